Context: an optimization exercise on an open-source flow, tuned for small area, a short achievable clock period and few clock cycles. The choices shown serve that exercise and are no tape-out recipe.
Where RTL was checked, it was by simulation tests only, not by an equivalence proof against the original.
Runs are listed by start time; runs that overlapped did not see each other's results, and the first one shown may already differ from the original design.
Not every run is shown, and edits may drop behaviour that the tests do not exercise.
Only the layout flow was run in runs 5 and 6; the RTL was not checked for function there.
No activity file was given, so power comes from the tool's default toggle rates.

## design/flow/config.mk

```make
export PLATFORM = sky130hd
export DESIGN_NAME = SingleCycleProcessor
export DESIGN_NICKNAME = SingleCycleProcessor
export VERILOG_FILES = /design/flow/design.v
export SDC_FILE = /design/flow/constraint.sdc
export NUM_CORES = 4
export LEC_CHECK = 0
export CAP_MARGIN = 20
export CORE_MARGIN = 2
export CORE_UTILIZATION = 40
export SLEW_MARGIN = 20
```

## design/flow/design.v

```verilog
`timescale 1ns / 1ps
module SingleCycleProcessor(
    input         clk,
    input         rst,
    output [31:0] imem_addr,
    input  [31:0] imem_rdata,
    output [31:0] dmem_addr,
    output [31:0] dmem_wdata,
    output        dmem_we,
    input  [31:0] dmem_rdata
    );
    wire [31:0] PC, PCNext;
    wire [31:0] PCPlus4;
    wire [31:0] PCTarget;
    wire [31:0] Instr;
    wire [31:0] WriteData;
    wire [31:0] ImmExt;
    wire [31:0] SrcA, SrcB;
    wire [31:0] ALUResult;
    wire [31:0] ReadData;
    wire [31:0] Result;
    wire [6:0] op;
    wire [2:0] func3;
    wire        funct7;
    wire        Zero;
    wire        PCSrc;
    wire [1:0]  ResultSrc;
    wire        MemWrite;
    wire [2:0]  ALUControl;
    wire        ALUSrc;
    wire [1:0]  ImmSrc;
    wire        RegWrite;
    assign op = Instr[6:0];
    assign func3 = Instr[14:12];
    assign funct7 = Instr[30];
    ControlUnit u_ControlUnit (
        .op(op),
        .func3(func3),
        .funct7(funct7),
        .Zero(Zero),
        .PCSrc(PCSrc),
        .ResultSrc(ResultSrc),
        .MemWrite(MemWrite),
        .ALUControl(ALUControl),
        .ALUSrc(ALUSrc),
        .ImmSrc(ImmSrc),
        .RegWrite(RegWrite)
    );
    assign PCPlus4 = PC + 4;
    assign PCTarget = PC + ImmExt;
    assign PCNext = (PCSrc == 1) ? PCTarget : PCPlus4;
    assign ImmExt = (ImmSrc == 2'b00 ) ? {{20{Instr[31]}},Instr[31:20]}:
    (ImmSrc == 2'b01 ) ? {{20{Instr[31]}},Instr[31:25],Instr[11:7]}:
    (ImmSrc == 2'b10)?{{20{Instr[31]}},Instr[7],Instr[31:25],Instr[11:8],1'b0}:
    {{12{Instr[31]}}, Instr[19:12], Instr[20], Instr[30:21],1'b0};
    ProgramCounter pc(
    .clk(clk),
    .rst(rst),
    .PCNext(PCNext),
    .PC(PC)
    );
    assign imem_addr = PC;
    assign Instr = imem_rdata;
    RegisterFile rf(
    .clk(clk),
    .WE3(RegWrite),
    .A1(Instr[19:15]),  
    .A2(Instr[24:20]),  
    .A3(Instr[11:7]),   
    .WD3(Result),
    .RD1(SrcA),
    .RD2(WriteData)
    );
    assign dmem_addr = ALUResult;
    assign dmem_wdata = WriteData;
    assign dmem_we = MemWrite;
    assign ReadData = dmem_rdata;
    assign SrcB = (ALUSrc == 0)? WriteData : ImmExt;
    ALU alu(
    .SrcA(SrcA),
    .SrcB(SrcB),
    .ALUControl(ALUControl),
    .ALUResult(ALUResult),
    .Zero(Zero)
    );
    assign Result = (ResultSrc == 2'b00)?ALUResult:
    (ResultSrc == 2'b01)?ReadData:
    (ResultSrc == 2'b10)?PCPlus4: 32'd0;
endmodule
module ProgramCounter(
    input clk,
    input rst,
    input [31:0] PCNext,
    output reg [31:0] PC
    );
    always @(posedge clk, posedge rst) begin
        if(rst == 1'b1) begin
            PC <= 32'h1000;
        end
        else begin
            PC <= PCNext;
        end
    end
endmodule
module RegisterFile(
    input clk,
    input WE3,  
    input [4:0] A1,  
    input [4:0] A2,  
    input [4:0] A3,  
    input [31:0] WD3,
    output  [31:0] RD1,
    output  [31:0] RD2
    );
    reg [31:0] x [1:31];
    assign RD1 = (A1 == 5'd0) ? 32'd0 : x[A1];
    assign RD2 = (A2 == 5'd0) ? 32'd0 : x[A2];
    always @(posedge clk) begin
        if(WE3  && A3 != 5'b00000) begin
            x[A3] <= WD3;
        end
    end
endmodule
module ALU(
    input [31:0] SrcA,
    input [31:0] SrcB,
    input [2:0] ALUControl,
    output reg[31:0] ALUResult,
    output Zero
    );
    always @(*) begin
        case(ALUControl)
            3'b000: ALUResult = SrcA + SrcB;
            3'b001: ALUResult = SrcA - SrcB;
            3'b010: ALUResult = SrcA & SrcB;
            3'b011: ALUResult = SrcA | SrcB;
            3'b100: ALUResult = SrcA ^ SrcB;
            3'b101: ALUResult = SrcA << SrcB;
            3'b110: ALUResult = SrcA >> SrcB;
            default: ALUResult = 32'd0;
        endcase
    end
    assign Zero = (ALUResult == 32'b0);
endmodule
module ControlUnit(
    input [6:0]op,
    input [2:0] func3,
    input funct7,
    input Zero,
    output PCSrc,
    output [1:0] ResultSrc,
    output MemWrite,
    output[2:0]ALUControl,
    output ALUSrc,
    output [1:0]ImmSrc,
    output RegWrite
    );
    wire Jump;
    wire Branch;
    wire [1:0]ALUOp ;
    MainDecoder m_D(op,Branch,Jump,ResultSrc,MemWrite,ALUSrc,ImmSrc,RegWrite,ALUOp);
    ALUDecoder alu_D(ALUOp,op[5],func3,funct7,ALUControl);
    assign PCSrc=(Zero&Branch) | Jump;
endmodule
module MainDecoder(
    input [6:0] op,
    output Branch,
    output Jump,
    output [1:0] ResultSrc,
    output MemWrite,
    output ALUSrc,
    output [1:0] ImmSrc,
    output RegWrite,
    output [1:0] ALUOp
    );
    assign RegWrite = (op == 7'b000_0011) || (op == 7'b011_0011) || (op == 7'b001_0011) || (op == 7'b110_1111);
    assign ImmSrc = (op == 7'b000_0011 || op == 7'b001_0011) ? 2'b00 :
                    (op == 7'b010_0011) ? 2'b01 :
                    (op == 7'b110_0011) ? 2'b10 :
                    (op == 7'b110_1111) ? 2'b11 : 2'b00;
    assign ALUSrc = (op==7'b000_0011 )|| (op == 7'b010_0011) || (op == 7'b001_0011);
    assign MemWrite = (op == 7'b010_0011);
    assign ResultSrc = (op == 7'b011_0011 || op == 7'b001_0011) ? 2'b00 :
                       (op == 7'b000_0011) ? 2'b01 :
                       (op == 7'b110_1111) ? 2'b10 : 2'b00;  
    assign Branch = (op == 7'b110_0011);
    assign ALUOp = ((op == 7'b000_0011) || (op == 7'b010_0011)) ? 2'b00 :
                   (op == 7'b011_0011 || op == 7'b001_0011) ? 2'b10 :
                   (op == 7'b110_0011) ? 2'b01 :
                   (op == 7'b110_1111) ? 2'b00 : 2'b00;  
    assign Jump = (op == 7'b110_1111);
endmodule
module ALUDecoder(
    input [1:0] ALUOp,
    input op5,
    input [2:0] funct3,
    input funct7,
    output [2:0] ALUControl
    );
    assign ALUControl = (ALUOp == 2'b00)? 3'b000:
    (ALUOp == 2'b01)? 3'b001:
    ((ALUOp == 2'b10) && (funct3 == 3'b000) && ({op5,funct7} !=2'b11))? 3'b000:
    ((ALUOp == 2'b10) && (funct3 == 3'b000) && ({op5,funct7} ==2'b11))? 3'b001:
    ((ALUOp == 2'b10) && (funct3 == 3'b010))? 3'b101:
    ((ALUOp == 2'b10) && (funct3 == 3'b110))? 3'b011:
    ((ALUOp == 2'b10) && (funct3 == 3'b111))? 3'b010: 3'b000;
endmodule
```

## design/flow/run.sh

```bash
#!/bin/bash
# synth_recipe.tcl (not shown) runs the flow's synth.tcl, then flattens the netlist and writes it again
# the make line also repeats each setting of config.mk as NAME=value (left out here)
make -C /OpenROAD-flow-scripts/flow DESIGN_CONFIG=/design/flow/config.mk WORK_HOME=/design/flow/orfs CLKGATE_MAP_FILE= SYNTH_SCRIPT=/design/flow/synth_recipe.tcl finish
```

## design/flow/constraint.sdc

```tcl
create_clock -name core_clock -period 10.0 [get_ports {clk}]
set_input_delay 2.0000 -clock core_clock [delete_from_list [all_inputs] [get_ports {clk}]]
set_output_delay 2.0000 -clock core_clock [all_outputs]
set_load 0.01 [all_outputs]
```

==> impl_metrics.csv, run 1 <==
group,metric,value,unit
critical_path,path_delay_family,"compound AO/OA/AOI/OAI gates",
status,run_status,"complete, no violations",
critical_path,crit_arrival,7690,ps
global_route,grt_max_degree,88,
pwr,power_density,199,nW/um^2
final_layout,utilization,0.476,
synthesis,yosysTopAreaCell,"edfxtp_1",
final_layout,final_area,67500,um^2
placement,postPlaceCellArea,63900,um^2
synthesis,syn-num-nets,4239,
critical_path,crit_fanout,5,
global_route,grt_overflow,0,
floorplan,fp.dieW,382,um
final_layout,final-seq-area,30600,um^2
synthesis,synth.distinct_cells,109,
cts,clockRootBuffer,"clkbuf_16",
final_layout,multi_input_area,25100,um^2
placement,globalplace.congestion,0.974,
cts,cts_max_level,3,
pwr,ir_drop,0.228,mV
sta,rsz0062_at_grt,"no",
critical_path,cp_common_cell,"buf_4",
floorplan,row_count,138,
sta,post-route-period-util,0.969,
critical_path,crit_required,8000,ps
worst_hold_path,min_path_cells,1,
critical_path,startpoint_type,"primary input",
drt,drc,0,
final_layout,final_common_cell,"edfxtp_1",
final_layout,layout-drive-gt1-share,0.263,
global_route,globalRouteTotalUtil,0.300,
sta,report.final.slew_viol_count,0,
drt,wire_per_inst,34.7,um
global_route,grt_pass1_vias,41100,
drt,wl,225,mm
placement,dp_hpwl,151,mm
cts,clkSinkCount,1024,
synthesis,synth-seq-cells,1024,
critical_path,critPathMaxStageDelay,470,ps
floorplan,ios,163,
global_route,grt_pass1_wl,311,mm
pwr,p_total,13.4,mW
floorplan,die_h,382,um
synthesis,yosys_warnings,3,
critical_path,crit_cells,25,
cts,cts_tree,"done",
sta,min_period,9690,ps
floorplan,coreArea,142000,um^2
synthesis,syn-mean-instance-area,14.1,um^2
sta,worstMarginPinSlew,1150,ps
cts,clk_pin_slew,60,ps
sta,finalHoldViolCount,0,
global_route,antenna_found_initial,7,
final_layout,layout.nets,4722,
drt,detailroute.via_count,42300,
final_layout,final_cell_mix,"edfxtp_1, buf_4, mux4_2",
synthesis,yosysSeqAreaShare,0.535,
cts,clk_latency,730,ps
sta,finalSetupViolCount,0,
pwr,p_leak,23.8,nW
sta,tns,0,ps
critical_path,crit_type,"in -> out",
cts,cts_buffer_depth,3,
sta,fmax,103,MHz
synthesis,synth_edf_count,992,
run,maxCapViolations,0,
worst_hold_path,hold_class,"reg -> reg",
synthesis,synthArstFlopShare,0.0313,
sta,relSlewSlack,0.231,
synthesis,synth-main-ff-cell,"edfxtp_1",
critical_path,rr_worst_depth,31,
drt,dr.first_iter.drc_count,5570,
floorplan,initial_core_util,0.403,
sta,skew,29.2,ps
sta,whs,594,ps
final_layout,syn2layout_area_growth,18.0,%
synthesis,synth.top_cell.area_share,0.521,
critical_path,cp_slowest_cell,"clkdlybuf4s50_1",
drt,vias_per_cell,6.50,
drt,first_pass_iters,6,
critical_path,path_buf_inv,7,
drt,ant_nets,0,
cts,cts-buffers-inserted,104,
synthesis,synth_area,57200,um^2
final_layout,nFillCells,12300,
synthesis,syn_inst,4043,
synthesis,synth.area.top_cells,"edfxtp_1, mux4_2, mux2i_1",
critical_path,cp-end-kind,"output pin",
cts,postCtsHoldBufs,0,
placement,io_buffers,162,
floorplan,die-area,146000,um^2
==> power by group <==
part           switching, mW  internal, mW
Clock                   1.71          2.11
Combinational           2.51          1.51
Sequential             0.111          5.47
Total                   4.33          9.08
==> worst paths after layout <==
path | slack (ps) | endpoint | startpoint
worst max-delay path | 310 | dmem_addr[28] | imem_rdata[4]
worst min-delay path | 590 | pc.PC[0] | pc.PC[0]
worst max register to register | 3050 | pc.PC[6] | rf.x[4][4]
worst min register to register | 590 | pc.PC[0] | pc.PC[0]
max in group asynchronous | 7950 | pc.PC[12] | rst
min in group asynchronous | 1700 | pc.PC[22] | rst
==> sequential cells by signal, indices dropped and copies added (netlist names) <==
| signal | flops |
|---|---|
| rf.x | 992 |
| pc.PC | 32 |
==> cell usage after synthesis, drive strengths merged, types with 23 or more instances <==
| master | count |
|---|---|
| a21o | 33 |
| a211oi | 66 |
| a22o | 23 |
| xor2 | 38 |
| nand3 | 79 |
| o22ai | 71 |
| mux2i | 320 |
| a31oi | 36 |
| o221ai | 37 |
| and3 | 28 |
| nand2 | 208 |
| buf | 176 |
| xnor2 | 64 |
| o21ai | 99 |
| nor2b | 29 |
| dfrtp | 31 |
| mux2 | 72 |
| edfxtp | 992 |
| mux4 | 361 |
| inv | 112 |
| nand2b | 26 |
| a221o | 25 |
| ha | 128 |
| and2 | 38 |
| nor2 | 227 |
| nor3 | 49 |
| clkbuf | 101 |
| a22oi | 90 |
| a21oi | 145 |
==> cell families (layout without fill, tap and decap cells) <==
kind of cell / count (synthesis) / in the layout / synth area share
flip-flops: 1024 / 1024 / 0.535
adder cells (fa/ha/maj): 130 / 130 / 0.0287
other: 0 / 2 / 0
AO/OA/AOI/OAI: 839 / 839 / 0.105
multiplexers: 753 / 753 / 0.212
XOR/XNOR: 102 / 102 / 0.0156
buffers and inverters: 390 / 958 / 0.0341
AND/OR/NAND/NOR: 805 / 805 / 0.0692
==> cell type report <==
cell class | instances | share of cell area
antenna | 2 | 0.0000742
clock buffer | 121 | 0.0398
clock inverter | 70 | 0.00875
inverter | 113 | 0.00628
multi-input combinational | 2629 | 0.372
sequential | 1024 | 0.453
tap | 1890 | 0.0350
timing repair buffer | 654 | 0.0853
==> routing by layer <==
metal | wire length [um] | part of all wire | GRT usage
met1 | 83800 | 0.37 | 0.384
met2 | 106000 | 0.47 | 0.486
met5 | 25 | 0.00011 | 0
met4 | 12900 | 0.057 | 0.149
met3 | 22800 | 0.10 | 0.0625
==> timing repair <==
item | CTS | global route
buffers inserted | 0 | 2
pin swaps | 0 | 3
gates resized for setup | 2 | 35
cloned | 0 | 4
setup endpoints to repair | 3 | 9
==> through the flow <==
| stage | cells | worst slack (ps) |
|---|---|---|
| after floorplan | 4043 | 528 |
| after global placement | 6302 | -198 |
| after detailed placement | 6304 | -169 |
| after CTS | 6495 | 62.2 |
| after global routing | 6501 | 4.99 |
| final | 6503 | 313 |
Testbench counts, summed over its fixed seeds: cycles 54,235.
==> run 2: changes to the inputs <==
==> design/flow/design.v (replaced) <==
`timescale 1ns / 1ps
module SingleCycleProcessor(
    input         clk,
    input         rst,
    output [31:0] imem_addr,
    input  [31:0] imem_rdata,
    output [31:0] dmem_addr,
    output [31:0] dmem_wdata,
    output        dmem_we,
    input  [31:0] dmem_rdata
    );
    localparam [6:0] OP_LW  = 7'b0000011;
    localparam [6:0] OP_SW  = 7'b0100011;
    localparam [6:0] OP_R   = 7'b0110011;
    localparam [6:0] OP_I   = 7'b0010011;
    localparam [6:0] OP_BEQ = 7'b1100011;
    localparam [6:0] OP_JAL = 7'b1101111;
    localparam ALU_ADD = 0, ALU_SUB = 1, ALU_SHL = 2, ALU_OR = 3, ALU_AND = 4;
    reg  [31:0] pc;
    reg         id_ir0;        
    reg  [31:1] id_irh;
    wire [31:0] id_ir = {id_irh, id_ir0};
    reg  [31:0] id_pc;
    reg  [31:0] ex_a, ex_b, ex_c;
    reg         ex_fa, ex_fb, ex_fc;
    reg  [4:0]  ex_alu;
    reg         ex_wr, ex_ld, ex_st, ex_br;
    reg  [4:0]  ex_rd;
    reg  [31:0] mem_res, mem_wd;
    reg         mem_we, mem_wr, mem_ld;
    reg  [4:0]  mem_rd;
    reg  [31:0] rf [1:31];
    assign imem_addr = pc;
    assign dmem_addr  = mem_res;
    assign dmem_wdata = mem_wd;
    assign dmem_we    = mem_we;
    wire [31:0] wb_data = mem_ld ? dmem_rdata : mem_res;
    always @(posedge clk) begin
        if (mem_wr)
            rf[mem_rd] <= wb_data;
    end
    wire [6:0] op  = id_ir[6:0];
    wire [4:0] rs1 = id_ir[19:15];
    wire [4:0] rs2 = id_ir[24:20];
    wire [4:0] rd  = id_ir[11:7];
    wire [2:0] f3  = id_ir[14:12];
    wire d_ld  = (op == OP_LW);
    wire d_st  = (op == OP_SW);
    wire d_r   = (op == OP_R);
    wire d_i   = (op == OP_I);
    wire d_br  = (op == OP_BEQ);
    wire d_jal = (op == OP_JAL);
    wire d_wr  = (d_ld | d_r | d_i | d_jal) & (rd != 5'd0);
    wire use1  = d_ld | d_st | d_r | d_i | d_br;
    wire use2  = d_st | d_r | d_br;
    wire [31:0] imm_i = {{20{id_ir[31]}}, id_ir[31:20]};
    wire [31:0] imm_s = {{20{id_ir[31]}}, id_ir[31:25], id_ir[11:7]};
    wire [31:0] imm_b = {{19{id_ir[31]}}, id_ir[7], id_ir[31], id_ir[30:25], id_ir[11:8], 1'b0};
    wire [31:0] imm_j = {{12{id_ir[31]}}, id_ir[19:12], id_ir[20], id_ir[30:21], 1'b0};
    wire [31:0] target = id_pc + (d_jal ? imm_j : imm_b);
    wire [31:0] link   = id_pc + 32'd4;
    wire [31:0] rv1 = (rs1 == 5'd0) ? 32'd0 :
                      (mem_wr && mem_rd == rs1) ? wb_data : rf[rs1];
    wire [31:0] rv2 = (rs2 == 5'd0) ? 32'd0 :
                      (mem_wr && mem_rd == rs2) ? wb_data : rf[rs2];
    wire hit1 = ex_wr && (ex_rd == rs1) && use1;
    wire hit2 = ex_wr && (ex_rd == rs2) && use2;
    wire stall = ex_ld && (hit1 || hit2);
    reg [4:0] d_alu;
    always @(*) begin
        d_alu = 5'b00001;
        if (d_r || d_i) begin
            case (f3)
                3'b000: d_alu = (d_r && id_ir[30]) ? 5'b00010 : 5'b00001;
                3'b010: d_alu = 5'b00100;
                3'b110: d_alu = 5'b01000;
                3'b111: d_alu = 5'b10000;
                default: d_alu = 5'b00001;
            endcase
        end
    end
    wire [31:0] a = ex_fa ? mem_res : ex_a;
    wire [31:0] b = ex_fb ? mem_res : ex_b;
    wire [31:0] c = ex_fc ? mem_res : ex_c;
    wire [31:0] sum  = a + (ex_alu[ALU_SUB] ? ~b : b) + {31'd0, ex_alu[ALU_SUB]};
    wire [31:0] shl  = (|b[31:5]) ? 32'd0 : (a << b[4:0]);
    wire [31:0] alu  = ex_alu[ALU_SHL] ? shl :
                       ex_alu[ALU_OR]  ? (a | b) :
                       ex_alu[ALU_AND] ? (a & b) : sum;
    wire taken = ex_br && (a == b);
    always @(posedge clk or posedge rst) begin
        if (rst) begin
            pc       <= 32'h1000;
            id_ir0 <= 1'b0;
            ex_wr    <= 1'b0;
            ex_ld    <= 1'b0;
            ex_st    <= 1'b0;
            ex_br    <= 1'b0;
            mem_we   <= 1'b0;
            mem_wr   <= 1'b0;
        end else begin
            mem_we <= ex_st;
            mem_wr <= ex_wr;
            if (taken || stall) begin
                ex_wr <= 1'b0;
                ex_ld <= 1'b0;
                ex_st <= 1'b0;
                ex_br <= 1'b0;
            end else begin
                ex_wr <= d_wr;
                ex_ld <= d_ld;
                ex_st <= d_st;
                ex_br <= d_br;
            end
            if (taken) begin
                pc       <= c;
                id_ir0 <= 1'b0;
            end else if (stall) begin
                pc       <= pc;
            end else if (d_jal) begin
                pc       <= target;
                id_ir0 <= 1'b0;
            end else begin
                pc       <= pc + 32'd4;
                id_ir0 <= imem_rdata[0];
            end
        end
    end
    always @(posedge clk) begin
        mem_res <= alu;
        mem_wd  <= c;
        mem_ld  <= ex_ld;
        mem_rd  <= ex_rd;
        if (!stall) begin
            id_irh <= imem_rdata[31:1];
            id_pc       <= pc;
        end
        ex_a   <= d_jal ? link : rv1;
        ex_b   <= (d_i || d_ld) ? imm_i : d_st ? imm_s : d_jal ? 32'd0 : rv2;
        ex_c   <= d_st ? rv2 : target;
        ex_fa  <= hit1;
        ex_fb  <= hit2 && !d_st;
        ex_fc  <= hit2 && d_st;
        ex_alu <= d_alu;
        ex_rd  <= rd;
    end
endmodule
==> run 2 against run 1 <==
Still clean. Design area increased by 9.5%. First-iteration DRC count decreased by 4.1%. Register-to-register slack improved by 2100 ps. Global-route usage decreased by 3.8 points. Die area increased by 14%. Routed wire length decreased by 3.0%. Combinational power decreased by 12%. Cell count increased by 4.6%. Core utilization decreased by 1.7 points.
==> impl_metrics.csv, run 2 <==
group,metric,value,unit
status,run_status,"complete, no violations",
synthesis,yosysSeqAreaShare,0.560,
critical_path,cp-end-kind,"flop",
sta,finalHoldViolCount,0,
critical_path,critPathMaxStageDelay,540,ps
final_layout,layout.nets,4713,
drt,detailroute.via_count,42500,
drt,ant_nets,0,
floorplan,initial_core_util,0.404,
sta,worstMarginPinSlew,1180,ps
drt,wire_per_inst,32.1,um
cts,clk_latency,780,ps
cts,cts_tree,"done",
global_route,grt_max_degree,130,
final_layout,largest_reg_flops,992,
final_layout,nFillCells,14000,
sta,min_period,4880,ps
floorplan,coreArea,161000,um^2
synthesis,synthArstFlopShare,0.0304,
synthesis,yosysTopAreaCell,"edfxtp_1",
floorplan,ios,163,
drt,wl,219,mm
drt,dr.first_iter.drc_count,5340,
final_layout,layout-drive-gt1-share,0.222,
synthesis,synth.top_cell.area_share,0.487,
floorplan,die-area,166000,um^2
synthesis,synth.area.top_cells,"edfxtp_1, mux4_2, dfxtp_1",
cts,cts_resized,0,
critical_path,crit_fanout,47,
global_route,grt_pass1_vias,41700,
cts,clockRootBuffer,"clkbuf_16",
synthesis,syn-mean-instance-area,14.7,um^2
synthesis,syn-num-nets,4626,
critical_path,path_buf_inv,1,
floorplan,row_count,147,
global_route,grt_overflow,0,
sta,post-route-period-util,0.488,
sta,skew,30.8,ps
synthesis,synth_area,65000,um^2
critical_path,path_delay_family,"compound AO/OA/AOI/OAI gates",
critical_path,startpoint_type,"flop",
run,maxCapViolations,0,
drt,drc,0,
synthesis,synth-seq-cells,1282,
critical_path,crit_arrival,5520,ps
synthesis,yosys_warnings,1,
placement,io_buffers,162,
cts,clk_pin_slew,60,ps
cts,cts_setup_buffers,0,
cts,clkSinkCount,1282,
final_layout,final_common_cell,"edfxtp_1",
cts,cts-buffers-inserted,139,
synthesis,syn_inst,4428,
pwr,p_leak,24.9,nW
global_route,grt_pass1_wl,309,mm
global_route,globalRouteTotalUtil,0.262,
cts,postCtsHoldBufs,0,
synthesis,synth_edf_count,1055,
synthesis,synth.distinct_cells,94,
critical_path,crit_required,10640,ps
pwr,p_total,16.2,mW
final_layout,final_area,73900,um^2
placement,dp_cells,6534,
placement,dp_hpwl,141,mm
sta,tns,0,ps
synthesis,synth-main-ff-cell,"edfxtp_1",
cts,cts_max_level,4,
worst_hold_path,hold_class,"reg -> reg",
floorplan,die_h,407,um
final_layout,top_register,"rf",
drt,vias_per_cell,6.24,
synthesis,synth_common_cells,"edfxtp_1, mux4_2, nand2_1",
drt,first_pass_iters,6,
sta,report.final.slew_viol_count,0,
global_route,antenna_found_initial,11,
placement,postPlaceCellArea,69100,um^2
synthesis,yosysMostFrequentCell,"edfxtp_1",
final_layout,syn2layout_area_growth,13.7,%
pwr,power_density,219,nW/um^2
critical_path,cp_common_cell,"nand2_1",
final_layout,final_cell_mix,"edfxtp_1, mux4_2, nand2_1",
sta,fmax,205,MHz
critical_path,worstPathCellList,"nor2b_1, nand3_4, buf_4, nand2_1, nand2_1, ha_1, and4_1, nand2_1, o31ai_1, a32oi_1, o21ai_0, xor2_1, a2111oi_0, nor2_1",
floorplan,fp.dieW,407,um
sta,fin_ws,5120,ps
pwr,ir_drop,0.173,mV
critical_path,crit_type,"reg -> reg",
placement,place_ws,5320,ps
sta,relSlewSlack,0.216,
cts,cts_buffer_depth,3,
critical_path,cp_slowest_cell,"o31ai_1",
sta,finalSetupViolCount,0,
placement,globalplace.congestion,0.957,
sta,rsz0062_at_grt,"no",
final_layout,fin_cells,6801,
[run 2: cell families after synthesis]
| logic type | count (synthesis) | synth area share |
|---|---|---|
| flops | 1282 | 0.560 |
| mux | 832 | 0.236 |
| compound gates | 812 | 0.0772 |
| xor+xnor | 128 | 0.0173 |
| fa+ha+maj | 132 | 0.0256 |
| buf+inv | 408 | 0.0260 |
| simple gates | 834 | 0.0570 |
[run 2: path summary, 6_finish.rpt]
check | from | endpoint | slack [ps] | depth (start not counted)
setup reg to reg | id_irh[5] | pc[26] | 5120 | 14
hold reg to reg | ex_st | mem_we | 360 | 0
setup / recovery | id_irh[5] | pc[26] | 5120 | 14
max in group asynchronous | rst | mem_wr | 7860 | 3
min in group asynchronous | rst | mem_we | 1670 | 3
hold / removal | ex_st | mem_we | 360 | 0
[run 2: worst reg2reg max path: stages (launching register included)]
cell and delay [ps]:
edfxtp_1 410, nor2b_1 470, nand3_4 500, buf_4 480
nand2_1 150, nand2_1 70, ha_1 370, and4_1 240
nand2_1 70, o31ai_1 540, a32oi_1 290, o21ai_0 390
xor2_1 200, a2111oi_0 460, nor2_1 100
[run 2: final cells by class]
type	count	area, um^2	area share
clock inverter	83	980	0.0133
inverter	94	354	0.00479
tap	2160	2700	0.0366
multi-input combinational	2738	27200	0.368
clock buffer	173	3750	0.0508
timing repair buffer	260	2440	0.0330
sequential	1282	36500	0.493
antenna	11	27.5	0.000372
[run 2: per-stage QoR]
step,hold slack [ps],util
2_1_floorplan,331,-
6_report,358,0.459
3_3_place_gp,342,0.429
5_1_grt,377,0.459
3_5_place_dp,347,0.430
4_1_cts,360,0.459
[run 2: where the power goes]
part	switching [mW]	total [mW]	internal (mW)
clock	2.21	5.36	3.15
sequential	0.592	7.29	6.70
combinational	2.27	3.54	1.27
[run 2: metal layers]
| layer | part of all wire | vias up | global-route usage |
|---|---|---|---|
| met5 | 0.000096 | - | 0 |
| met3 | 0.086 | 438 | 0.0388 |
| li1 | - | 17800 | - |
| met1 | 0.40 | 22000 | 0.362 |
| met2 | 0.48 | 2233 | 0.421 |
| met4 | 0.041 | 4 | 0.0987 |
Testbench counts for the RTL of run 2, summed over its fixed seeds: cycles 65,421.
==> run 3: changes to the inputs <==
--- a/design/flow/design.v
+++ b/design/flow/design.v
@@ -17,4 +17,4 @@
     localparam [6:0] OP_JAL = 7'b1101111;
-    localparam ALU_ADD = 0, ALU_SUB = 1, ALU_SHL = 2, ALU_OR = 3, ALU_AND = 4;
-    reg  [31:0] pc;
+    localparam ALU_SUB = 0, ALU_SHL = 1, ALU_OR = 2, ALU_AND = 3;
+    reg  [31:1] pc;
     reg         id_ir0;        
@@ -22,6 +22,6 @@
     wire [31:0] id_ir = {id_irh, id_ir0};
-    reg  [31:0] id_pc;
+    reg  [31:1] id_x;          
     reg  [31:0] ex_a, ex_b, ex_c;
     reg         ex_fa, ex_fb, ex_fc;
-    reg  [4:0]  ex_alu;
+    reg  [3:0]  ex_alu;
     reg         ex_wr, ex_ld, ex_st, ex_br;
@@ -32,3 +32,10 @@
     reg  [31:0] rf [1:31];
-    assign imem_addr = pc;
+    assign imem_addr = {pc, 1'b0};
+    wire [31:0] fi = imem_rdata;
+    wire f_jal   = (fi[6:0] == OP_JAL);
+    wire f_bsame = (fi[6:0] == OP_BEQ) && (fi[19:15] == fi[24:20]);
+    wire [31:1] f_imm = f_jal ? {{12{fi[31]}}, fi[19:12], fi[20], fi[30:21]}
+                              : {{19{fi[31]}}, fi[7], fi[31], fi[30:25], fi[11:8]};
+    wire [31:1] f_target = pc + f_imm;
+    wire [31:1] f_next   = pc + 31'd2;
     assign dmem_addr  = mem_res;
@@ -50,3 +57,3 @@
     wire d_i   = (op == OP_I);
-    wire d_br  = (op == OP_BEQ);
+    wire d_br  = (op == OP_BEQ) && (rs1 != rs2);
     wire d_jal = (op == OP_JAL);
@@ -57,6 +64,2 @@
     wire [31:0] imm_s = {{20{id_ir[31]}}, id_ir[31:25], id_ir[11:7]};
-    wire [31:0] imm_b = {{19{id_ir[31]}}, id_ir[7], id_ir[31], id_ir[30:25], id_ir[11:8], 1'b0};
-    wire [31:0] imm_j = {{12{id_ir[31]}}, id_ir[19:12], id_ir[20], id_ir[30:21], 1'b0};
-    wire [31:0] target = id_pc + (d_jal ? imm_j : imm_b);
-    wire [31:0] link   = id_pc + 32'd4;
     wire [31:0] rv1 = (rs1 == 5'd0) ? 32'd0 :
@@ -65,15 +68,15 @@
                       (mem_wr && mem_rd == rs2) ? wb_data : rf[rs2];
-    wire hit1 = ex_wr && (ex_rd == rs1) && use1;
-    wire hit2 = ex_wr && (ex_rd == rs2) && use2;
+    wire hit1  = ex_wr && (ex_rd == rs1) && use1;
+    wire hit2  = ex_wr && (ex_rd == rs2) && use2;
     wire stall = ex_ld && (hit1 || hit2);
-    reg [4:0] d_alu;
+    reg [3:0] d_alu;
     always @(*) begin
-        d_alu = 5'b00001;
+        d_alu = 4'b0000;
         if (d_r || d_i) begin
             case (f3)
-                3'b000: d_alu = (d_r && id_ir[30]) ? 5'b00010 : 5'b00001;
-                3'b010: d_alu = 5'b00100;
-                3'b110: d_alu = 5'b01000;
-                3'b111: d_alu = 5'b10000;
-                default: d_alu = 5'b00001;
+                3'b000: d_alu = {3'b000, d_r & id_ir[30]};
+                3'b010: d_alu = 4'b0010;
+                3'b110: d_alu = 4'b0100;
+                3'b111: d_alu = 4'b1000;
+                default: d_alu = 4'b0000;
             endcase
@@ -84,7 +87,7 @@
     wire [31:0] c = ex_fc ? mem_res : ex_c;
-    wire [31:0] sum  = a + (ex_alu[ALU_SUB] ? ~b : b) + {31'd0, ex_alu[ALU_SUB]};
-    wire [31:0] shl  = (|b[31:5]) ? 32'd0 : (a << b[4:0]);
-    wire [31:0] alu  = ex_alu[ALU_SHL] ? shl :
-                       ex_alu[ALU_OR]  ? (a | b) :
-                       ex_alu[ALU_AND] ? (a & b) : sum;
+    wire [31:0] sum = a + (ex_alu[ALU_SUB] ? ~b : b) + {31'd0, ex_alu[ALU_SUB]};
+    wire [31:0] shl = (|b[31:5]) ? 32'd0 : (a << b[4:0]);
+    wire [31:0] alu = ex_alu[ALU_SHL] ? shl :
+                      ex_alu[ALU_OR]  ? (a | b) :
+                      ex_alu[ALU_AND] ? (a & b) : sum;
     wire taken = ex_br && (a == b);
@@ -92,10 +95,10 @@
         if (rst) begin
-            pc       <= 32'h1000;
+            pc     <= 31'h800;        
             id_ir0 <= 1'b0;
-            ex_wr    <= 1'b0;
-            ex_ld    <= 1'b0;
-            ex_st    <= 1'b0;
-            ex_br    <= 1'b0;
-            mem_we   <= 1'b0;
-            mem_wr   <= 1'b0;
+            ex_wr  <= 1'b0;
+            ex_ld  <= 1'b0;
+            ex_st  <= 1'b0;
+            ex_br  <= 1'b0;
+            mem_we <= 1'b0;
+            mem_wr <= 1'b0;
         end else begin
@@ -115,11 +118,6 @@
             if (taken) begin
-                pc       <= c;
+                pc     <= c[31:1];
                 id_ir0 <= 1'b0;
-            end else if (stall) begin
-                pc       <= pc;
-            end else if (d_jal) begin
-                pc       <= target;
-                id_ir0 <= 1'b0;
-            end else begin
-                pc       <= pc + 32'd4;
+            end else if (!stall) begin
+                pc     <= (f_jal || f_bsame) ? f_target : f_next;
                 id_ir0 <= imem_rdata[0];
@@ -135,7 +133,7 @@
             id_irh <= imem_rdata[31:1];
-            id_pc       <= pc;
+            id_x   <= f_jal ? f_next : f_target;
         end
-        ex_a   <= d_jal ? link : rv1;
+        ex_a   <= d_jal ? {id_x, 1'b0} : rv1;
         ex_b   <= (d_i || d_ld) ? imm_i : d_st ? imm_s : d_jal ? 32'd0 : rv2;
-        ex_c   <= d_st ? rv2 : target;
+        ex_c   <= d_st ? rv2 : {id_x, 1'b0};
         ex_fa  <= hit1;
--- a/design/flow/config.mk
+++ b/design/flow/config.mk
@@ -7,2 +7,3 @@
 export LEC_CHECK = 0
+export ABC_CLOCK_PERIOD_IN_PS = 3000
 export CAP_MARGIN = 20
@@ -10,2 +11,4 @@
 export CORE_UTILIZATION = 40
+export SETUP_SLACK_MARGIN = 5
 export SLEW_MARGIN = 20
+export TNS_END_PERCENT = 100
==> run 3 against run 2 <==
Design area increased by 0.29%. Routed wire length up 3.4%. Combinational power rose by 5.9%. Power grew 0.53%. Setup slack better by 56 ps. Non-clock buffer count increased by 2. Worst hold slack worse by 5.5 ps. Sequential share of layout area shrank 0.22 points. Area after synthesis grew 0.62%. Critical path type unchanged. Highest routed layer is now met4.
==> impl_metrics.csv, run 3 <==
group,metric,value,unit
pwr,power_density,220,nW/um^2
synthesis,synth.top_cell.area_share,0.484,
placement,postPlaceCellArea,69400,um^2
run,maxCapViolations,0,
sta,finalSetupViolCount,0,
synthesis,synth.area.top_cells,"edfxtp_1, mux4_2, dfxtp_1",
worst_hold_path,min_path_cells,0,
sta,rsz0062_at_grt,"no",
synthesis,synth-seq-cells,1280,
floorplan,fp.dieW,408,um
synthesis,yosysTopAreaCell,"edfxtp_1",
drt,wire_per_inst,33.3,um
final_layout,syn2layout_area_growth,13.3,%
synthesis,synth_area,65400,um^2
sta,report.final.slew_viol_count,0,
final_layout,largest_reg_flops,992,
sta,worstMarginPinSlew,1130,ps
final_layout,utilization,0.456,
drt,dr.first_iter.drc_count,5570,
cts,cts_tree,"done",
cts,cts-buffers-inserted,142,
critical_path,cp_common_cell,"buf_4",
sta,finalHoldViolCount,0,
synthesis,synth-main-ff-cell,"edfxtp_1",
final_layout,final_area,74100,um^2
cts,cts_max_level,4,
synthesis,synth.distinct_cells,107,
final_layout,final_common_cell,"edfxtp_1",
placement,dp_cells,6530,
floorplan,initial_core_util,0.402,
final_layout,fin_cells,6800,
status,run_status,"complete, no violations",
drt,ant_nets,0,
critical_path,cp-end-kind,"flop",
final_layout,layout.nets,4714,
cts,clockRootBuffer,"clkbuf_16",
sta,post-route-period-util,0.482,
placement,io_buffers,161,
cts,postCtsHoldBufs,0,
cts,cts_buffer_depth,3,
floorplan,coreArea,163000,um^2
critical_path,rrSetupSlack,5180,ps
global_route,grt_pass1_wl,318,mm
critical_path,path_buf_inv,2,
cts,clk_latency,790,ps
synthesis,yosysSeqAreaShare,0.556,
sta,relSlewSlack,0.245,
global_route,grt_overflow,0,
sta,min_period,4820,ps
final_layout,final_cell_mix,"edfxtp_1, mux4_2, nand2_1",
worst_hold_path,hold_class,"reg -> reg",
critical_path,timing.rr.end,"pc[25]",
synthesis,yosys_warnings,1,
placement,globalplace.congestion,0.995,
critical_path,crit_fanout,29,
floorplan,die_h,408,um
sta,skew,23.4,ps
synthesis,syn_inst,4418,
sta,tns,0,ps
floorplan,die-area,167000,um^2
synthesis,synth_common_cells,"edfxtp_1, mux4_2, nand2_1",
critical_path,path_delay_family,"simple AND/OR/NAND/NOR gates",
critical_path,crit_required,10670,ps
floorplan,row_count,148,
drt,vias_per_cell,6.24,
critical_path,cp_slowest_cell,"dfxtp_2",
drt,first_pass_iters,6,
critical_path,worstPathCellList,"buf_4, mux2i_1, ha_1, nor4_1, nand2_1, or4_1, buf_4, nand2_2, nor2_1, a221o_1",
final_layout,nFillCells,14300,
critical_path,critPathMaxStageDelay,540,ps
pwr,ir_drop,0.190,mV
global_route,grt_max_degree,137,
sta,fmax,207,MHz
drt,detailroute.via_count,42400,
critical_path,startpoint_type,"flop",
sta,fin_ws,5180,ps
synthesis,syn-num-nets,4615,
worst_hold_path,hp-start,"ex_st",
synthesis,yosysMostFrequentCell,"edfxtp_1",
drt,drc,0,
placement,place_ws,3820,ps
global_route,globalRouteTotalUtil,0.267,
final_layout,top_register,"rf",
cts,clk_pin_slew,70,ps
global_route,grt_pass1_vias,42100,
pwr,p_leak,25.2,nW
worst_hold_path,hold_end,"mem_we",
floorplan,ios,163,
critical_path,r2r-start,"ex_fa",
cts,clkSinkCount,1280,
placement,dp_hpwl,142,mm
global_route,antenna_found_initial,8,
critical_path,crit_type,"reg -> reg",
synthesis,syn-mean-instance-area,14.8,um^2
critical_path,crit_arrival,5490,ps
synthesis,synth_edf_count,1054,
drt,wl,226,mm
synthesis,synthArstFlopShare,0.0297,
final_layout,layout-drive-gt1-share,0.229,
critical_path,rr_worst_depth,10,
[run 3: area by class of cell]
cell class | count | area, um^2 | share of cell area
repair buffers | 262 | 2500 | 0.0337
flip-flops and latches | 1280 | 36400 | 0.491
clock inverters | 76 | 662 | 0.00893
diodes | 3 | 7.51 | 0.000101
clock buffers | 173 | 3740 | 0.0505
multi-input cells | 2745 | 27800 | 0.374
well taps | 2175 | 2720 | 0.0367
inverters | 86 | 325 | 0.00439
[run 3: worst reg2reg max path: cells and delay by family (launching register included)]
kind / cells / cell delay [ps]
compound gates: 1 / 410
fa+ha+maj: 1 / 370
mux: 1 / 540
flops: 1 / 540
simple gates: 5 / 2040
buf+inv: 2 / 800
[run 3: worst max-delay path by stage]
stage	startpoint	endpoint	slack (ps)	cells past startpoint
finish	ex_fa	pc[25]	5180	10
CTS	imem_rdata[6]	pc[31]	5030	16
detailed placement	imem_rdata[6]	id_x[30]	3820	16
global placement	imem_rdata[6]	id_x[30]	3820	16
floorplan	imem_rdata[6]	pc[31]	4930	17
global route	imem_rdata[6]	pc[31]	5080	16
[run 3: logic make-up after synthesis]
group | after synthesis | synth area share
compound gates | 750 | 0.0719
xor+xnor | 141 | 0.0191
fa+ha+maj | 131 | 0.0253
buf+inv | 395 | 0.0262
flops | 1280 | 0.556
mux | 870 | 0.243
other cells | 1 | 0.0000573
simple gates | 850 | 0.0588
[run 3: stage by stage]
stage               total power, mW  hold slack [ps]
global placement               11.2              339
CTS                            16.2              354
finish                         16.3              352
floorplan                      9.28              331
detailed placement             11.2              342
global route                   16.8              357
[run 3: repair_timing]
item | 4_1_cts | 5_1_grt
resized for setup | 6 | 23
pin swaps | 3 | 15
buffers inserted | 8 | 7
setup endpoints to repair | 28 | 29
gates cloned | 2 | 1
[run 3: metal layers]
| layer | vias to the layer above | track usage | part of all wire | wire length (um) |
|---|---|---|---|---|
| met3 | 425 | 0.0526 | 0.088 | 20000 |
| met4 | 0 | 0.115 | 0.045 | 10300 |
| met5 | - | 0 | 0 | 0 |
| met1 | 22100 | 0.348 | 0.38 | 86800 |
| li1 | 17800 | - | - | - |
| met2 | 2130 | 0.436 | 0.48 | 109000 |
[run 3: report_power, final]
part / internal (mW) / total, mW / switching (mW) / leakage [nW]
logic: 1.38 / 3.75 / 2.37 / 11.4
clock network: 2.87 / 5.09 / 2.22 / 2.15
registers: 6.76 / 7.44 / 0.678 / 11.6
Testbench counts for the RTL of run 3, summed over its fixed seeds: cycles 58,973.
==> run 4: changes to the inputs <==
==> design/flow/flow/run.sh (new file) <==
#!/bin/bash
# The standard ORFS layout, with the resizer's setup repair aiming MARGIN ns
# below the (unchanged) clock period instead of config.mk's at most 5 ns.
set -euo pipefail
MARGIN=6.4
sed "s/SETUP_SLACK_MARGIN=[^ ]*/SETUP_SLACK_MARGIN=$MARGIN/" standard.sh > standard_margin.sh
grep -q "SETUP_SLACK_MARGIN=$MARGIN" standard_margin.sh
bash standard_margin.sh > make.log 2>&1
==> design/flow/standard.sh (new file) <==
#!/bin/bash
# synth_recipe.tcl (not shown) runs the flow's synth.tcl, then flattens the netlist and writes it again
# the make line also repeats each setting of config.mk as NAME=value (left out here)
make -C /OpenROAD-flow-scripts/flow DESIGN_CONFIG=/design/flow/config.mk WORK_HOME=/design/flow/orfs CLKGATE_MAP_FILE= SYNTH_SCRIPT=/design/flow/synth_recipe.tcl "${@:-finish}"
removed: design/flow/run.sh
==> run 4 against run 3 <==
Still clean on timing, DRC and antenna. Worst hold slack improved by 3.9 ps. Register-to-register slack gained 880 ps. Synthesized cell count did not move. Non-clock buffer count rose by 210. First-iteration DRC count shrank 0.81%. Maximum frequency rose by 0.42%. Clock skew is 16 ps higher. Critical path depth is 17 higher. Power up 4.8%. Via count increased by 4.6%.
==> impl_metrics.csv, run 4 <==
group,metric,value,unit
cts,cts-buffers-inserted,140,
floorplan,initial_core_util,0.402,
final_layout,final-seq-area,36600,um^2
placement,dp_hpwl,142,mm
final_layout,multi_input_area,29200,um^2
floorplan,die_h,408,um
cts,clk_latency,810,ps
drt,wl_met2,113,mm
drt,wl,238,mm
pwr,p_total,17.1,mW
final_layout,layout.nets,4926,
critical_path,crit_type,"in -> reg",
critical_path,crit_fanout,6,
synthesis,yosysSeqAreaShare,0.556,
pwr,power_density,218,nW/um^2
placement,io_buffers,161,
final_layout,largest_reg_flops,992,
synthesis,yosysMostFrequentCell,"edfxtp_1",
critical_path,cp_slowest_cell,"a221o_1",
cts,cts_buffer_depth,3,
pwr,p_leak,27.0,nW
floorplan,row_count,148,
global_route,grt_pass1_vias,43100,
drt,dr.first_iter.drc_count,5525,
synthesis,yosysTopAreaCell,"edfxtp_1",
critical_path,cp-end-kind,"flop",
drt,wl_met3,21.5,mm
synthesis,synthArstFlopShare,0.0297,
global_route,grt_max_degree,131,
cts,cts_tree,"done",
synthesis,synth-main-ff-cell,"edfxtp_1",
synthesis,syn-num-nets,4615,
cts,clkSinkCount,1280,
critical_path,path_delay_family,"buffers and inverters",
final_layout,nFillCells,14000,
cts,cts_max_level,4,
sta,finalHoldViolCount,0,
placement,globalplace.congestion,0.994,
floorplan,coreArea,163000,um^2
drt,dr.max_layer_used,"met5",
drt,vias_per_cell,6.33,
synthesis,synth_edf_count,1054,
final_layout,final_common_cell,"edfxtp_1",
final_layout,utilization,0.481,
sta,min_period,4800,ps
synthesis,syn_inst,4418,
critical_path,crit_arrival,5470,ps
sta,report.final.slew_viol_count,0,
critical_path,critPathMaxStageDelay,280,ps
synthesis,synth-seq-cells,1280,
drt,ant_nets,0,
drt,detailroute.via_count,44400,
drt,wire_per_inst,33.9,um
sta,post-route-period-util,0.480,
global_route,globalRouteTotalUtil,0.276,
run,maxCapViolations,0,
final_layout,layout-drive-gt1-share,0.316,
sta,finalSetupViolCount,0,
final_layout,final_cell_mix,"edfxtp_1, mux4_2, nand2_1",
synthesis,synth.distinct_cells,107,
status,run_status,"complete, no violations",
synthesis,yosys_warnings,1,
drt,wl_met1,89.1,mm
floorplan,die-area,167000,um^2
sta,rsz0062_at_grt,"yes",
synthesis,synth.area.top_cells,"edfxtp_1, mux4_2, dfxtp_1",
synthesis,syn-mean-instance-area,14.8,um^2
cts,postCtsHoldBufs,0,
sta,fmax,208,MHz
sta,tns,0,ps
floorplan,fp.dieW,408,um
global_route,grt_pass1_wl,328,mm
sta,relSlewSlack,0.293,
cts,clockRootBuffer,"clkbuf_16",
global_route,antenna_found_initial,6,
synthesis,synth.top_cell.area_share,0.484,
synthesis,synth_common_cells,"edfxtp_1, mux4_2, nand2_1",
pwr,ir_drop,0.184,mV
critical_path,startpoint_type,"primary input",
synthesis,synth_area,65400,um^2
critical_path,path_buf_inv,19,
critical_path,cp_common_cell,"buf_6",
worst_hold_path,hold_class,"reg -> reg",
drt,drc,0,
critical_path,crit_required,10670,ps
cts,clk_pin_slew,60,ps
final_layout,syn2layout_area_growth,19.6,%
floorplan,ios,163,
final_layout,top_register,"rf",
sta,worstMarginPinSlew,1060,ps
global_route,grt_overflow,0,
sta,skew,39.1,ps
drt,first_pass_iters,5,
-- run 4: cell counts after synthesis --
Identical to the previous run, type by type.
-- run 4: worst paths after layout --
kind	slack, ps	endpoint	cells past startpoint	start
max	5200	pc[25]	27	imem_rdata[4]
min	360	mem_we	0	ex_st
max reg2reg	6060	pc[25]	10	ex_fa
min reg2reg	360	mem_we	0	ex_st
max in group asynchronous	7730	pc[4]	2	rst
min in group asynchronous	1670	pc[24]	2	rst
-- run 4: stage by stage --
| step | worst slack (ps) | instances | hold slack (ps) | instance area, um^2 |
|---|---|---|---|---|
| floorplan | 4930 | 4418 | 331 | 65600 |
| global placement | 3180 | 6538 | 336 | 69600 |
| detailed placement | 3260 | 6538 | 347 | 69600 |
| CTS | 5230 | 6928 | 359 | 76500 |
| global route | 5180 | 7014 | 375 | 78200 |
| finish | 5200 | 7015 | 356 | 78200 |
-- run 4: repair_timing --
item	CTS	global route
gates resized for setup	424	206
buffers inserted	124	71
pin swaps	80	116
endpoints found under the setup margin	260	102
cloned	14	15
-- run 4: power breakdown --
part	internal (mW)	total, mW	switching, mW
logic	1.66	4.44	2.78
clock network	3.02	5.26	2.24
registers	6.81	7.36	0.554
total	11.5	17.1	5.58
-- run 4: area by class of cell --
cell class              instances  area share
clock inverters                72      0.0106
diodes                          1   0.0000320
inverters                      86     0.00418
flip-flops and latches       1280       0.467
repair buffers                472      0.0621
well taps                    2175      0.0348
clock buffers                 180      0.0483
multi-input cells            2749       0.373
-- run 4: per-layer routing --
| layer | vias up | track usage |
|---|---|---|
| li1 | 18200 | - |
| met1 | 23100 | 0.358 |
| met2 | 2480 | 0.450 |
| met3 | 586 | 0.0504 |
| met4 | 8 | 0.131 |
| met5 | - | 0 |
-- run 4: logic make-up after synthesis --
family          synth area share
buf+inv                   0.0262
mux                        0.243
flops                      0.556
fa+ha+maj                 0.0253
simple gates              0.0588
xor+xnor                  0.0191
other cells            0.0000573
compound gates            0.0719
==> run 5: changes to the inputs <==
--- a/design/flow/design.v
+++ b/design/flow/design.v
@@ -36,5 +36,6 @@
     wire f_bsame = (fi[6:0] == OP_BEQ) && (fi[19:15] == fi[24:20]);
-    wire [31:1] f_imm = f_jal ? {{12{fi[31]}}, fi[19:12], fi[20], fi[30:21]}
+    wire [31:1] f_imm = fi[2] ? {{12{fi[31]}}, fi[19:12], fi[20], fi[30:21]}
                               : {{19{fi[31]}}, fi[7], fi[31], fi[30:25], fi[11:8]};
-    wire [31:1] f_target = pc + f_imm;
+    wire [31:1] f_target;
+    PrefixAdder #(.W(31)) u_f_target (.x(pc), .y(f_imm), .s(f_target));
     wire [31:1] f_next   = pc + 31'd2;
@@ -64,6 +65,14 @@
     wire [31:0] imm_s = {{20{id_ir[31]}}, id_ir[31:25], id_ir[11:7]};
-    wire [31:0] rv1 = (rs1 == 5'd0) ? 32'd0 :
-                      (mem_wr && mem_rd == rs1) ? wb_data : rf[rs1];
-    wire [31:0] rv2 = (rs2 == 5'd0) ? 32'd0 :
-                      (mem_wr && mem_rd == rs2) ? wb_data : rf[rs2];
+    reg  [31:0] rf1, rf2;
+    integer k;
+    always @(*) begin
+        rf1 = 32'd0;
+        rf2 = 32'd0;
+        for (k = 1; k < 32; k = k + 1) begin
+            rf1 = rf1 | ({32{rs1 == k[4:0]}} & rf[k]);
+            rf2 = rf2 | ({32{rs2 == k[4:0]}} & rf[k]);
+        end
+    end
+    wire [31:0] rv1 = (rs1 != 5'd0 && mem_wr && mem_rd == rs1) ? wb_data : rf1;
+    wire [31:0] rv2 = (rs2 != 5'd0 && mem_wr && mem_rd == rs2) ? wb_data : rf2;
     wire hit1  = ex_wr && (ex_rd == rs1) && use1;
@@ -133,3 +142,3 @@
             id_irh <= imem_rdata[31:1];
-            id_x   <= f_jal ? f_next : f_target;
+            id_x   <= fi[2] ? f_next : f_target;
         end
@@ -145 +154,27 @@
 endmodule
+module PrefixAdder #(parameter W = 32) (
+    input  [W-1:0] x,
+    input  [W-1:0] y,
+    output [W-1:0] s
+    );
+    localparam L = $clog2(W);
+    wire [W-1:0] g [0:L];
+    wire [W-1:0] p [0:L];
+    assign g[0] = x & y;
+    assign p[0] = x ^ y;
+    genvar l, i;
+    generate
+        for (l = 0; l < L; l = l + 1) begin : lvl
+            for (i = 0; i < W; i = i + 1) begin : bt
+                if (i >= (1 << l)) begin : node
+                    assign g[l+1][i] = g[l][i] | (p[l][i] & g[l][i-(1<<l)]);
+                    assign p[l+1][i] = p[l][i] & p[l][i-(1<<l)];
+                end else begin : pass
+                    assign g[l+1][i] = g[l][i];
+                    assign p[l+1][i] = p[l][i];
+                end
+            end
+        end
+    endgenerate
+    assign s = p[0] ^ {g[L][W-2:0], 1'b0};
+endmodule
--- a/design/flow/flow/run.sh
+++ b/design/flow/flow/run.sh
@@ -4,3 +4,3 @@
 set -euo pipefail
-MARGIN=6.4
+MARGIN=6.5
 sed "s/SETUP_SLACK_MARGIN=[^ ]*/SETUP_SLACK_MARGIN=$MARGIN/" standard.sh > standard_margin.sh
--- a/design/flow/config.mk
+++ b/design/flow/config.mk
@@ -7,3 +7,2 @@
 export LEC_CHECK = 0
-export ABC_CLOCK_PERIOD_IN_PS = 3000
 export CAP_MARGIN = 20
==> run 5 against run 4 <==
Global-route usage grew 11 points. Area after synthesis fell by 8.7%. Design area decreased by 5.2%. Still clean. Non-clock buffer count is 128 higher.
==> impl_metrics.csv, run 5 <==
group,metric,value,unit
drt,ant_nets,0,
final_layout,layout.nets,5448,
drt,wl,303,mm
pwr,ir_drop,0.199,mV
critical_path,critPathMaxStageDelay,360,ps
drt,detailroute.via_count,53700,
critical_path,crit_required,10700,ps
synthesis,syn-num-nets,5049,
placement,place_ws,3780,ps
pwr,power_density,227,nW/um^2
worst_hold_path,hold_class,"reg -> reg",
final_layout,final_common_cell,"edfxtp_1",
synthesis,synth-seq-cells,1270,
synthesis,syn_inst,4855,
floorplan,row_count,141,
cts,cts_tree,"done",
sta,skew,32.6,ps
final_layout,multi_input_area,24800,um^2
sta,finalSetupViolCount,0,
floorplan,initial_core_util,0.403,
final_layout,layout-drive-gt1-share,0.236,
cts,cts_max_level,4,
sta,fin_ws,5810,ps
synthesis,yosysMostFrequentCell,"edfxtp_1",
placement,globalplace.congestion,0.959,
floorplan,die_h,390,um
global_route,grt_pass1_wl,405,mm
cts,clk_latency,800,ps
sta,fmax,239,MHz
placement,dp_hpwl,169,mm
sta,tns,0,ps
synthesis,yosys_warnings,2,
synthesis,synthArstFlopShare,0.0299,
critical_path,path_delay_family,"compound AO/OA/AOI/OAI gates",
cts,cts_buffer_depth,3,
floorplan,die-area,152000,um^2
cts,postCtsHoldBufs,0,
run,maxCapViolations,0,
placement,io_buffers,161,
final_layout,final-seq-area,36300,um^2
sta,worstMarginPinSlew,1190,ps
critical_path,crit_fanout,8,
critical_path,crit_arrival,4890,ps
critical_path,crit_type,"in -> reg",
synthesis,synth_area,59700,um^2
critical_path,path_buf_inv,5,
synthesis,synth.area.top_cells,"edfxtp_1, dfxtp_1, a22oi_1",
floorplan,ios,163,
final_layout,utilization,0.501,
drt,vias_per_cell,7.35,
cts,clockRootBuffer,"clkbuf_16",
final_layout,nFillCells,12600,
floorplan,coreArea,148000,um^2
cts,clk_pin_slew,60,ps
placement,dp_cells,6760,
sta,whs,368,ps
synthesis,yosysTopAreaCell,"edfxtp_1",
critical_path,cp_common_cell,"o21ai_2",
global_route,globalRouteTotalUtil,0.384,
critical_path,startpoint_type,"primary input",
global_route,grt_overflow,0,
synthesis,synth-main-ff-cell,"edfxtp_1",
sta,post-route-period-util,0.419,
drt,wire_per_inst,41.4,um
final_layout,largest_reg_flops,992,
sta,relSlewSlack,0.206,
floorplan,fp.dieW,390,um
synthesis,synth.distinct_cells,83,
global_route,antenna_found_initial,18,
final_layout,top_register,"rf",
cts,cts-buffers-inserted,137,
sta,min_period,4190,ps
global_route,grt_max_degree,67,
drt,dr.first_iter.drc_count,12600,
synthesis,yosysSeqAreaShare,0.606,
synthesis,synth.top_cell.area_share,0.530,
final_layout,final_cell_mix,"edfxtp_1, a22oi_1, buf_4",
pwr,p_leak,25.6,nW
sta,finalHoldViolCount,0,
status,run_status,"complete, no violations",
final_layout,fin_cells,7308,
drt,drc,0,
critical_path,cp_slowest_cell,"fa_2",
critical_path,cp-end-kind,"flop",
critical_path,worstPathCellList,"buf_12, buf_12, mux2_4, ha_4, inv_2, fa_2, nor2b_2, o21ai_2, a21oi_2, o21ai_2, a21oi_4, buf_4, buf_6, o31ai_4, o21ai_2, nand2_1, a211o_1, a31oi_1",
synthesis,syn-mean-instance-area,12.3,um^2
synthesis,synth_edf_count,1054,
cts,clkSinkCount,1270,
sta,rsz0062_at_grt,"yes",
sta,report.final.slew_viol_count,0,
synthesis,synth_common_cells,"edfxtp_1, a22oi_1, nand2_1",
final_layout,syn2layout_area_growth,24.2,%
drt,first_pass_iters,8,
global_route,grt_pass1_vias,49700,
-- run 5: cell types whose count changed after synthesis, moves of 65 or more --
| cell | change |
|---|---|
| nand4_1 | +118 |
| clkbuf_1 | +116 |
| nand3_1 | +65 |
| mux2i_1 | -131 |
| o21ai_1 | -126 |
| a22oi_1 | +424 |
| o21ai_0 | +95 |
| a221oi_1 | +233 |
| mux4_2 | -563 |
| a22o_1 | +221 |
-- run 5: cell type report --
| type | instances | area share |
|---|---|---|
| Clock buffer | 168 | 0.0499 |
| Sequential cell | 1270 | 0.490 |
| Antenna cell | 11 | 0.000371 |
| Timing Repair inverter | 1 | 0.000118 |
| Inverter | 97 | 0.00543 |
| Tap cell | 1930 | 0.0326 |
| Timing Repair Buffer | 600 | 0.0756 |
| Multi-Input combinational cell | 3147 | 0.334 |
| Clock inverter | 84 | 0.0121 |
-- run 5: per-layer routing --
layer	up-vias	part of all wire	wire length, um	GRT usage
li1	20300	-	-	-
met1	26000	0.34	102000	0.486
met2	5860	0.40	120000	0.522
met3	1541	0.18	53600	0.166
met4	12	0.088	26700	0.268
met5	-	0.00052	156	0.00159
-- run 5: timing repair --
action | in CTS | in global routing
setup endpoints to repair | 330 | 158
gates cloned | 12 | 1
pin swaps | 115 | 126
buffers inserted | 192 | 80
gates resized for setup | 562 | 236
-- run 5: path summary, 6_finish.rpt --
check,to,start,slack [ps],cells after the start
max in group asynchronous,pc[12],rst,7810,3
min in group asynchronous,mem_we,rst,1570,2
max,pc[29],imem_rdata[2],5810,18
min reg2reg,mem_we,ex_st,370,0
min,mem_we,ex_st,370,0
max reg2reg,pc[26],ex_fa,6220,12
-- run 5: power by group --
group          internal [mW]  total (mW)  leakage [nW]  switching (mW)
Clock                   3.00        5.27          2.23            2.27
Combinational           1.60        4.46          11.8            2.86
Sequential              6.73        7.10          11.5           0.373
Total                   11.3        16.8          25.6            5.50
-- run 5: metrics by stage --
stage | instance area, um^2 | power (mW)
global route | 74100 | 17.2
floorplan | 60100 | 8.89
finish | 74200 | 16.8
detailed placement | 64600 | 10.6
global placement | 64500 | 10.6
CTS | 72400 | 16.2
-- run 5: kinds of logic (layout without fill, tap and decap cells) --
group | count (synthesis) | after routing | share of synthesized area
flops | 1270 | 1270 | 0.606
buf+inv | 438 | 950 | 0.0281
simple gates | 1101 | 1101 | 0.0867
mux | 203 | 203 | 0.0365
xor+xnor | 132 | 132 | 0.0194
fa+ha+maj | 128 | 128 | 0.0271
other cells | 1 | 12 | 0.0000628
compound gates | 1582 | 1582 | 0.197
-- run 5: worst register-to-register path: cells and delay by family, from the launching register on --
kind | cells | cell delay, ps
AND/OR/NAND/NOR | 4 | 1480
adder cells (fa/ha/maj) | 1 | 350
AO/OA/AOI/OAI | 2 | 200
flip-flops | 1 | 370
buffers and inverters | 4 | 710
multiplexers | 1 | 580
==> run 6: changes to the inputs <==
--- a/design/flow/design.v
+++ b/design/flow/design.v
@@ -24,3 +24,2 @@
     reg  [31:0] ex_a, ex_b, ex_c;
-    reg         ex_fa, ex_fb, ex_fc;
     reg  [3:0]  ex_alu;
@@ -33,10 +32,10 @@
     assign imem_addr = {pc, 1'b0};
-    wire [31:0] fi = imem_rdata;
-    wire f_jal   = (fi[6:0] == OP_JAL);
-    wire f_bsame = (fi[6:0] == OP_BEQ) && (fi[19:15] == fi[24:20]);
-    wire [31:1] f_imm = fi[2] ? {{12{fi[31]}}, fi[19:12], fi[20], fi[30:21]}
-                              : {{19{fi[31]}}, fi[7], fi[31], fi[30:25], fi[11:8]};
-    wire [31:1] f_target;
-    PrefixAdder #(.W(31)) u_f_target (.x(pc), .y(f_imm), .s(f_target));
-    wire [31:1] f_next   = pc + 31'd2;
+    wire [31:1] pc_d, x_d;
+    wire        taken, stall;
+    FetchUnit u_fetch (
+        .pc(pc), .fi(imem_rdata),
+        .id_ir(id_ir), .ex_rd(ex_rd), .ex_ld(ex_ld), .ex_wr(ex_wr),
+        .ex_br(ex_br), .ex_a(ex_a), .ex_b(ex_b), .ex_c(ex_c[31:1]),
+        .pc_d(pc_d), .x_d(x_d), .taken(taken), .stall(stall)
+    );
     assign dmem_addr  = mem_res;
@@ -61,4 +60,2 @@
     wire d_wr  = (d_ld | d_r | d_i | d_jal) & (rd != 5'd0);
-    wire use1  = d_ld | d_st | d_r | d_i | d_br;
-    wire use2  = d_st | d_r | d_br;
     wire [31:0] imm_i = {{20{id_ir[31]}}, id_ir[31:20]};
@@ -77,5 +74,4 @@
     wire [31:0] rv2 = (rs2 != 5'd0 && mem_wr && mem_rd == rs2) ? wb_data : rf2;
-    wire hit1  = ex_wr && (ex_rd == rs1) && use1;
-    wire hit2  = ex_wr && (ex_rd == rs2) && use2;
-    wire stall = ex_ld && (hit1 || hit2);
+    wire hit1 = ex_wr && (ex_rd == rs1);
+    wire hit2 = ex_wr && (ex_rd == rs2);
     reg [3:0] d_alu;
@@ -93,5 +89,4 @@
     end
-    wire [31:0] a = ex_fa ? mem_res : ex_a;
-    wire [31:0] b = ex_fb ? mem_res : ex_b;
-    wire [31:0] c = ex_fc ? mem_res : ex_c;
+    wire [31:0] a = ex_a;
+    wire [31:0] b = ex_b;
     wire [31:0] sum = a + (ex_alu[ALU_SUB] ? ~b : b) + {31'd0, ex_alu[ALU_SUB]};
@@ -101,3 +96,2 @@
                       ex_alu[ALU_AND] ? (a & b) : sum;
-    wire taken = ex_br && (a == b);
     always @(posedge clk or posedge rst) begin
@@ -113,2 +107,3 @@
         end else begin
+            pc     <= pc_d;
             mem_we <= ex_st;
@@ -126,9 +121,6 @@
             end
-            if (taken) begin
-                pc     <= c[31:1];
+            if (taken)
                 id_ir0 <= 1'b0;
-            end else if (!stall) begin
-                pc     <= (f_jal || f_bsame) ? f_target : f_next;
+            else if (!stall)
                 id_ir0 <= imem_rdata[0];
-            end
         end
@@ -137,3 +129,3 @@
         mem_res <= alu;
-        mem_wd  <= c;
+        mem_wd  <= ex_c;
         mem_ld  <= ex_ld;
@@ -142,10 +134,7 @@
             id_irh <= imem_rdata[31:1];
-            id_x   <= fi[2] ? f_next : f_target;
-        end
-        ex_a   <= d_jal ? {id_x, 1'b0} : rv1;
-        ex_b   <= (d_i || d_ld) ? imm_i : d_st ? imm_s : d_jal ? 32'd0 : rv2;
-        ex_c   <= d_st ? rv2 : {id_x, 1'b0};
-        ex_fa  <= hit1;
-        ex_fb  <= hit2 && !d_st;
-        ex_fc  <= hit2 && d_st;
+            id_x   <= x_d;
+        end
+        ex_a   <= d_jal ? {id_x, 1'b0} : hit1 ? alu : rv1;
+        ex_b   <= (d_i || d_ld) ? imm_i : d_st ? imm_s : d_jal ? 32'd0 : hit2 ? alu : rv2;
+        ex_c   <= !d_st ? {id_x, 1'b0} : hit2 ? alu : rv2;
         ex_alu <= d_alu;
@@ -154,27 +143,101 @@
 endmodule
-module PrefixAdder #(parameter W = 32) (
-    input  [W-1:0] x,
-    input  [W-1:0] y,
-    output [W-1:0] s
-    );
-    localparam L = $clog2(W);
-    wire [W-1:0] g [0:L];
-    wire [W-1:0] p [0:L];
-    assign g[0] = x & y;
-    assign p[0] = x ^ y;
-    genvar l, i;
-    generate
-        for (l = 0; l < L; l = l + 1) begin : lvl
-            for (i = 0; i < W; i = i + 1) begin : bt
-                if (i >= (1 << l)) begin : node
-                    assign g[l+1][i] = g[l][i] | (p[l][i] & g[l][i-(1<<l)]);
-                    assign p[l+1][i] = p[l][i] & p[l][i-(1<<l)];
-                end else begin : pass
-                    assign g[l+1][i] = g[l][i];
-                    assign p[l+1][i] = p[l][i];
+module FetchUnit (
+    input  [31:1] pc,
+    input  [31:0] fi,         
+    input  [31:0] id_ir,      
+    input  [4:0]  ex_rd,
+    input         ex_ld,
+    input         ex_wr,
+    input         ex_br,
+    input  [31:0] ex_a,
+    input  [31:0] ex_b,
+    input  [31:1] ex_c,       
+    output [31:1] pc_d,
+    output [31:1] x_d,
+    output        taken,
+    output        stall
+    );
+    localparam [6:0] OP_LW  = 7'b0000011;
+    localparam [6:0] OP_SW  = 7'b0100011;
+    localparam [6:0] OP_R   = 7'b0110011;
+    localparam [6:0] OP_I   = 7'b0010011;
+    localparam [6:0] OP_BEQ = 7'b1100011;
+    localparam [6:0] OP_JAL = 7'b1101111;
+    function automatic [20:0] prefix_add21(input [20:0] x, input [20:0] y);
+        reg [20:0] g, p, gn, pn;
+        integer l, i;
+        begin
+            g = x & y;
+            p = x ^ y;
+            for (l = 1; l < 21; l = l * 2) begin
+                gn = g;
+                pn = p;
+                for (i = l; i < 21; i = i + 1) begin
+                    gn[i] = g[i] | (p[i] & g[i-l]);
+                    pn[i] = p[i] & p[i-l];
                 end
+                g = gn;
+                p = pn;
             end
-        end
-    endgenerate
-    assign s = p[0] ^ {g[L][W-2:0], 1'b0};
+            prefix_add21 = (x ^ y) ^ {g[19:0], 1'b0};
+        end
+    endfunction
+    function automatic [12:0] prefix_add13(input [12:0] x, input [12:0] y);
+        reg [12:0] g, p, gn, pn;
+        integer l, i;
+        begin
+            g = x & y;
+            p = x ^ y;
+            for (l = 1; l < 13; l = l * 2) begin
+                gn = g;
+                pn = p;
+                for (i = l; i < 13; i = i + 1) begin
+                    gn[i] = g[i] | (p[i] & g[i-l]);
+                    pn[i] = p[i] & p[i-l];
+                end
+                g = gn;
+                p = pn;
+            end
+            prefix_add13 = (x ^ y) ^ {g[11:0], 1'b0};
+        end
+    endfunction
+    assign taken = ex_br && (ex_a == ex_b);
+    wire [6:0] op  = id_ir[6:0];
+    wire [4:0] rs1 = id_ir[19:15];
+    wire [4:0] rs2 = id_ir[24:20];
+    wire use1 = (op == OP_LW) | (op == OP_SW) | (op == OP_R) | (op == OP_I) |
+                ((op == OP_BEQ) && (rs1 != rs2));
+    wire use2 = (op == OP_SW) | (op == OP_R) | ((op == OP_BEQ) && (rs1 != rs2));
+    assign stall = ex_ld && ex_wr && (((ex_rd == rs1) && use1) || ((ex_rd == rs2) && use2));
+    wire f_jal   = (fi[6:0] == OP_JAL);
+    wire f_bsame = (fi[6:0] == OP_BEQ) && (fi[19:15] == fi[24:20]);
+    wire [31:1] f_next;
+    wire [31:21] inc21, dec21;
+    wire [31:13] inc13, dec13;
+    PcSteps u_steps (.pc(pc), .next(f_next), .inc21(inc21), .dec21(dec21),
+                     .inc13(inc13), .dec13(dec13));
+    wire [20:0] lj = prefix_add21({1'b0, pc[20:1]}, {1'b0, fi[31], fi[19:12], fi[20], fi[30:21]});
+    wire [12:0] lb = prefix_add13({1'b0, pc[12:1]}, {1'b0, fi[7], fi[31], fi[30:25], fi[11:8]});
+    wire s = fi[31];
+    wire [31:1] f_tj = {(lj[20] == s) ? pc[31:21] : lj[20] ? inc21 : dec21, lj[19:0]};
+    wire [31:1] f_tb = {(lb[12] == s) ? pc[31:13] : lb[12] ? inc13 : dec13, lb[11:0]};
+    assign pc_d = taken ? ex_c :
+                  stall ? pc :
+                  f_jal ? f_tj :
+                  f_bsame ? f_tb : f_next;
+    assign x_d = fi[2] ? f_next : f_tb;
 endmodule
+module PcSteps (
+    input  [31:1]  pc,
+    output [31:1]  next,
+    output [31:21] inc21,
+    output [31:21] dec21,
+    output [31:13] inc13,
+    output [31:13] dec13
+    );
+    assign next  = pc + 31'd2;
+    assign inc21 = pc[31:21] + 1'b1;
+    assign dec21 = pc[31:21] - 1'b1;
+    assign inc13 = pc[31:13] + 1'b1;
+    assign dec13 = pc[31:13] - 1'b1;
+endmodule
--- a/design/flow/config.mk
+++ b/design/flow/config.mk
@@ -12,2 +12,3 @@
 export SLEW_MARGIN = 20
+export SYNTH_HIERARCHICAL = 1
 export TNS_END_PERCENT = 100
==> run 6 against run 5 <==
Sequential share of layout area fell by 0.53 points. Maximum frequency up 13%. Area after synthesis is 4.2% higher. Register-to-register slack better by 60 ps. Clock skew grew 6.8 ps. Flip-flop and latch count down 3. Combinational power down 1%. Synthesized cell count up 8.5%. Via count rose by 4.8%.
==> impl_metrics.csv, run 6 <==
group,metric,value,unit
status,run_status,"complete, no violations",
cts,clk_pin_slew,60,ps
drt,ant_nets,0,
synthesis,synth.top_cell.area_share,0.508,
sta,rsz0062_at_grt,"yes",
pwr,ir_drop,0.191,mV
global_route,grt_pass1_vias,51900,
critical_path,crit_type,"reg -> reg",
synthesis,syn_inst,5269,
final_layout,top_register,"rf",
floorplan,die-area,159000,um^2
cts,cts_buffer_depth,3,
placement,postPlaceCellArea,66700,um^2
placement,place_ws,4340,ps
cts,postCtsHoldBufs,0,
synthesis,synth_edf_count,1054,
cts,clockRootBuffer,"clkbuf_16",
synthesis,yosys_warnings,8,
global_route,globalRouteTotalUtil,0.387,
floorplan,initial_core_util,0.404,
synthesis,yosysSeqAreaShare,0.580,
worst_hold_path,hp-start,"ex_st",
placement,dp_hpwl,186,mm
sta,post-route-period-util,0.372,
synthesis,synth.distinct_cells,115,
drt,dr.first_iter.drc_count,12900,
critical_path,cp-end-kind,"flop",
synthesis,synthArstFlopShare,0.0300,
placement,io_buffers,161,
final_layout,syn2layout_area_growth,19.9,%
global_route,grt_pass1_wl,426,mm
sta,fin_ws,6280,ps
drt,drc,0,
critical_path,critPathLaunch,"id_irh[22]",
drt,vias_per_cell,7.33,
cts,cts_tree,"done",
final_layout,final_cell_mix,"edfxtp_1, a22oi_1, nand2_1",
synthesis,syn-mean-instance-area,11.8,um^2
critical_path,crit_required,10700,ps
synthesis,synth-seq-cells,1267,
sta,skew,39.4,ps
sta,tns,0,ps
pwr,power_density,221,nW/um^2
sta,relSlewSlack,0.214,
critical_path,startpoint_type,"flop",
global_route,antenna_found_initial,8,
cts,clkSinkCount,1267,
pwr,p_total,16.5,mW
cts,cts_max_level,4,
floorplan,fp.dieW,399,um
final_layout,final_common_cell,"edfxtp_1",
critical_path,crit_fanout,24,
worst_hold_path,hold_class,"reg -> reg",
drt,wl,316,mm
floorplan,die_h,399,um
placement,globalplace.congestion,0.990,
drt,wire_per_inst,41.2,um
floorplan,coreArea,154000,um^2
floorplan,ios,163,
final_layout,layout-drive-gt1-share,0.200,
cts,cts-buffers-inserted,133,
synthesis,synth-main-ff-cell,"edfxtp_1",
synthesis,yosysMostFrequentCell,"edfxtp_1",
pwr,p_leak,26.1,nW
final_layout,layout.nets,5651,
floorplan,row_count,144,
run,maxCapViolations,0,
critical_path,r2r-start,"id_irh[22]",
sta,finalHoldViolCount,0,
critical_path,crit_arrival,4420,ps
sta,min_period,3720,ps
global_route,grt_max_degree,53,
sta,fmax,269,MHz
final_layout,largest_reg_flops,992,
synthesis,syn-num-nets,5403,
sta,finalSetupViolCount,0,
sta,worstMarginPinSlew,1180,ps
drt,first_pass_iters,9,
drt,detailroute.via_count,56300,
sta,report.final.slew_viol_count,0,
synthesis,synth_area,62300,um^2
global_route,grt_overflow,0,
final_layout,final_area,74600,um^2
cts,clk_latency,820,ps
synthesis,synth_common_cells,"edfxtp_1, a22oi_1, nand2_1",
final_layout,nFillCells,13800,
synthesis,synth.area.top_cells,"edfxtp_1, a22oi_1, dfxtp_1",
synthesis,yosysTopAreaCell,"edfxtp_1",
-- run 6: cell types whose count changed after synthesis, moves of 59 or more --
cell / delta
xor2_1: +95
a22oi_1: +471
a31oi_1: +68
nor4_1: +59
a221oi_1: -220
ha_1: -61
a21oi_1: -83
nand2_1: +130
a22o_1: -225
o21ai_0: -93
-- run 6: modules after synthesis, one instance, submodules excluded --
module,cells inside,flops+latches,copies in the design
SingleCycleProcessor,4349,1267,1
FetchUnit,695,0,1
PcSteps,225,0,1
-- run 6: final timing paths --
check                               end  slack (ps)  cells past startpoint
min in group asynchronous        pc[31]        1730                      2
worst max-delay path            ex_c[3]        6280                     10
worst min register to register   mem_we         350                      0
max in group asynchronous        pc[18]        7620                      2
worst min-delay path             mem_we         350                      0
worst max register to register  ex_c[3]        6280                     10
-- run 6: where the power goes --
group | total, mW | internal [mW] | leakage, nW | switching (mW)
Sequential | 7.03 | 6.61 | 11.5 | 0.421
Combinational | 4.40 | 1.56 | 12.5 | 2.84
Clock | 5.06 | 2.83 | 2.09 | 2.24
-- run 6: cells by family after synthesis --
logic type | Yosys count | share of synthesized area
multiplexers | 203 | 0.0404
other | 1 | 0.0000602
flip-flops | 1267 | 0.580
buffers and inverters | 450 | 0.0310
adder cells (fa/ha/maj) | 68 | 0.0140
XOR/XNOR | 221 | 0.0311
AO/OA/AOI/OAI | 1624 | 0.193
AND/OR/NAND/NOR | 1435 | 0.111
-- run 6: timing repair --
item | CTS | global route
buffers inserted | 121 | 39
resized for setup | 595 | 152
endpoints found under the setup margin | 315 | 171
cloned | 13 | 2
pin swaps | 97 | 60
-- run 6: per-layer routing --
layer  GRT usage  vias to the layer above  routed length [um]
met3       0.157                     1500               55600
met4       0.263                        6               28300
met2       0.528                     6108              124000
li1            -                    21500                   -
met5           0                        -                 122
met1       0.500                    27200              108000
-- run 6: through the flow --
stage / utilization / hold WS [ps] / std cells
finish: 0.484 / 347 / 7677
floorplan: - / 310 / 5269
global route: 0.484 / 354 / 7671
detailed placement: 0.433 / 320 / 7251
global placement: 0.433 / 321 / 7250
CTS: 0.478 / 348 / 7629
-- run 6: layout make-up --
cell class                 count  area (um^2)  share of cell area
sequential                  1267        36200               0.485
multi-input combinational   3553        26600               0.356
timing repair buffer         505         4720              0.0632
clock buffer                 169         3540              0.0474
tap                         2044         2560              0.0343
clock inverter                75          830              0.0111
inverter                      56          218             0.00292
antenna                        7         17.5            0.000235
timing repair inverter         1         5.00           0.0000671
-- run 6: worst max-delay path: stages (launching register included) --
cell      delay, ps
edfxtp_1        380
buf_6           210
nand3b_1        390
nor2_4          510
buf_6           570
a222oi_1        230
nand3_1         120
nor3_1           60
a31oi_2         540
mux2i_4         270
o21ai_0         270
==> run 7: changes to the inputs <==
--- a/design/flow/design.v
+++ b/design/flow/design.v
@@ -91,3 +91,3 @@
     wire [31:0] b = ex_b;
-    wire [31:0] sum = a + (ex_alu[ALU_SUB] ? ~b : b) + {31'd0, ex_alu[ALU_SUB]};
+    wire [31:0] sum = a + b + {31'd0, ex_alu[ALU_SUB]};
     wire [31:0] shl = (|b[31:5]) ? 32'd0 : (a << b[4:0]);
@@ -137,3 +137,4 @@
         ex_a   <= d_jal ? {id_x, 1'b0} : hit1 ? alu : rv1;
-        ex_b   <= (d_i || d_ld) ? imm_i : d_st ? imm_s : d_jal ? 32'd0 : hit2 ? alu : rv2;
+        ex_b   <= (d_i || d_ld) ? imm_i : d_st ? imm_s : d_jal ? 32'd0 :
+                  {32{d_alu[ALU_SUB]}} ^ (hit2 ? alu : rv2);
         ex_c   <= !d_st ? {id_x, 1'b0} : hit2 ? alu : rv2;
--- a/design/flow/config.mk
+++ b/design/flow/config.mk
@@ -10,2 +10,3 @@
 export CORE_UTILIZATION = 40
+export CTS_CLUSTER_SIZE = 30
 export SETUP_SLACK_MARGIN = 5
==> run 7 against run 6 <==
Register-to-register slack better by 130 ps. Count of clock-buffer cells in the layout grew 12. Synthesized cell count rose by 2.6%. Non-clock buffer count rose by 50. Die area grew 1.5%. First-iteration DRC count rose by 4.5%. Setup slack got worse by 47 ps. Highest routed layer unchanged. Design area grew 2.3%. Global-route usage is 0.76 points lower. Power rose by 0.45%. Critical endpoint is now id_x[23]. Routed wire length rose by 1.7%.
==> impl_metrics.csv, run 7 <==
group,metric,value,unit
status,run_status,"complete, no violations",
cts,clk_pin_slew,60,ps
global_route,grt_pass1_vias,53200,
floorplan,fp.dieW,402,um
critical_path,cp_slowest_cell,"fa_2",
critical_path,rrSetupSlack,6410,ps
floorplan,initial_core_util,0.404,
cts,postCtsHoldBufs,0,
cts,cts_max_level,4,
synthesis,yosysTopAreaCell,"edfxtp_1",
worst_hold_path,hp-start,"ex_c[0]",
sta,tns,0,ps
drt,ant_nets,0,
critical_path,critPathMaxStageDelay,340,ps
synthesis,synth_edf_count,1054,
worst_hold_path,hold_class,"reg -> reg",
critical_path,startpoint_type,"primary input",
sta,rsz0062_at_grt,"yes",
drt,first_pass_iters,14,
pwr,ir_drop,0.198,mV
synthesis,synth_fa_ha_area_frac,0.0205,
placement,globalplace.congestion,0.990,
drt,wire_per_inst,40.8,um
sta,report.final.slew_viol_count,0,
pwr,p_total,16.6,mW
global_route,grt_max_degree,62,
floorplan,ios,163,
synthesis,synth-main-ff-cell,"edfxtp_1",
floorplan,coreArea,157000,um^2
synthesis,synth-simple-area-share,0.119,
final_layout,largest_reg_flops,992,
synthesis,synthArstFlopShare,0.0300,
sta,finalSetupViolCount,0,
sta,fin_ws,6230,ps
final_layout,layout.nets,5862,
drt,wl,321,mm
drt,dr.first_iter.drc_count,13500,
cts,cts_tree,"done",
worst_hold_path,min_path_cells,0,
critical_path,crit_type,"in -> reg",
placement,place_ws,4500,ps
critical_path,path_buf_inv,4,
cts,cts_buffer_depth,3,
sta,min_period,3770,ps
synthesis,yosysSeqAreaShare,0.571,
floorplan,die_h,402,um
synthesis,synth-compound-area-share,0.187,
pwr,p_leak,26.6,nW
critical_path,crit_fanout,5,
final_layout,final_common_cell,"edfxtp_1",
synthesis,synthXorXnorAreaFrac,0.0259,
global_route,globalRouteTotalUtil,0.379,
floorplan,die-area,161000,um^2
sta,relSlewSlack,0.199,
synthesis,synth_top_family_by_area,"compound AO/OA/AOI/OAI gates",
critical_path,rr_worst_depth,12,
synthesis,synth_common_cells,"edfxtp_1, a22oi_1, nand2_1",
floorplan,row_count,145,
sta,finalHoldViolCount,0,
cts,clockRootBuffer,"clkbuf_16",
worst_hold_path,hold_end,"mem_wd[0]",
critical_path,cp_common_cell,"buf_12",
synthesis,yosysMostFrequentCell,"edfxtp_1",
final_layout,layout-drive-gt1-share,0.209,
critical_path,worstPathCellList,"buf_8, ha_4, fa_2, a21o_1, a21oi_4, nor4_4, o22a_2, buf_12, buf_12, buf_12, mux2i_1, mux2i_1, mux2_4",
sta,worstMarginPinSlew,1200,ps
synthesis,synth_area,63200,um^2
synthesis,synth.distinct_cells,116,
critical_path,cp-end-kind,"flop",
final_layout,top_register,"rf",
final_layout,syn2layout_area_growth,20.8,%
drt,drc,0,
cts,clk_latency,810,ps
global_route,antenna_found_initial,12,
drt,detailroute.via_count,58100,
placement,dp_hpwl,185,mm
critical_path,crit_required,10530,ps
synthesis,syn-mean-instance-area,11.7,um^2
pwr,power_density,217,nW/um^2
final_layout,final_cell_mix,"edfxtp_1, a22oi_1, nand2_1",
critical_path,timing.rr.end,"ex_b[7]",
run,maxCapViolations,0,
critical_path,crit_arrival,4300,ps
synthesis,synthMuxAreaShare,0.0409,
cts,cts-buffers-inserted,137,
synthesis,syn_inst,5404,
synthesis,synth-seq-cells,1267,
global_route,grt_pass1_wl,429,mm
drt,vias_per_cell,7.37,
synthesis,yosys_warnings,8,
placement,io_buffers,161,
sta,post-route-period-util,0.377,
global_route,grt_overflow,0,
synthesis,synth.top_cell.area_share,0.501,
sta,fmax,265,MHz
critical_path,r2r-start,"id_irh[20]",
cts,clkSinkCount,1267,
sta,skew,36.0,ps
synthesis,synth.area.top_cells,"edfxtp_1, a22oi_1, dfxtp_1",
final_layout,nFillCells,13700,
critical_path,path_delay_family,"compound AO/OA/AOI/OAI gates",
synthesis,syn-num-nets,5571,
==> run 7: cell count changes in the layout (fill, tap and decap cells not counted), moves of 37 or more <==
cell,before,now
a21oi_1,72,111
and3_1,57,94
xor2_1,145,108
nand3_1,135,191
nand2_1,467,418
a22oi_1,900,779
inv_1,49,99
==> run 7: worst max-delay path by stage <==
stage	start	slack [ps]	to	depth (start not counted)
final	imem_rdata[8]	6230	id_x[23]	13
after global routing	imem_rdata[8]	6210	id_x[23]	13
after CTS	imem_rdata[8]	6300	pc[15]	13
after detailed placement	imem_rdata[27]	4500	pc[29]	10
after global placement	imem_rdata[27]	4530	pc[29]	10
after floorplan	imem_rdata[8]	5720	id_x[23]	12
==> run 7: stage by stage <==
stage	std cells	instance area [um^2]	util	hold WS, ps
2_1_floorplan	5404	63400	-	310
3_3_place_gp	7394	67600	0.432	315
3_5_place_dp	7394	67600	0.432	322
4_1_cts	7798	74900	0.478	325
5_1_grt	7864	76300	0.488	324
6_report	7877	76400	0.488	324
==> run 7: kinds of logic after synthesis <==
group | Yosys count
other | 1
AOI/OAI and AO/OA | 1602
DFF | 1267
muxes | 212
adders and majority gates | 101
and+or+nand+nor | 1514
xor gates and xnor gates | 187
buffers and inverters | 520
==> run 7: modules after synthesis (local to each module, per instance) <==
module | area [um^2] | cells
FetchUnit | 4860 | 695
PcSteps | 1550 | 225
SingleCycleProcessor | 56800 | 4484
==> run 7: cell type report <==
type                    instances  area (um^2)  share of cell area
flip-flops and latches       1267        36200               0.474
repair inverters                2         10.0            0.000131
clock inverters                69          507             0.00663
inverters                     113          462             0.00605
repair buffers                555         5390              0.0705
well taps                    2058         2570              0.0337
multi-input cells            3619        27400               0.359
clock buffers                 181         3780              0.0495
diodes                         13         32.5            0.000426
==> run 7: power breakdown <==
group	leakage (nW)	switching (mW)	internal, mW
clock network	2.10	2.21	2.79
logic	13.0	2.91	1.63
registers	11.5	0.417	6.62
==> run 7: worst register-to-register path: stages, from the launching register on <==
cell and delay (ps):
edfxtp_1 360, buf_4 230, nor2_1 150, buf_4 380, and2_2 450, buf_12 430
a222oi_1 210, nand3_1 100, nor2_1 50, a31oi_2 440, mux2_4 330, nor2_1 70
a221o_1 260
==> run 7: per-layer routing <==
layer | wire length [um] | part of all wire | up-vias | GRT usage
met5 | 135 | 0.00042 | - | 0.000892
met4 | 25900 | 0.080 | 11 | 0.230
met3 | 58600 | 0.18 | 1559 | 0.171
met2 | 123000 | 0.38 | 6437 | 0.508
met1 | 113000 | 0.35 | 28000 | 0.497
li1 | - | - | 22100 | -
==> run 7: repair_timing <==
item                                    4_1_cts  5_1_grt
pin swaps                                    93       76
cloned                                       13        5
endpoints found under the setup margin      319      210
setup buffers                               141       60
gates resized for setup                     585      265
Testbench counts for the RTL of run 7, summed over its fixed seeds: cycles 58,973.
==> run 8: changes to the inputs <==
--- a/design/flow/design.v
+++ b/design/flow/design.v
@@ -175,5 +175,7 @@
                 pn = p;
-                for (i = l; i < 21; i = i + 1) begin
-                    gn[i] = g[i] | (p[i] & g[i-l]);
-                    pn[i] = p[i] & p[i-l];
+                for (i = 0; i < 21; i = i + 1) begin
+                    if ((i / l) % 2 == 1) begin
+                        gn[i] = g[i] | (p[i] & g[(i / l) * l - 1]);
+                        pn[i] = p[i] & p[(i / l) * l - 1];
+                    end
                 end
@@ -194,5 +196,7 @@
                 pn = p;
-                for (i = l; i < 13; i = i + 1) begin
-                    gn[i] = g[i] | (p[i] & g[i-l]);
-                    pn[i] = p[i] & p[i-l];
+                for (i = 0; i < 13; i = i + 1) begin
+                    if ((i / l) % 2 == 1) begin
+                        gn[i] = g[i] | (p[i] & g[(i / l) * l - 1]);
+                        pn[i] = p[i] & p[(i / l) * l - 1];
+                    end
                 end
--- a/design/flow/flow/run.sh
+++ b/design/flow/flow/run.sh
@@ -4,3 +4,3 @@
 set -euo pipefail
-MARGIN=6.5
+MARGIN=6.7
 sed "s/SETUP_SLACK_MARGIN=[^ ]*/SETUP_SLACK_MARGIN=$MARGIN/" standard.sh > standard_margin.sh
==> run 8 against run 7 <==
Synthesized cell count decreased by 0.57%. Power increased by 6.8%. Flip-flop and latch count unchanged. Sequential share of layout area is 1.6 points lower. Core utilization up 2.0 points. Global-route usage increased by 1.5 points. Still clean. Count of clock-buffer cells in the layout up 8. Cell count up 1.4%. Largest cell class unchanged.
==> impl_metrics.csv, run 8 <==
group,metric,value,unit
synthesis,syn-mean-instance-area,11.7,um^2
synthesis,synth_common_cells,"edfxtp_1, a22oi_1, nand2_1",
drt,wl,336,mm
pwr,internal_power,11.7,mW
sta,fmax,270,MHz
global_route,grt_overflow,0,
drt,vias_per_cell,7.42,
critical_path,crit_required,8000,ps
synthesis,synth.distinct_cells,108,
final_layout,nFillCells,13400,
placement,io_buffers,161,
drt,dr.first_iter.drc_count,14800,
global_route,globalRouteTotalUtil,0.394,
critical_path,crit_cells,1,
pwr,p_leak,27.7,nW
cts,cts_buffer_depth,3,
final_layout,final_common_cell,"edfxtp_1",
sta,min_period,3700,ps
critical_path,worstPathCellList,"buf_2",
pwr,p_clk_frac,0.295,
synthesis,yosysSeqAreaShare,0.575,
pwr,swShare,0.341,
critical_path,crit_fanout,3,
floorplan,die-area,160000,um^2
final_layout,syn2layout_area_growth,26.3,%
synthesis,synth_area,62800,um^2
floorplan,coreArea,156000,um^2
cts,clk_latency,830,ps
placement,globalplace.congestion,0.991,
pwr,ir_drop,0.200,mV
placement,place_ws,4070,ps
sta,post-route-period-util,0.370,
synthesis,yosysMostFrequentCell,"edfxtp_1",
pwr,seq_power_share,0.406,
synthesis,yosys_warnings,8,
worst_hold_path,hold_class,"reg -> reg",
synthesis,synth_edf_count,1054,
global_route,grt_pass1_vias,52800,
critical_path,crit_arrival,1700,ps
critical_path,crit_type,"reg -> out",
final_layout,final_cell_mix,"edfxtp_1, a22oi_1, nand2_1",
sta,worstMarginPinSlew,1250,ps
sta,rsz0062_at_grt,"yes",
synthesis,synth.top_cell.area_share,0.504,
final_layout,layout.nets,5978,
critical_path,path_delay_family,"flip-flops",
cts,cts_tree,"done",
sta,skew,49.3,ps
cts,clk_pin_slew,60,ps
synthesis,syn_inst,5373,
critical_path,rr_worst_depth,11,
worst_hold_path,min_path_cells,0,
final_layout,utilization,0.508,
global_route,antenna_found_initial,18,
critical_path,path_buf_inv,1,
sta,relSlewSlack,0.166,
final_layout,top_register,"rf",
sta,finalSetupViolCount,0,
drt,detailroute.via_count,59200,
synthesis,synth.area.top_cells,"edfxtp_1, a22oi_1, dfxtp_1",
cts,clkSinkCount,1267,
synthesis,synth-main-ff-cell,"edfxtp_1",
pwr,combPwrFrac,0.299,
sta,finalHoldViolCount,0,
critical_path,startpoint_type,"flop",
sta,report.final.slew_viol_count,0,
sta,fin_ws,6300,ps
final_layout,largest_reg_flops,992,
critical_path,cp_slowest_cell,"dfxtp_1",
global_route,grt_pass1_wl,436,mm
cts,cts-buffers-inserted,140,
floorplan,ios,163,
critical_path,critPathMaxStageDelay,670,ps
cts,postCtsHoldBufs,0,
drt,first_pass_iters,13,
synthesis,yosysTopAreaCell,"edfxtp_1",
cts,cts_max_level,4,
status,run_status,"complete, no violations",
synthesis,synthArstFlopShare,0.0300,
synthesis,synth-seq-cells,1267,
global_route,grt_max_degree,63,
critical_path,cp-end-kind,"output pin",
floorplan,initial_core_util,0.402,
final_layout,layout-drive-gt1-share,0.265,
pwr,switchingPower,6.04,mW
sta,tns,0,ps
drt,drc,0,
pwr,power_density,223,nW/um^2
drt,wire_per_inst,42.1,um
floorplan,die_h,400,um
drt,ant_nets,0,
floorplan,row_count,145,
floorplan,fp.dieW,400,um
synthesis,syn-num-nets,5545,
cts,clockRootBuffer,"clkbuf_16",
placement,dp_hpwl,188,mm
run,maxCapViolations,0,
-- run 8: power groups by stage --
stage | registers (mW) | logic (mW) | clock network [mW]
detailed placement | 7.30 | 3.75 | 0
global route | 7.17 | 5.45 | 5.39
finish | 7.18 | 5.29 | 5.22
floorplan | 7.01 | 2.26 | 0
global placement | 7.31 | 3.72 | 0
CTS | 7.12 | 4.64 | 5.18
-- run 8: worst paths after layout --
path	slack, ps	end	from
worst min register to register	340	mem_wd[0]	ex_c[0]
worst max-delay path	6300	dmem_addr[25]	mem_res[25]
worst min-delay path	340	mem_wd[0]	ex_c[0]
max in group asynchronous	7660	pc[18]	rst
worst max register to register	6540	ex_a[29]	id_irh[19]
min in group asynchronous	1680	pc[30]	rst
-- run 8: cells by family (layout without fill, tap and decap cells) --
family / Yosys count / count (layout) / share of synthesized area
simple gates: 1483 / 1484 / 0.117
compound gates: 1624 / 1624 / 0.190
other cells: 1 / 16 / 0.0000597
mux: 170 / 178 / 0.0342
buf+inv: 542 / 1071 / 0.0368
flops: 1267 / 1267 / 0.575
xor+xnor: 180 / 180 / 0.0251
fa+ha+maj: 106 / 106 / 0.0224
-- run 8: routing by layer --
layer | track usage | vias to the layer above | share of wire
met5 | 0.00575 | - | 0.0025
met1 | 0.511 | 28500 | 0.34
li1 | - | 22200 | -
met4 | 0.257 | 36 | 0.094
met2 | 0.529 | 6719 | 0.38
met3 | 0.174 | 1853 | 0.18
-- run 8: Yosys stat by module, one instance, submodules excluded --
module	copies in the design	flops+latches
PcSteps	1	0
SingleCycleProcessor	1	1267
FetchUnit	1	0
-- run 8: cell type report --
type,instances,area [um^2],area share
sequential,1267,36400,0.459
clock inverter,58,608,0.00767
multi-input combinational,3573,28100,0.354
antenna,15,37.5,0.000473
clock buffer,189,3880,0.0490
inverter,137,564,0.00712
tap,2058,2570,0.0325
timing repair buffer,683,7140,0.0900
timing repair inverter,4,20.0,0.000252
-- run 8: per-stage QoR --
stage          hold slack [ps]  total power, mW  cells  area [um^2]
5_1_grt                    344             18.0   7970        79300
6_report                   340             17.7   7984        79300
2_1_floorplan              310             9.28   5373        63100
3_3_place_gp               316             11.0   7357        67300
4_1_cts                    340             16.9   7833        76200
3_5_place_dp               318             11.0   7357        67300
-- run 8: timing repair --
action	4_1_cts	5_1_grt
gates resized for setup	1149	349
cloned	19	22
setup buffers	210	114
endpoints found under the hold margin	0	0
pin swaps	123	136
endpoints found under the setup margin	368	247
Testbench counts for the RTL of run 8, summed over its fixed seeds: cycles 58,973.
==> run 9: changes to the inputs <==
==> design/flow/flow/run.sh (replaced) <==
#!/bin/bash
# The standard ORFS layout, with two changes made on make's command line:
#  - the resizer's setup repair aims MARGIN ns below the (unchanged) clock
#    period instead of config.mk's at most 5 ns;
#  - the buffer put on every input and output port is buf_2 instead of the
#    delay cell buffer_ports picks on its own.
set -euo pipefail
MARGIN=6.7
sed -e "s/SETUP_SLACK_MARGIN=[^ ]*/SETUP_SLACK_MARGIN=$MARGIN/" \
    -e "s/CLKGATE_MAP_FILE= /CLKGATE_MAP_FILE= 'BUFFER_PORTS_ARGS=-buffer_cell sky130_fd_sc_hd__buf_2' /" \
    standard.sh > standard_margin.sh
grep -q "SETUP_SLACK_MARGIN=$MARGIN" standard_margin.sh
grep -q "BUFFER_PORTS_ARGS" standard_margin.sh
bash standard_margin.sh > make.log 2>&1
--- a/design/flow/config.mk
+++ b/design/flow/config.mk
@@ -10,3 +10,3 @@
 export CORE_UTILIZATION = 40
-export CTS_CLUSTER_SIZE = 30
+export CTS_BUF_LIST = sky130_fd_sc_hd__clkbuf_8
 export SETUP_SLACK_MARGIN = 5
==> run 9 against run 8 <==
Still clean on timing, DRC and antenna. Clock power shrank 13%. Sequential power about the same. Global-route usage up 0.22 points. Synthesized cell count is the same. Combinational power down 6.2%. Largest cell class unchanged. Largest power group unchanged.
==> impl_metrics.csv, run 9 <==
group,metric,value,unit
critical_path,crit_type,"reg -> out",
placement,io_buffers,161,
cts,clkSinkCount,1267,
critical_path,critPathMaxStageDelay,580,ps
synthesis,yosysSeqAreaShare,0.575,
synthesis,synth-main-ff-cell,"edfxtp_1",
floorplan,fp.dieW,400,um
cts,cts_buffer_depth,3,
pwr,p_leak,27.7,nW
global_route,antenna_found_initial,22,
pwr,ir_drop,0.190,mV
sta,whs,320,ps
global_route,grt_pass1_wl,438,mm
global_route,met1_usage,0.508,
floorplan,initial_core_util,0.402,
final_layout,layout.nets,6037,
floorplan,die-area,160000,um^2
synthesis,yosysMostFrequentCell,"edfxtp_1",
critical_path,cp_slowest_cell,"dfstp_2",
critical_path,path_delay_family,"flip-flops",
final_layout,layout-drive-gt1-share,0.281,
pwr,switchingPower,5.85,mW
drt,detailroute.via_count,59600,
pwr,p_clk_frac,0.271,
cts,clk_latency,1010,ps
critical_path,crit_required,8000,ps
synthesis,syn-mean-instance-area,11.7,um^2
synthesis,syn-num-nets,5545,
cts,cts-buffers-inserted,206,
drt,wire_per_inst,41.0,um
synthesis,synth.area.top_cells,"edfxtp_1, a22oi_1, dfxtp_1",
cts,cts_tree,"done",
global_route,globalRouteTotalUtil,0.396,
drt,dr.first_iter.drc_count,14700,
global_route,grtUsageMet2,0.527,
drt,ant_nets,0,
sta,min_period,3700,ps
sta,fmax,270,MHz
critical_path,crit_arrival,1700,ps
worst_hold_path,hold_class,"reg -> reg",
synthesis,synth.top_cell.area_share,0.504,
global_route,grt_pass1_vias,54100,
floorplan,ios,163,
sta,skew,66.2,ps
sta,rsz0062_at_grt,"yes",
sta,post-route-period-util,0.370,
critical_path,rrSetupSlack,6390,ps
status,run_status,"complete, no violations",
synthesis,synth_area,62800,um^2
critical_path,cp-end-kind,"output pin",
critical_path,crit_fanout,2,
global_route,use_met3,0.196,
pwr,seq_power_share,0.431,
critical_path,path_buf_inv,1,
cts,postCtsHoldBufs,0,
final_layout,top_register,"rf",
sta,relSlewSlack,0.291,
drt,wl,333,mm
drt,first_pass_iters,10,
final_layout,final_common_cell,"edfxtp_1",
placement,dp_cells,7355,
floorplan,coreArea,156000,um^2
drt,drc,0,
synthesis,synth_edf_count,1054,
pwr,swShare,0.351,
pwr,combPwrFrac,0.297,
critical_path,worstPathCellList,"buf_6",
placement,globalplace.congestion,1.01,
cts,clk_pin_slew,60,ps
final_layout,fin_cells,8107,
global_route,top_usage_layer,"met2",
cts,clockRootBuffer,"clkbuf_8",
synthesis,synth-seq-cells,1267,
floorplan,row_count,145,
critical_path,startpoint_type,"flop",
synthesis,synthArstFlopShare,0.0300,
pwr,power_density,212,nW/um^2
sta,worstMarginPinSlew,1060,ps
floorplan,die_h,400,um
synthesis,yosys_warnings,8,
final_layout,largest_reg_flops,992,
sta,finalHoldViolCount,0,
synthesis,synth.distinct_cells,108,
synthesis,syn_inst,5373,
sta,finalSetupViolCount,0,
synthesis,synth_common_cells,"edfxtp_1, a22oi_1, nand2_1",
placement,dp_hpwl,187,mm
sta,report.final.slew_viol_count,0,
pwr,internal_power,10.8,mW
final_layout,final_cell_mix,"edfxtp_1, a22oi_1, nand2_1",
global_route,grt_overflow,0,
global_route,grt_max_degree,63,
sta,tns,0,ps
drt,vias_per_cell,7.35,
final_layout,syn2layout_area_growth,25.2,%
cts,cts_max_level,4,
run,maxCapViolations,0,
synthesis,yosysTopAreaCell,"edfxtp_1",
## run 9: cell count changes in the layout (fill, tap and decap cells not counted), sizes merged, moves of 2 or more
cell           delta
dlygate4sd2      -11
bufbuf            +4
dlymetal6s2s      -9
clkbuf           +26
clkdlybuf4s15     -2
buf              +53
clkinv           +34
clkinvlp          -4
clkdlybuf4s50    -26
inv              +67
mux2              -8
## run 9: what timing repair did
action                     4_1_cts  5_1_grt
resized for setup              671      366
setup endpoints to repair      288      388
cloned                          19       12
buffers inserted               183      144
pin swaps                      110      154
## run 9: through the flow
stage | total power, mW | utilization | worst slack, ps | cell area [um^2]
2_1_floorplan | 9.28 | - | 5830 | 63100
5_1_grt | 17.0 | 0.504 | 6310 | 78600
3_3_place_gp | 10.8 | 0.426 | 4540 | 66500
3_5_place_dp | 10.8 | 0.426 | 4520 | 66500
4_1_cts | 16.0 | 0.483 | 6260 | 75400
6_report | 16.7 | 0.504 | 6300 | 78600
## run 9: cell type report
type / instances / area [um^2]
Multi-Input combinational cell: 3566 / 27800
Clock inverter: 156 / 935
Clock buffer: 222 / 3060
Timing Repair inverter: 2 / 10.0
Inverter: 137 / 552
Fill cell: 13500 / 77400
Tap cell: 2058 / 2570
Antenna cell: 14 / 35.0
Sequential cell: 1267 / 36400
Timing Repair Buffer: 685 / 7250
## run 9: path summary, 6_finish.rpt
| kind | end | depth (start not counted) | from |
|---|---|---|---|
| min in group asynchronous | mem_we | 2 | rst |
| max | imem_addr[12] | 1 | pc[12] |
| min | mem_wd[31] | 0 | ex_c[31] |
| min reg2reg | mem_wd[31] | 0 | ex_c[31] |
| max in group asynchronous | pc[2] | 2 | rst |
| max reg2reg | ex_b[25] | 11 | id_irh[23] |
## run 9: modules after synthesis (local to each module, per instance)
module,cells,times used
SingleCycleProcessor,4484,1
PcSteps,225,1
FetchUnit,664,1
## run 9: logic make-up (layout without fill, tap and decap cells)
| family | after synthesis | in the layout | synth area share |
|---|---|---|---|
| buf+inv | 542 | 1202 | 0.0368 |
| mux | 170 | 170 | 0.0342 |
| other cells | 1 | 15 | 0.0000597 |
| compound gates | 1624 | 1624 | 0.190 |
| simple gates | 1483 | 1485 | 0.117 |
| xor+xnor | 180 | 180 | 0.0251 |
| flops | 1267 | 1267 | 0.575 |
| fa+ha+maj | 106 | 106 | 0.0224 |
## run 9: per-layer routing
layer  vias to the layer above  part of all wire  wire [um]
li1                      22300                 -          -
met1                     28600              0.34     114000
met2                      6855              0.38     128000
met3                      1805              0.19      62400
met4                        21             0.085      28400
met5                         -            0.0013        428
## run 9: power by group through the flow
| stage | Sequential [mW] | Combinational [mW] | Clock, mW |
|---|---|---|---|
| 3_3_place_gp | 7.30 | 3.50 | 0 |
| 4_1_cts | 7.14 | 4.36 | 4.48 |
| 3_5_place_dp | 7.29 | 3.54 | 0 |
| 2_1_floorplan | 7.01 | 2.26 | 0 |
| 6_report | 7.19 | 4.96 | 4.52 |
| 5_1_grt | 7.18 | 5.12 | 4.70 |
==> run 10: changes to the inputs <==
--- a/design/flow/flow/run.sh
+++ b/design/flow/flow/run.sh
@@ -7,3 +7,3 @@
 set -euo pipefail
-MARGIN=6.7
+MARGIN=6.4
 sed -e "s/SETUP_SLACK_MARGIN=[^ ]*/SETUP_SLACK_MARGIN=$MARGIN/" \
--- a/design/flow/config.mk
+++ b/design/flow/config.mk
@@ -10,3 +10,2 @@
 export CORE_UTILIZATION = 40
-export CTS_BUF_LIST = sky130_fd_sc_hd__clkbuf_8
 export SETUP_SLACK_MARGIN = 5
==> run 10 against run 9 <==
Routed wire length shrank 6.0%. Maximum frequency is essentially flat. Via count fell by 4.9%. Setup slack better by 1.1 ps. Global-route usage is 1.8 points lower. Area after synthesis is the same. Critical path depth rose by 9. Clock power grew 15%. Sequential share of layout area increased by 2.9 points. Largest power group unchanged.
==> impl_metrics.csv, run 10 <==
group,metric,value,unit
synthesis,syn-num-nets,5545,
sta,tns,0,ps
pwr,ir_drop,0.166,mV
synthesis,synth_area,62800,um^2
sta,fmax,270,MHz
synthesis,syn_inst,5373,
final_layout,final_cell_mix,"edfxtp_1, a22oi_1, nand2_1",
placement,dp_hpwl,183,mm
pwr,p_leak,25.5,nW
sta,finalHoldViolCount,0,
drt,wl_met2,122,mm
critical_path,crit_cells,10,
critical_path,crit_fanout,32,
final_layout,final_common_cell,"edfxtp_1",
floorplan,die-area,160000,um^2
critical_path,worstPathCellList,"buf_4, or3_1, nor2_4, buf_4, a22oi_1, nand4_1, nor3_1, a31oi_1, a21oi_2, o21ai_0",
cts,cts_tree,"done",
drt,vias_per_cell,7.33,
synthesis,synth-seq-cells,1267,
critical_path,crit_arrival,4430,ps
floorplan,fp.dieW,400,um
final_layout,largest_reg_flops,992,
global_route,grt_overflow,0,
drt,wire_per_inst,40.4,um
floorplan,ios,163,
critical_path,path_buf_inv,2,
placement,postPlaceCellArea,66400,um^2
sta,fin_ws,6300,ps
synthesis,yosys_warnings,8,
floorplan,die_h,400,um
final_layout,nFillCells,13900,
synthesis,synth-main-ff-cell,"edfxtp_1",
cts,clkSinkCount,1267,
synthesis,synth.area.top_cells,"edfxtp_1, a22oi_1, dfxtp_1",
sta,post-route-period-util,0.370,
floorplan,initial_core_util,0.402,
sta,relSlewSlack,0.201,
synthesis,synth.top_cell.area_share,0.504,
synthesis,synth_common_cells,"edfxtp_1, a22oi_1, nand2_1",
cts,clockRootBuffer,"clkbuf_16",
global_route,grt_max_degree,63,
placement,place_ws,4550,ps
floorplan,coreArea,156000,um^2
run,maxCapViolations,0,
final_layout,layout-drive-gt1-share,0.196,
cts,clk_pin_slew,60,ps
pwr,power_density,227,nW/um^2
critical_path,path_delay_family,"compound AO/OA/AOI/OAI gates",
critical_path,cp_common_cell,"buf_4",
final_layout,top_register,"rf",
critical_path,startpoint_type,"flop",
status,run_status,"complete, no violations",
synthesis,syn-mean-instance-area,11.7,um^2
global_route,grt_pass1_wl,421,mm
drt,drc,0,
drt,wl_met1,110,mm
sta,worstMarginPinSlew,1190,ps
critical_path,cp-end-kind,"flop",
critical_path,rr_worst_depth,10,
drt,wl,313,mm
critical_path,crit_type,"reg -> reg",
global_route,antenna_found_initial,13,
sta,min_period,3700,ps
sta,report.final.slew_viol_count,0,
cts,cts_buffer_depth,3,
placement,io_buffers,161,
synthesis,synthArstFlopShare,0.0300,
global_route,globalRouteTotalUtil,0.379,
drt,dr.max_layer_used,"met5",
sta,finalSetupViolCount,0,
cts,cts-buffers-inserted,141,
drt,detailroute.via_count,56600,
drt,ant_nets,0,
final_layout,layout.nets,5722,
cts,postCtsHoldBufs,0,
critical_path,cp_slowest_cell,"buf_4",
worst_hold_path,min_path_cells,0,
synthesis,yosysSeqAreaShare,0.575,
synthesis,yosysTopAreaCell,"edfxtp_1",
floorplan,row_count,145,
critical_path,critPathMaxStageDelay,830,ps
cts,clk_latency,830,ps
final_layout,syn2layout_area_growth,17.2,%
global_route,grt_pass1_vias,52100,
drt,first_pass_iters,13,
placement,dp_cells,7354,
sta,skew,67.2,ps
critical_path,crit_required,10730,ps
synthesis,synth.distinct_cells,108,
final_layout,final_area,73600,um^2
worst_hold_path,hold_class,"reg -> reg",
final_layout,fin_cells,7729,
sta,rsz0062_at_grt,"yes",
placement,globalplace.congestion,0.978,
synthesis,yosysMostFrequentCell,"edfxtp_1",
synthesis,synth_edf_count,1054,
drt,wl_met3,56.6,mm
drt,dr.first_iter.drc_count,14200,
cts,cts_max_level,4,
## run 10: cell counts after synthesis
No cell type changed its count.
## run 10: layout make-up
cell class / instances / area, um^2 / area share
multi-input cells: 3565 / 26200 / 0.356
diodes: 9 / 22.5 / 0.000306
clock buffers: 173 / 3750 / 0.0510
inverters: 137 / 536 / 0.00727
clock inverters: 82 / 774 / 0.0105
flip-flops and latches: 1267 / 36200 / 0.492
repair buffers: 438 / 3540 / 0.0481
well taps: 2058 / 2570 / 0.0350
## run 10: what timing repair did
item,4_1_cts,5_1_grt
pin swaps,39,60
setup buffers,68,33
resized for setup,240,171
gates cloned,8,2
endpoints found under the setup margin,221,155
## run 10: kinds of logic after synthesis
family,count (synthesis),share of synthesized area
AOI/OAI and AO/OA,1624,0.190
and+or+nand+nor,1483,0.117
DFF,1267,0.575
buffers and inverters,542,0.0368
xor gates and xnor gates,180,0.0251
muxes,170,0.0342
adders and majority gates,106,0.0224
other,1,0.0000597
## run 10: metrics by stage
| stage | power, mW | util | hold WS (ps) |
|---|---|---|---|
| 5_1_grt | 17.1 | 0.472 | 337 |
| 4_1_cts | 16.3 | 0.466 | 320 |
| 6_report | 16.7 | 0.472 | 332 |
| 3_5_place_dp | 10.8 | 0.426 | 323 |
| 3_3_place_gp | 10.8 | 0.426 | 316 |
| 2_1_floorplan | 9.26 | - | 310 |
## run 10: Yosys stat by module (local to each module, per instance)
| module | flip-flops and latches | area, um^2 |
|---|---|---|
| FetchUnit | 0 | 4440 |
| PcSteps | 0 | 1550 |
| SingleCycleProcessor | 1267 | 56800 |
## run 10: final timing paths
check,endpoint,start,slack [ps]
setup / recovery,ex_a[31],id_irh[17],6300
hold / removal,mem_wd[0],ex_c[0],330
setup reg to reg,ex_a[31],id_irh[17],6300
hold reg to reg,mem_wd[0],ex_c[0],330
max in group asynchronous,pc[23],rst,8160
min in group asynchronous,ex_st,rst,1350
## run 10: worst register-to-register path, delay by kind of cell, from the launching register on
kind            cells  cell delay [ps]
flops               1              360
compound gates      4             1380
simple gates        4              870
buf+inv             2             1020
## run 10: power breakdown
part | leakage, nW | internal (mW) | total, mW | switching (mW)
Sequential | 11.4 | 6.66 | 7.18 | 0.516
Clock | 2.21 | 2.88 | 5.20 | 2.32
Combinational | 11.8 | 1.47 | 4.31 | 2.84
## run 10: routing by layer
metal	up-vias	GRT usage
met2	6281	0.509
met1	27300	0.503
met3	1453	0.159
met5	-	0
li1	21600	-
met4	8	0.229
==> run 11: changes to the inputs <==
--- a/design/flow/config.mk
+++ b/design/flow/config.mk
@@ -9,3 +9,3 @@
 export CORE_MARGIN = 2
-export CORE_UTILIZATION = 40
+export CORE_UTILIZATION = 50
 export SETUP_SLACK_MARGIN = 5
==> run 11 against run 10 <==
Still clean on timing, DRC and antenna. Core utilization increased by 12 points. Area after synthesis unchanged. Maximum frequency decreased by 2.5%. Clock skew decreased by 30 ps. Worst hold slack improved by 1.5 ps. Combinational power increased by 4.6%. Register-to-register slack got worse by 90 ps. Largest cell class unchanged.
==> impl_metrics.csv, run 11 <==
group,metric,value,unit
critical_path,crit_fanout,17,
final_layout,syn2layout_area_growth,17.7,%
global_route,use_met3,0.228,
critical_path,worst_setup_path_endpoint,"ex_a[6]",
final_layout,final_cell_mix,"edfxtp_1, a22oi_1, nand2_1",
floorplan,coreArea,125000,um^2
critical_path,crit_cells,11,
final_layout,nFillCells,10100,
synthesis,synth.top_cell.area_share,0.504,
global_route,top_usage_layer,"met2",
critical_path,worstPathCellList,"or3b_2, nor2_4, buf_4, buf_6, a22o_1, a221oi_1, nand3_1, nor4_4, a21oi_1, mux2i_1, o21ai_0",
sta,rsz0062_at_grt,"yes",
synthesis,synthArstFlopShare,0.0300,
critical_path,rrSetupSlack,6210,ps
synthesis,synth-main-ff-cell,"edfxtp_1",
final_layout,layout-drive-gt1-share,0.208,
cts,clk_pin_slew,70,ps
sta,relSlewSlack,0.0973,
critical_path,path_buf_inv,2,
drt,drc,0,
cts,cts_tree,"done",
drt,vias_per_cell,7.78,
final_layout,final_area,73900,um^2
synthesis,synth.distinct_cells,108,
synthesis,syn-mean-instance-area,11.7,um^2
sta,finalHoldViolCount,0,
final_layout,layout.nets,5751,
pwr,power_density,230,nW/um^2
sta,worstMarginPinSlew,1350,ps
floorplan,fp.dieW,358,um
synthesis,synth_area,62800,um^2
final_layout,largest_reg_flops,992,
synthesis,synth.area.top_cells,"edfxtp_1, a22oi_1, dfxtp_1",
final_layout,top_register,"rf",
synthesis,syn-num-nets,5545,
global_route,globalRouteTotalUtil,0.477,
cts,cts-buffers-inserted,138,
floorplan,row_count,130,
synthesis,yosysTopAreaCell,"edfxtp_1",
critical_path,timing.rr.end,"ex_a[6]",
sta,skew,37.5,ps
placement,io_buffers,161,
global_route,grt_pass1_vias,52000,
placement,dp_hpwl,183,mm
critical_path,r2r-start,"id_irh[18]",
synthesis,yosysSeqAreaShare,0.575,
synthesis,syn_inst,5373,
final_layout,final_common_cell,"edfxtp_1",
drt,wire_per_inst,42.8,um
sta,fmax,264,MHz
sta,min_period,3790,ps
floorplan,die-area,128000,um^2
global_route,grt_max_degree,63,
synthesis,synth-seq-cells,1267,
status,run_status,"complete, no violations",
cts,postCtsHoldBufs,0,
sta,tns,0,ps
floorplan,ios,163,
placement,postPlaceCellArea,66100,um^2
sta,post-route-period-util,0.379,
pwr,p_leak,25.7,nW
global_route,met1_usage,0.627,
sta,finalSetupViolCount,0,
critical_path,rr_worst_depth,11,
global_route,antenna_found_initial,18,
synthesis,yosys_warnings,8,
critical_path,path_delay_family,"simple AND/OR/NAND/NOR gates",
global_route,grtUsageMet2,0.629,
pwr,p_total,17.0,mW
drt,detailroute.via_count,57200,
floorplan,initial_core_util,0.502,
cts,clkSinkCount,1267,
critical_path,startpoint_type,"flop",
synthesis,synth_common_cells,"edfxtp_1, a22oi_1, nand2_1",
cts,cts_max_level,4,
pwr,ir_drop,0.264,mV
cts,clockRootBuffer,"clkbuf_16",
global_route,grt_overflow,0,
global_route,grt_pass1_wl,420,mm
drt,wl,314,mm
critical_path,crit_required,10690,ps
critical_path,critPathLaunch,"id_irh[18]",
drt,ant_nets,0,
drt,dr.first_iter.drc_count,14200,
critical_path,critPathMaxStageDelay,660,ps
critical_path,cp-end-kind,"flop",
run,maxCapViolations,0,
synthesis,yosysMostFrequentCell,"edfxtp_1",
critical_path,crit_type,"reg -> reg",
synthesis,synth_edf_count,1054,
critical_path,crit_arrival,4480,ps
sta,report.final.slew_viol_count,0,
drt,first_pass_iters,12,
critical_path,cp_slowest_cell,"or3b_2",
cts,cts_buffer_depth,3,
worst_hold_path,hold_class,"reg -> reg",
floorplan,die_h,358,um
cts,clk_latency,800,ps
placement,globalplace.congestion,1.03,
-- run 11: cell types whose count changed in the layout (fill, tap and decap cells not counted), moves of 8 or more --
cell      delta
o21ai_2      +8
mux2i_1     -10
buf_6       +18
dfrtp_2      -8
a211oi_1    -10
o31ai_2      +8
-- run 11: Yosys stat by module (local to each module, per instance) --
module                cells inside  times used
PcSteps                        225           1
SingleCycleProcessor          4484           1
FetchUnit                      664           1
-- run 11: metrics by stage --
step           worst slack, ps  hold WS, ps  cells   util
2_1_floorplan             5830          310   5373      -
5_1_grt                   6250          343   7337  0.590
3_3_place_gp              4820          314   6963  0.528
6_report                  6210          333   7348  0.591
3_5_place_dp              4770          326   6966  0.528
4_1_cts                   6300          337   7289  0.579
-- run 11: kinds of logic (layout without fill, tap and decap cells) --
group                    count (synthesis)  in the layout  share of synthesized area
AO/OA/AOI/OAI                         1624           1624                      0.190
XOR/XNOR                               180            180                     0.0251
adder cells (fa/ha/maj)                106            106                     0.0224
buffers and inverters                  542            856                     0.0368
flip-flops                            1267           1267                      0.575
multiplexers                           170            170                     0.0342
other                                    1             12                  0.0000597
AND/OR/NAND/NOR                       1483           1483                      0.117
-- run 11: layout make-up --
class                   count  area [um^2]  share of cell area
diodes                     11         27.5            0.000373
flip-flops and latches   1267        36200               0.490
repair buffers            469         3940              0.0533
inverters                 137          539             0.00730
clock inverters            73          822              0.0111
repair inverters            2         10.0            0.000135
multi-input cells        3564        26500               0.359
well taps                1650         2060              0.0279
clock buffers             175         3760              0.0509
-- run 11: per-layer routing --
layer	up-vias	wire [um]
met1	27500	108000
li1	21700	-
met4	12	26300
met5	-	101
met3	1629	59800
met2	6430	120000
-- run 11: worst min path at each step --
stage / from / to / slack [ps] / cells after the start
floorplan: ex_c[0] / mem_wd[0] / 310 / 0
global placement: ex_c[0] / mem_wd[0] / 310 / 0
detailed placement: ex_c[0] / mem_wd[0] / 330 / 0
CTS: ex_c[0] / mem_wd[0] / 340 / 0
global route: ex_c[0] / mem_wd[0] / 340 / 0
finish: ex_c[0] / mem_wd[0] / 330 / 0
-- run 11: repair_timing --
| action | in CTS | in global routing |
|---|---|---|
| setup endpoints to repair | 219 | 121 |
| setup buffers | 68 | 39 |
| cloned | 7 | 7 |
| endpoints found under the hold margin | 0 | 0 |
| resized for setup | 258 | 210 |
| pin swaps | 52 | 75 |
-- run 11: where the power goes --
part / switching [mW] / internal (mW)
registers: 0.556 / 6.66
logic: 2.91 / 1.60
clock network: 2.28 / 3.02
total: 5.74 / 11.3

afterwards: timing with drivers on the ports:
In the flow no input, the clock included, has a driving cell. The finished layouts below were timed again as built, in two steps. Step 1 assumes that a clkbuf_16 drives the clock port and a buf_2 every other input. Step 2, shift: input delay + t, output delay - t, t = (earliest + latest rising clock arrival at the registers) / 2. This alone moves slack from input paths to output paths. Three values: no drivers, after step 1, after step 2; two values: the first two.
run	t, ns	setup slack, ns	worst hold slack (ns)	worst data-port slew with drivers (ns)
run 1	0.794	0.313 / 0.282 / 0.282	0.594 / 0.594 / 0.594	0.08
run 2	0.853	5.124 / 5.124 / 5.124	0.358 / 0.358 / 0.358	0.11
run 3	0.859	5.179 / 5.179 / 4.386	0.352 / 0.352 / 0.352	0.10
run 4	0.881	5.199 / 5.240 / 4.359	0.356 / 0.356 / 0.356	0.09
run 5	0.859	5.808 / 5.826 / 4.967	0.368 / 0.368 / 0.368	0.11
run 6	0.891	6.279 / 6.279 / 5.514	0.347 / 0.347 / 0.347	0.08
run 7	0.879	6.232 / 6.274 / 5.395	0.324 / 0.324 / 0.324	0.06
run 8	0.890	6.298 / 6.215 / 5.477	0.340 / 0.340 / 0.340	0.10
run 9	1.060	6.302 / 6.213 / 5.540	0.320 / 0.320 / 0.320	0.07
run 10	0.888	6.303 / 6.303 / 5.498	0.332 / 0.332 / 0.332	0.06
run 11	0.871	6.210 / 6.210 / 5.474	0.333 / 0.333 / 0.333	0.06
After both steps setup and hold are still met in every run listed. The setup slack of run 5, which loses most, moves by +0.018 ns with the drivers and by -0.841 ns with both steps.
